This design comes from an exercise in tuning for small area and a short achievable clock period on the open sky130 flow, not from production work.
The RTL was checked by simulation tests, not by an equivalence proof against the original design.
Runs are listed by start time; runs that overlapped did not see each other's results, and the first one shown may already differ from the original design.
Some runs may be left out. An edit can pass the tests and still lose a function that they never use.

$ cat design/flow/run.sh
#!/bin/bash
# synth_recipe.tcl (not shown) runs the flow's synth.tcl, then flattens the netlist and writes it again
# the make line also repeats each setting of config.mk as NAME=value (left out here)
make -C /OpenROAD-flow-scripts/flow DESIGN_CONFIG=/design/flow/config.mk WORK_HOME=/design/flow/orfs CLKGATE_MAP_FILE= SYNTH_SCRIPT=/design/flow/synth_recipe.tcl finish
$ cat design/flow/config.mk
export PLATFORM = sky130hd
export DESIGN_NAME = kalman_core
export DESIGN_NICKNAME = kalman_core
export VERILOG_FILES = /design/flow/design.v
export SDC_FILE = /design/flow/constraint.sdc
export NUM_CORES = 4
export LEC_CHECK = 0
export CAP_MARGIN = 20
export CORE_MARGIN = 2
export CORE_UTILIZATION = 40
export SLEW_MARGIN = 20
$ cat design/flow/constraint.sdc
create_clock -name core_clock -period 110.0 [get_ports {clk}]
set_input_delay 22.0000 -clock core_clock [delete_from_list [all_inputs] [get_ports {clk}]]
set_output_delay 22.0000 -clock core_clock [all_outputs]
set_load 0.01 [all_outputs]
$ cat design/flow/design.v
module kalman_core (
    input  logic        clk,
    input  logic        rst_n,
    input  logic        valid_in,
    input  logic [15:0] imu_data,
    input  logic [15:0] lidar_data,
    input  logic [15:0] q_noise,
    input  logic [15:0] r_noise,
    output logic [15:0] kalman_out,
    output logic        valid_out
);
    localparam int KA = 10;         
    localparam int KB = 16 - KA;    
    localparam int W  = 20;         
    logic [15:0] r_q, q_q, imu_q, lid_q;
    logic [15:0] zd;
    logic [16:0] yd;
    logic [15:0] pd;
    logic [W-1:0] s_ws, s_wc;       
    logic [15:0]  s_dn;             
    logic [KA-1:0] s_qp, s_qm;      
    logic [16:0] dsum;
    assign dsum = {1'b0, pd} + {1'b0, r_q};
    logic [16:0] d4, d3, d2, d1, d0;
    logic [16:0] n4, n3, n2, n1, n0;
    assign d4 = (dsum[16:1] == 16'd0) ? {dsum[0], 16'd0}  : dsum;
    assign n4 = (dsum[16:1] == 16'd0) ? 17'd0             : {1'b0, pd};
    assign d3 = (d4[16:9] == 8'd0)    ? {d4[8:0], 8'd0}   : d4;
    assign n3 = (d4[16:9] == 8'd0)    ? {n4[8:0], 8'd0}   : n4;
    assign d2 = (d3[16:13] == 4'd0)   ? {d3[12:0], 4'd0}  : d3;
    assign n2 = (d3[16:13] == 4'd0)   ? {n3[12:0], 4'd0}  : n3;
    assign d1 = (d2[16:15] == 2'd0)   ? {d2[14:0], 2'd0}  : d2;
    assign n1 = (d2[16:15] == 2'd0)   ? {n2[14:0], 2'd0}  : n2;
    assign d0 = (d1[16] == 1'b0)      ? {d1[15:0], 1'b0}  : d1;
    assign n0 = (d1[16] == 1'b0)      ? {n1[15:0], 1'b0}  : n1;
    function automatic logic [2*W+1:0] srt_step(input logic [W-1:0] ws,
                                                input logic [W-1:0] wc,
                                                input logic [16:0]  dn);
        logic [W-1:0] a, b, m, s, c;
        logic [3:0]   est;
        logic         qp, qm;
        a   = {ws[W-2:0], 1'b0};
        b   = {wc[W-2:0], 1'b0};
        est = a[W-1:W-4] + b[W-1:W-4];
        qp  = ~est[3];                        
        qm  = est[3] & (est != 4'hF);         
        m   = qp ? ~{{(W-17){1'b0}}, dn} : (qm ? {{(W-17){1'b0}}, dn} : '0);
        s   = a ^ b ^ m;
        c   = {((a & b) | (a & m) | (b & m)), qp};
        srt_step = {qp, qm, s, c};
    endfunction
    logic [W-1:0]  a_ws [0:KA];
    logic [W-1:0]  a_wc [0:KA];
    logic [KA-1:0] a_qp, a_qm;
    assign a_ws[0] = {{(W-17){1'b0}}, n0};
    assign a_wc[0] = '0;
    genvar gi;
    generate
        for (gi = 0; gi < KA; gi++) begin : g_srt_a
            assign {a_qp[KA-1-gi], a_qm[KA-1-gi], a_ws[gi+1], a_wc[gi+1]} =
                srt_step(a_ws[gi], a_wc[gi], d0);
        end
    endgenerate
    logic [W-1:0]  b_ws [0:KB];
    logic [W-1:0]  b_wc [0:KB];
    logic [KB-1:0] b_qp, b_qm;
    assign b_ws[0] = s_ws;
    assign b_wc[0] = s_wc;
    generate
        for (gi = 0; gi < KB; gi++) begin : g_srt_b
            assign {b_qp[KB-1-gi], b_qm[KB-1-gi], b_ws[gi+1], b_wc[gi+1]} =
                srt_step(b_ws[gi], b_wc[gi], {1'b1, s_dn});
        end
    endgenerate
    logic [W-1:0] rem_f;
    logic [15:0]  kb;                  
    assign rem_f = b_ws[KB] + b_wc[KB];
    assign kb    = {s_qp, b_qp} - {s_qm, b_qm} - {15'd0, rem_f[W-1]};
    logic [16:0] pp;
    logic [31:0] pnew;
    assign pp   = {1'b0, pd} + {1'b0, q_q};
    assign pnew = {pp[15:0], 16'd0} - {15'd0, pp} * {16'd0, kb};
    logic [31:0] xnew;
    assign xnew = {kalman_out, 16'd0} + {{15{yd[16]}}, yd} * {16'd0, kb};
    logic [16:0] zsum;
    assign zsum = {1'b0, imu_q} + {1'b0, lid_q};
    always_ff @(posedge clk or negedge rst_n) begin
        if (!rst_n) begin
            r_q        <= 16'd1;
            q_q        <= 16'd1;
            imu_q      <= 16'd0;
            lid_q      <= 16'd0;
            zd         <= 16'd0;
            yd         <= 17'd0;
            pd         <= 16'd0;
            s_ws       <= '0;
            s_wc       <= '0;
            s_dn       <= '0;
            s_qp       <= '0;
            s_qm       <= '0;
            kalman_out <= 16'd0;
            valid_out  <= 1'b0;
        end else if (valid_in) begin
            r_q        <= r_noise;
            q_q        <= q_noise;
            imu_q      <= imu_data;
            lid_q      <= lidar_data;
            zd         <= zsum[16:1];
            yd         <= {1'b0, zd} - {1'b0, kalman_out};
            pd         <= pnew[31:16];
            s_ws       <= a_ws[KA];
            s_wc       <= a_wc[KA];
            s_dn       <= d0[15:0];
            s_qp       <= a_qp;
            s_qm       <= a_qm;
            kalman_out <= xnew[31:16];
            valid_out  <= 1'b1;
        end else begin
            valid_out  <= 1'b0;
        end
    end
endmodule
==> results_dict.tcl, run 1 <==
set metrics [dict create \
    status "complete, no violations" \
    area_growth_pct 7.97 \
    relSlewSlack_pct 23.1 \
    fmax_mhz 30.7 \
    critPathArrivalTime_ps 32980 \
    grt_usage_pct 22.9 \
    routabilityCongestion 0.950 \
    fin_crit_sh_pct 29.6 \
    grtUsageMet1_pct 31.7 \
    yosys-top-cells-area "fa_1 (36%), dfrtp_1 (12%), ha_1 (11%)" \
    setup_viol 0 \
    synthArstFlopShare_pct 100 \
    drc 0 \
    required_ps 110450 \
    clockBufferDepth 3 \
    tightest_slew_ps 1140 \
    avgSynthCellArea_um2 9.06 \
    synth_area_mm2 0.0427 \
    routed_wl_mm 122 \
    synth_cells 4719 \
    cts_buffers 25 \
    setup-tns-final_ps 0 \
    synth_edf_count 0 \
    ys_seq_elements 201 \
    avgRoutedWirePerCell_um 19.9 \
    die_area_mm2 0.110 \
    cpPeakStageDelay_ps 830 \
    synth_cell_types 89 \
    final_common_cell "inv_1" \
    drt-initial-drc-count 1857 \
    vias_per_cell 5.24 \
    drtAntennaViolNets 0 \
    post_cts_buffers 0 \
    initial_core_util_pct 40.4 \
    clk_pin_slew_ps 70 \
    slew_violations 0 \
    cts_max_level 1 \
    n_fill_cell 10474 \
    num_io_pins 84 \
    gr-total-overflow 0 \
    cts_hold_buffers 0 \
    cp-end-kind "register" \
    fp.dieH_um 331 \
    timing.final.crit_period_ps 32520 \
    vias 32079 \
    use_met3_pct 2.77 \
    finalHoldViolCount 0 \
    cts_tree "built" \
    grt_busiest_layer "met2" \
    cp-start-kind "register" \
    final_cell_mix "inv_1 (906), fa_1 (761), ha_1 (374), nand2_1 (372), nor2_1 (348)" \
    ctsRootBufferMaster "clkbuf_16" \
    dpl.hpwl_mm 97.0 \
    rsz0062_at_grt "no" \
    drt_pass1_iterations 5 \
    crit_fanout 36 \
    portBuffers 83 \
    nets 5911 \
    finClkSkew_ps 21.4 \
    yosys.area.top_type_share_pct 35.7 \
    cts_resized 0 \
    critPathBufInv 14 \
    cpLargestDelayFamily "adder cells" \
    ys_warn_count 5 \
    hold_class "reg2reg" \
    drv_cap 0 \
    grt_pass1_wl_mm 195 \
    synthesis.nets 5922 \
    rows 119 \
    grt_max_degree 83 \
    clock-sinks 201 \
    crit_slowest_cell "clkinv_1" \
    yosysSeqAreaShare_pct 11.8 \
    ys.flop_type "dfrtp_1" \
    core_area_mm2 0.106 \
    drive_above_1_share_pct 7.17 \
    yosys.area.top_type "fa_1" \
    antenna_found_initial 6 \
    grt_use_met2_pct 38.8 \
    fp.dieW_um 331 \
    critical_path_class "reg2reg" \
    crit_path_frequent_cell "xnor2_1" \
    insertion_delay_ps 570 \
    grt_pass1_vias 33823 \
]
-- stage by stage --
stage	util, %	cell area (um2)	worst slack [ps]	hold WS (ps)	cells
floorplan	-	42700	82400	456	4719
global placement	42.9	45300	78620	463	6071
detailed placement	42.9	45300	77770	471	6072
CTS	43.7	46200	77700	485	6118
global route	43.7	46200	75030	513	6119
finish	43.7	46200	77480	481	6119
-- sequential cells by signal, indices dropped and copies added (netlist names) --
| name | flops |
|---|---|
| b_ws | 19 |
| b_wc | 17 |
| yd | 17 |
| imu_q | 16 |
| kalman_out | 16 |
| lid_q | 16 |
| pd | 16 |
| q_q | 16 |
| r_q | 16 |
| s_dn | 16 |
| zd | 16 |
| s_qp | 10 |
| s_qm | 9 |
| valid_out | 1 |
-- logic make-up (layout without fill, tap and decap cells) --
family                   after synthesis  in the layout  synth area share [%]
AND/OR/NAND/NOR                     1187           1187                  12.8
AO/OA/AOI/OAI                        672            672                  9.49
multiplexers                         207            207                  5.28
adder cells (fa/ha/maj)             1136           1136                  46.6
buffers and inverters               1128           1136                  9.93
other                                  1              2               0.00877
XOR/XNOR                             187            187                  4.06
flip-flops                           201            201                  11.8
-- per-layer routing --
layer / vias up / share of wire [%] / wire [um]
met5: - / 0.019 / 23
met1: 16294 / 44 / 54000
met3: 156 / 5.8 / 7010
met2: 836 / 48 / 58100
met4: 4 / 2.0 / 2430
li1: 14789 / - / -
-- worst paths after layout --
check	endpoint	slack [ps]	startpoint	cells after the start
max	b_ws[0][10]	77480	pd[0]	110
min	yd[9]	480	yd[9]	2
max reg2reg	b_ws[0][10]	77480	pd[0]	110
min reg2reg	yd[9]	480	yd[9]	2
max in group asynchronous	r_q[6]	87180	rst_n	2
min in group asynchronous	imu_q[3]	21390	rst_n	1
-- cell usage after synthesis, types with 59 or more instances --
library cell	n
ha_1	374
mux2_2	147
nand2_1	372
dfrtp_1	199
xnor2_1	129
clkbuf_1	190
fa_1	762
mux2i_1	59
nor2_1	350
inv_1	906
o21ai_0	163
a21oi_1	280
nor3_1	103
and2_1	145
-- worst min-delay path, delay by kind of cell (launching register included) --
family | cells | cell delay (ps)
flops | 1 | 340
compound gates | 1 | 50
simple gates | 1 | 50
-- final cells by class --
cell class	count	area [um2]	share of cell area, %
Clock buffer	31	648	1.40
Clock inverter	15	159	0.344
Tap cell	1391	1740	3.77
Antenna cell	1	2.50	0.00542
Timing Repair Buffer	170	1500	3.24
Inverter	920	3450	7.48
Sequential cell	201	5030	10.9
Multi-Input combinational cell	3390	33600	72.8
Power of run 1 is not shown: default switching activity piles up to over one toggle a cycle in this logic, so the estimate is an artifact.
==> run 2: too many edits to list; what changed since run 1 <==
design/flow/design.v: 122 -> 1946 lines; modules unchanged: 0
  kalman_core: edited, 122 -> 1946 lines, shown in part
==> module kalman_core, changes in run 2, first 52 of 1911 lines <==
@@ -9,18 +9,130 @@
     output logic [15:0] kalman_out,
     output logic        valid_out
 );
-    localparam int KA = 10;         
-    localparam int KB = 16 - KA;    
-    localparam int W  = 20;         
+    localparam int KA = 10;
+    localparam int KB = 6;
+    localparam int W  = 20;
     logic [15:0] r_q, q_q, imu_q, lid_q;
     logic [15:0] zd;
     logic [16:0] yd;
     logic [15:0] pd;
-    logic [W-1:0] s_ws, s_wc;       
-    logic [15:0]  s_dn;             
-    logic [KA-1:0] s_qp, s_qm;      
+    logic [W-1:0] s_ws, s_wc;
+    logic [15:0]  s_dn;
+    logic [KA-1:0] s_qp, s_qm;
+    wire da_g0_0 = pd[0] & r_q[0];
+    wire da_p0_0 = pd[0] ^ r_q[0];
+    wire da_g0_1 = pd[1] & r_q[1];
+    wire da_p0_1 = pd[1] ^ r_q[1];
+    wire da_g0_2 = pd[2] & r_q[2];
+    wire da_p0_2 = pd[2] ^ r_q[2];
+    wire da_g0_3 = pd[3] & r_q[3];
+    wire da_p0_3 = pd[3] ^ r_q[3];
+    wire da_g0_4 = pd[4] & r_q[4];
+    wire da_p0_4 = pd[4] ^ r_q[4];
+    wire da_g0_5 = pd[5] & r_q[5];
+    wire da_p0_5 = pd[5] ^ r_q[5];
+    wire da_g0_6 = pd[6] & r_q[6];
+    wire da_p0_6 = pd[6] ^ r_q[6];
+    wire da_g0_7 = pd[7] & r_q[7];
+    wire da_p0_7 = pd[7] ^ r_q[7];
+    wire da_g0_8 = pd[8] & r_q[8];
+    wire da_p0_8 = pd[8] ^ r_q[8];
+    wire da_g0_9 = pd[9] & r_q[9];
+    wire da_p0_9 = pd[9] ^ r_q[9];
+    wire da_g0_10 = pd[10] & r_q[10];
+    wire da_p0_10 = pd[10] ^ r_q[10];
+    wire da_g0_11 = pd[11] & r_q[11];
+    wire da_p0_11 = pd[11] ^ r_q[11];
+    wire da_g0_12 = pd[12] & r_q[12];
+    wire da_p0_12 = pd[12] ^ r_q[12];
+    wire da_g0_13 = pd[13] & r_q[13];
+    wire da_p0_13 = pd[13] ^ r_q[13];
+    wire da_g0_14 = pd[14] & r_q[14];
+    wire da_p0_14 = pd[14] ^ r_q[14];
+    wire da_g0_15 = pd[15] & r_q[15];
+    wire da_p0_15 = pd[15] ^ r_q[15];
--- a/design/flow/config.mk
+++ b/design/flow/config.mk
@@ -5,6 +5,7 @@
 export SDC_FILE = /design/flow/constraint.sdc
 export NUM_CORES = 4
 export LEC_CHECK = 0
+export ABC_AREA = 1
 export CAP_MARGIN = 20
 export CORE_MARGIN = 2
 export CORE_UTILIZATION = 40
==> run 2 against run 1 <==
  * Still clean on timing, DRC and antenna
  * Die area shrank 17%
  * Synthesized cell count fell by 7.2%
  * Register-to-register slack better by 3700 ps
  * Fmax rose by 13%
  * Cell count down 10%
  * Core utilization is 0.36 points lower
  * Critical path depth grew 18
  * Design area shrank 17%
  * First-iteration DRC count grew 19%
  * Highest routed layer is now met4
==> results_dict.tcl, run 2 <==
set metrics [dict create \
    dpl.hpwl_mm 74.9 \
    routabilityCongestion 0.906 \
    drtAntennaViolNets 0 \
    finClkSkew_ps 38.6 \
    post_cts_buffers 0 \
    vias_per_cell 5.19 \
    ctsRootBufferMaster "clkbuf_16" \
    drv_cap 0 \
    stdcell_count 5501 \
    cpPeakStageDelay_ps 770 \
    relSlewSlack_pct 25.3 \
    yosys-top-cells-area "fa_1 (30%), dfrtp_1 (14%), nand2_1 (9.5%)" \
    rsz0062_at_grt "no" \
    critical_path_class "reg2reg" \
    cp-end-kind "register" \
    num_io_pins 84 \
    grt_usage_pct 21.9 \
    gr-total-overflow 0 \
    synth_cell_types 59 \
    tightest_slew_ps 1110 \
    ys_warn_count 5 \
    routed-wl-met3_mm 4.71 \
    fmax_mhz 34.6 \
    avgSynthCellArea_um2 8.07 \
    vias 28528 \
    antenna_found_initial 1 \
    crit_path_frequent_cell "inv_1" \
    rows 109 \
    cpLargestDelayFamily "simple AND/OR/NAND/NOR gates" \
    core_area_mm2 0.0880 \
    fin_hold_ws_ps 470 \
    crit_slowest_cell "nor2_1" \
    routed.top_layer "met4" \
    initial_core_util_pct 40.2 \
    yosys.area.top_type "fa_1" \
    cts_tree "built" \
    drt-met1-wl_mm 43.7 \
    synth_edf_count 0 \
    setup-tns-final_ps 0 \
    setup_viol 0 \
    portBuffers 83 \
    setup_ws_ps 81130 \
    critPathArrivalTime_ps 29290 \
    numPlacedInstances 5456 \
    avgRoutedWirePerCell_um 17.7 \
    synthArstFlopShare_pct 100 \
    grt_pass1_vias 29022 \
    finalHoldViolCount 0 \
    hold_class "reg2reg" \
    cts_buffers 25 \
    largest_reg_flops 19 \
    final_common_cell "nand2_1" \
    nets 5150 \
    synth_cells 4381 \
    cp-start-kind "register" \
    crit_fanout 26 \
    fin_crit_sh_pct 26.2 \
    synth_most_common_cell "nand2_1" \
    fp.dieH_um 301 \
    cts_max_level 1 \
    drt-initial-drc-count 2209 \
    routed_wl_mm 97.3 \
    fp.dieW_um 301 \
    cts_resized 0 \
    status "complete, no violations" \
    ys.flop_type "dfrtp_1" \
    yosysSeqAreaShare_pct 14.2 \
    required_ps 110430 \
    slew_violations 0 \
    num_antenna_cells 0 \
    wl_met2_mm 46.5 \
    critPathBufInv 27 \
    drive_above_1_share_pct 4.77 \
    n_fill_cell 8824 \
    insertion_delay_ps 560 \
    clk_pin_slew_ps 60 \
    timing.final.crit_period_ps 28870 \
    final_cell_mix "nand2_1 (894), inv_1 (764), fa_1 (534), o21ai_0 (434), xor2_1 (295)" \
    clock-sinks 201 \
    die_area_mm2 0.0908 \
    drc 0 \
    area_growth_pct 7.77 \
    ys_seq_elements 201 \
    grt_pass1_wl_mm 160 \
    grt_max_degree 123 \
    clockBufferDepth 3 \
    yosys.area.top_type_share_pct 30.2 \
    synth_area_mm2 0.0353 \
    cts_hold_buffers 0 \
    preCtsSetupSlack_ps 81160 \
    drt_pass1_iterations 6 \
    synthesis.nets 5213 \
    synth_commonest_cells "nand2_1 (894), inv_1 (764), fa_1 (534)" \
]
==> run 2: cell types whose count changed after synthesis, sizes merged, moves of 83 or more <==
| cell | previous run | this run |
|---|---|---|
| o21ai | 174 | 487 |
| inv | 914 | 782 |
| fa | 762 | 534 |
| xor2 | 53 | 298 |
| ha | 374 | 231 |
| mux2 | 148 | 0 |
| xnor2 | 132 | 49 |
| nor2 | 353 | 122 |
| a21oi | 281 | 76 |
| and2 | 146 | 0 |
| o22ai | 4 | 257 |
| nand2 | 372 | 926 |
| nor3 | 103 | 8 |
==> run 2: routing by layer <==
metal	up-vias	global-route usage (%)
met4	0	5.54
met1	13946	30.7
met2	812	36.9
li1	13614	-
met3	156	1.61
met5	-	0
==> run 2: final cells by class <==
type / instances / area (um2) / area share, %
inverters: 797 / 3010 / 7.89
flip-flops and latches: 201 / 5030 / 13.2
clock inverters: 9 / 123 / 0.322
well taps: 1165 / 1460 / 3.83
multi-input cells: 3149 / 26500 / 69.5
clock buffers: 36 / 707 / 1.86
repair buffers: 144 / 1290 / 3.40
==> run 2: worst min-delay path, delay by kind of cell (launching register included) <==
family / cells / cell delay [ps]
AND/OR/NAND/NOR: 2 / 100
flip-flops: 1 / 340
==> run 2: per-stage QoR <==
step,area [um2],util [%]
after detailed placement,37300,42.4
final,38100,43.3
after global placement,37300,42.4
after floorplan,35300,-
after CTS,38100,43.3
after global routing,38100,43.3
==> run 2: worst paths after layout <==
check / from / end / slack, ps / cells past startpoint
max: r_q[0] / b_ws[0][13] / 81130 / 128
min: imu_q[0] / imu_q[0] / 470 / 2
max reg2reg: r_q[0] / b_ws[0][13] / 81130 / 128
min reg2reg: imu_q[0] / imu_q[0] / 470 / 2
max in group asynchronous: rst_n / b_wc[0][3] / 86420 / 3
min in group asynchronous: rst_n / lid_q[2] / 21470 / 1
==> run 2: cell families after synthesis <==
group,after synthesis,share of synthesized area (%)
compound gates,874,13.8
xor+xnor,347,8.64
flops,201,14.2
fa+ha+maj,765,38.4
simple gates,1157,13.7
mux,5,0.142
buf+inv,1031,11.1
other cells,1,0.0106
Power of run 2 is left out for the same reason.
==> inputs of run 3 (changes only) <==
--- a/design/flow/design.v
+++ b/design/flow/design.v
@@ -9,16 +9,16 @@
     output logic [15:0] kalman_out,
     output logic        valid_out
 );
-    localparam int KA = 10;
-    localparam int KB = 6;
-    localparam int W  = 20;
+    localparam int KA = 5;
+    localparam int KB = 4;
+    localparam int W  = 18;
     logic [15:0] r_q, q_q, imu_q, lid_q;
     logic [15:0] zd;
     logic [16:0] yd;
     logic [15:0] pd;
-    logic [W-1:0] s_ws, s_wc;
-    logic [15:0]  s_dn;
-    logic [KA-1:0] s_qp, s_qm;
+    logic [17:0] s_ws, s_wc;
+    logic [15:0] s_dn;
+    logic [11:0] s_dg;
     wire da_g0_0 = pd[0] & r_q[0];
     wire da_p0_0 = pd[0] ^ r_q[0];
     wire da_g0_1 = pd[1] & r_q[1];
@@ -145,51 +145,554 @@
     assign n1 = (d2[16:15] == 2'd0)   ? {n2[14:0], 2'd0}  : n2;
     assign d0 = (d1[16] == 1'b0)      ? {d1[15:0], 1'b0}  : d1;
     assign n0 = (d1[16] == 1'b0)      ? {n1[15:0], 1'b0}  : n1;
-    function automatic logic [2*W+1:0] srt_step(input logic [W-1:0] ws,
-                                                input logic [W-1:0] wc,
-                                                input logic [16:0]  dn);
-        logic [W-1:0] a, b, m, s, c;
-        logic [3:0]   est;
-        logic         qp, qm;
-        a   = {ws[W-2:0], 1'b0};
-        b   = {wc[W-2:0], 1'b0};
-        est = a[W-1:W-4] + b[W-1:W-4];
-        qp  = ~est[3];
-        qm  = est[3] & (est != 4'hF);
-        m   = qp ? ~{{(W-17){1'b0}}, dn} : (qm ? {{(W-17){1'b0}}, dn} : '0);
-        s   = a ^ b ^ m;
-        c   = {((a & b) | (a & m) | (b & m)), qp};
-        srt_step = {qp, qm, s, c};
+    function automatic logic [2:0] sel4(input logic [6:0] yh, input logic [2:0] k);
+        logic signed [7:0] y;
+        logic signed [7:0] t2, t1, t0, tm;
+        y = {yh[6], yh};
+        case (k)
+            3'd0: begin t2 = 12; t1 = 4; t0 = -4; tm = -13; end
+            3'd1: begin t2 = 14; t1 = 4; t0 = -6; tm = -15; end
+            3'd2: begin t2 = 15; t1 = 4; t0 = -6; tm = -16; end
+            3'd3: begin t2 = 16; t1 = 4; t0 = -6; tm = -18; end
+            3'd4: begin t2 = 18; t1 = 6; t0 = -8; tm = -20; end
+            3'd5: begin t2 = 20; t1 = 6; t0 = -8; tm = -20; end
+            3'd6: begin t2 = 20; t1 = 8; t0 = -8; tm = -22; end
+            default: begin t2 = 24; t1 = 8; t0 = -8; tm = -24; end
+        endcase
+        if (y >= t2)      sel4 = 3'b101;
+        else if (y >= t1) sel4 = 3'b011;
+        else if (y >= t0) sel4 = 3'b000;
+        else if (y >= tm) sel4 = 3'b010;
+        else              sel4 = 3'b100;
     endfunction
-    logic [W-1:0]  a_ws [0:KA];
-    logic [W-1:0]  a_wc [0:KA];
-    logic [KA-1:0] a_qp, a_qm;
-    assign a_ws[0] = {{(W-17){1'b0}}, n0};
-    assign a_wc[0] = '0;
-    genvar gi;
-    generate
-        for (gi = 0; gi < KA; gi++) begin : g_srt_a
-            assign {a_qp[KA-1-gi], a_qm[KA-1-gi], a_ws[gi+1], a_wc[gi+1]} =
-                srt_step(a_ws[gi], a_wc[gi], d0);
-        end
-    endgenerate
-    logic [W-1:0]  b_ws [0:KB];
-    logic [W-1:0]  b_wc [0:KB];
-    logic [KB-1:0] b_qp, b_qm;
-    assign b_ws[0] = s_ws;
-    assign b_wc[0] = s_wc;
-    generate
-        for (gi = 0; gi < KB; gi++) begin : g_srt_b
-            assign {b_qp[KB-1-gi], b_qm[KB-1-gi], b_ws[gi+1], b_wc[gi+1]} =
-                srt_step(b_ws[gi], b_wc[gi], {1'b1, s_dn});
-        end
-    endgenerate
-    logic [15:0] qpos, qneg;
-    logic [W-1:0] rs, rc;
-    assign qpos = {s_qp, b_qp};
-    assign qneg = {s_qm, b_qm};
-    assign rs = b_ws[KB];
-    assign rc = b_wc[KB];
+    wire [2:0] ra0_q = sel4({3'b000, n0[16], n0[15], n0[14], n0[13]}, {d0[15], d0[14], d0[13]});
+    wire ra0_two = ra0_q[2];
+    wire ra0_one = ra0_q[1];
+    wire ra0_sub = ra0_q[0];
+    wire ra0_m0 = ((ra0_one & d0[0]) | (ra0_two & 1'b0)) ^ ra0_sub;
+    wire ra0_m1 = ((ra0_one & d0[1]) | (ra0_two & d0[0])) ^ ra0_sub;
+    wire ra0_m2 = ((ra0_one & d0[2]) | (ra0_two & d0[1])) ^ ra0_sub;
+    wire ra0_m3 = ((ra0_one & d0[3]) | (ra0_two & d0[2])) ^ ra0_sub;
+    wire ra0_m4 = ((ra0_one & d0[4]) | (ra0_two & d0[3])) ^ ra0_sub;
+    wire ra0_m5 = ((ra0_one & d0[5]) | (ra0_two & d0[4])) ^ ra0_sub;
+    wire ra0_m6 = ((ra0_one & d0[6]) | (ra0_two & d0[5])) ^ ra0_sub;
+    wire ra0_m7 = ((ra0_one & d0[7]) | (ra0_two & d0[6])) ^ ra0_sub;
+    wire ra0_m8 = ((ra0_one & d0[8]) | (ra0_two & d0[7])) ^ ra0_sub;
+    wire ra0_m9 = ((ra0_one & d0[9]) | (ra0_two & d0[8])) ^ ra0_sub;
+    wire ra0_m10 = ((ra0_one & d0[10]) | (ra0_two & d0[9])) ^ ra0_sub;
+    wire ra0_m11 = ((ra0_one & d0[11]) | (ra0_two & d0[10])) ^ ra0_sub;
+    wire ra0_m12 = ((ra0_one & d0[12]) | (ra0_two & d0[11])) ^ ra0_sub;
+    wire ra0_m13 = ((ra0_one & d0[13]) | (ra0_two & d0[12])) ^ ra0_sub;
+    wire ra0_m14 = ((ra0_one & d0[14]) | (ra0_two & d0[13])) ^ ra0_sub;
+    wire ra0_m15 = ((ra0_one & d0[15]) | (ra0_two & d0[14])) ^ ra0_sub;
+    wire ra0_m16 = ((ra0_one & d0[16]) | (ra0_two & d0[15])) ^ ra0_sub;
+    wire ra0_m17 = ((ra0_one & 1'b0) | (ra0_two & d0[16])) ^ ra0_sub;
+    wire ra0_s0 = n0[0] ^ ra0_m0;
+    wire ra0_s1 = n0[1] ^ ra0_m1;
+    wire ra0_s2 = n0[2] ^ ra0_m2;
+    wire ra0_s3 = n0[3] ^ ra0_m3;
+    wire ra0_s4 = n0[4] ^ ra0_m4;
+    wire ra0_s5 = n0[5] ^ ra0_m5;
+    wire ra0_s6 = n0[6] ^ ra0_m6;
+    wire ra0_s7 = n0[7] ^ ra0_m7;
+    wire ra0_s8 = n0[8] ^ ra0_m8;
+    wire ra0_s9 = n0[9] ^ ra0_m9;
+    wire ra0_s10 = n0[10] ^ ra0_m10;
+    wire ra0_s11 = n0[11] ^ ra0_m11;
+    wire ra0_s12 = n0[12] ^ ra0_m12;
+    wire ra0_s13 = n0[13] ^ ra0_m13;
+    wire ra0_s14 = n0[14] ^ ra0_m14;
+    wire ra0_s15 = n0[15] ^ ra0_m15;
+    wire ra0_s16 = n0[16] ^ ra0_m16;
+    wire ra0_s17 = 1'b0 ^ ra0_m17;
+    wire ra0_c1 = n0[0] & ra0_m0;
+    wire ra0_c2 = n0[1] & ra0_m1;
+    wire ra0_c3 = n0[2] & ra0_m2;
+    wire ra0_c4 = n0[3] & ra0_m3;
+    wire ra0_c5 = n0[4] & ra0_m4;
+    wire ra0_c6 = n0[5] & ra0_m5;
+    wire ra0_c7 = n0[6] & ra0_m6;
+    wire ra0_c8 = n0[7] & ra0_m7;
+    wire ra0_c9 = n0[8] & ra0_m8;
+    wire ra0_c10 = n0[9] & ra0_m9;
+    wire ra0_c11 = n0[10] & ra0_m10;
+    wire ra0_c12 = n0[11] & ra0_m11;
+    wire ra0_c13 = n0[12] & ra0_m12;
+    wire ra0_c14 = n0[13] & ra0_m13;
+    wire ra0_c15 = n0[14] & ra0_m14;
+    wire ra0_c16 = n0[15] & ra0_m15;
+    wire ra0_c17 = n0[16] & ra0_m16;
+    wire [6:0] ra1_yh = {ra0_s17, ra0_s16, ra0_s15, ra0_s14, ra0_s13, ra0_s12, ra0_s11} + {ra0_c17, ra0_c16, ra0_c15, ra0_c14, ra0_c13, ra0_c12, ra0_c11};
+    wire [2:0] ra1_q = sel4(ra1_yh, {d0[15], d0[14], d0[13]});
+    wire ra1_two = ra1_q[2];
+    wire ra1_one = ra1_q[1];
+    wire ra1_sub = ra1_q[0];
+    wire ra1_m0 = ((ra1_one & d0[0]) | (ra1_two & 1'b0)) ^ ra1_sub;
+    wire ra1_m1 = ((ra1_one & d0[1]) | (ra1_two & d0[0])) ^ ra1_sub;
+    wire ra1_m2 = ((ra1_one & d0[2]) | (ra1_two & d0[1])) ^ ra1_sub;
+    wire ra1_m3 = ((ra1_one & d0[3]) | (ra1_two & d0[2])) ^ ra1_sub;
+    wire ra1_m4 = ((ra1_one & d0[4]) | (ra1_two & d0[3])) ^ ra1_sub;
+    wire ra1_m5 = ((ra1_one & d0[5]) | (ra1_two & d0[4])) ^ ra1_sub;
+    wire ra1_m6 = ((ra1_one & d0[6]) | (ra1_two & d0[5])) ^ ra1_sub;
+    wire ra1_m7 = ((ra1_one & d0[7]) | (ra1_two & d0[6])) ^ ra1_sub;
+    wire ra1_m8 = ((ra1_one & d0[8]) | (ra1_two & d0[7])) ^ ra1_sub;
+    wire ra1_m9 = ((ra1_one & d0[9]) | (ra1_two & d0[8])) ^ ra1_sub;
+    wire ra1_m10 = ((ra1_one & d0[10]) | (ra1_two & d0[9])) ^ ra1_sub;
+    wire ra1_m11 = ((ra1_one & d0[11]) | (ra1_two & d0[10])) ^ ra1_sub;
+    wire ra1_m12 = ((ra1_one & d0[12]) | (ra1_two & d0[11])) ^ ra1_sub;
+    wire ra1_m13 = ((ra1_one & d0[13]) | (ra1_two & d0[12])) ^ ra1_sub;
+    wire ra1_m14 = ((ra1_one & d0[14]) | (ra1_two & d0[13])) ^ ra1_sub;
+    wire ra1_m15 = ((ra1_one & d0[15]) | (ra1_two & d0[14])) ^ ra1_sub;
+    wire ra1_m16 = ((ra1_one & d0[16]) | (ra1_two & d0[15])) ^ ra1_sub;
+    wire ra1_m17 = ((ra1_one & 1'b0) | (ra1_two & d0[16])) ^ ra1_sub;
+    wire ra1_s0 = 1'b0 ^ 1'b0 ^ ra1_m0;
+    wire ra1_s1 = 1'b0 ^ 1'b0 ^ ra1_m1;
+    wire ra1_s2 = ra0_s0 ^ ra0_sub ^ ra1_m2;
+    wire ra1_s3 = ra0_s1 ^ ra0_c1 ^ ra1_m3;
+    wire ra1_s4 = ra0_s2 ^ ra0_c2 ^ ra1_m4;
+    wire ra1_s5 = ra0_s3 ^ ra0_c3 ^ ra1_m5;
+    wire ra1_s6 = ra0_s4 ^ ra0_c4 ^ ra1_m6;
+    wire ra1_s7 = ra0_s5 ^ ra0_c5 ^ ra1_m7;
+    wire ra1_s8 = ra0_s6 ^ ra0_c6 ^ ra1_m8;
+    wire ra1_s9 = ra0_s7 ^ ra0_c7 ^ ra1_m9;
+    wire ra1_s10 = ra0_s8 ^ ra0_c8 ^ ra1_m10;
+    wire ra1_s11 = ra0_s9 ^ ra0_c9 ^ ra1_m11;
+    wire ra1_s12 = ra0_s10 ^ ra0_c10 ^ ra1_m12;
+    wire ra1_s13 = ra0_s11 ^ ra0_c11 ^ ra1_m13;
+    wire ra1_s14 = ra0_s12 ^ ra0_c12 ^ ra1_m14;
+    wire ra1_s15 = ra0_s13 ^ ra0_c13 ^ ra1_m15;
+    wire ra1_s16 = ra0_s14 ^ ra0_c14 ^ ra1_m16;
+    wire ra1_s17 = ra0_s15 ^ ra0_c15 ^ ra1_m17;
+    wire ra1_c1 = (1'b0 & 1'b0) | (1'b0 & ra1_m0) | (1'b0 & ra1_m0);
+    wire ra1_c2 = (1'b0 & 1'b0) | (1'b0 & ra1_m1) | (1'b0 & ra1_m1);
+    wire ra1_c3 = (ra0_s0 & ra0_sub) | (ra0_s0 & ra1_m2) | (ra0_sub & ra1_m2);
+    wire ra1_c4 = (ra0_s1 & ra0_c1) | (ra0_s1 & ra1_m3) | (ra0_c1 & ra1_m3);
+    wire ra1_c5 = (ra0_s2 & ra0_c2) | (ra0_s2 & ra1_m4) | (ra0_c2 & ra1_m4);
+    wire ra1_c6 = (ra0_s3 & ra0_c3) | (ra0_s3 & ra1_m5) | (ra0_c3 & ra1_m5);
+    wire ra1_c7 = (ra0_s4 & ra0_c4) | (ra0_s4 & ra1_m6) | (ra0_c4 & ra1_m6);
+    wire ra1_c8 = (ra0_s5 & ra0_c5) | (ra0_s5 & ra1_m7) | (ra0_c5 & ra1_m7);
+    wire ra1_c9 = (ra0_s6 & ra0_c6) | (ra0_s6 & ra1_m8) | (ra0_c6 & ra1_m8);
+    wire ra1_c10 = (ra0_s7 & ra0_c7) | (ra0_s7 & ra1_m9) | (ra0_c7 & ra1_m9);
+    wire ra1_c11 = (ra0_s8 & ra0_c8) | (ra0_s8 & ra1_m10) | (ra0_c8 & ra1_m10);
+    wire ra1_c12 = (ra0_s9 & ra0_c9) | (ra0_s9 & ra1_m11) | (ra0_c9 & ra1_m11);
+    wire ra1_c13 = (ra0_s10 & ra0_c10) | (ra0_s10 & ra1_m12) | (ra0_c10 & ra1_m12);
+    wire ra1_c14 = (ra0_s11 & ra0_c11) | (ra0_s11 & ra1_m13) | (ra0_c11 & ra1_m13);
+    wire ra1_c15 = (ra0_s12 & ra0_c12) | (ra0_s12 & ra1_m14) | (ra0_c12 & ra1_m14);
+    wire ra1_c16 = (ra0_s13 & ra0_c13) | (ra0_s13 & ra1_m15) | (ra0_c13 & ra1_m15);
+    wire ra1_c17 = (ra0_s14 & ra0_c14) | (ra0_s14 & ra1_m16) | (ra0_c14 & ra1_m16);
+    wire [6:0] ra2_yh = {ra1_s17, ra1_s16, ra1_s15, ra1_s14, ra1_s13, ra1_s12, ra1_s11} + {ra1_c17, ra1_c16, ra1_c15, ra1_c14, ra1_c13, ra1_c12, ra1_c11};
+    wire [2:0] ra2_q = sel4(ra2_yh, {d0[15], d0[14], d0[13]});
+    wire ra2_two = ra2_q[2];
+    wire ra2_one = ra2_q[1];
+    wire ra2_sub = ra2_q[0];
+    wire ra2_m0 = ((ra2_one & d0[0]) | (ra2_two & 1'b0)) ^ ra2_sub;
+    wire ra2_m1 = ((ra2_one & d0[1]) | (ra2_two & d0[0])) ^ ra2_sub;
+    wire ra2_m2 = ((ra2_one & d0[2]) | (ra2_two & d0[1])) ^ ra2_sub;
+    wire ra2_m3 = ((ra2_one & d0[3]) | (ra2_two & d0[2])) ^ ra2_sub;
+    wire ra2_m4 = ((ra2_one & d0[4]) | (ra2_two & d0[3])) ^ ra2_sub;
+    wire ra2_m5 = ((ra2_one & d0[5]) | (ra2_two & d0[4])) ^ ra2_sub;
+    wire ra2_m6 = ((ra2_one & d0[6]) | (ra2_two & d0[5])) ^ ra2_sub;
+    wire ra2_m7 = ((ra2_one & d0[7]) | (ra2_two & d0[6])) ^ ra2_sub;
+    wire ra2_m8 = ((ra2_one & d0[8]) | (ra2_two & d0[7])) ^ ra2_sub;
+    wire ra2_m9 = ((ra2_one & d0[9]) | (ra2_two & d0[8])) ^ ra2_sub;
+    wire ra2_m10 = ((ra2_one & d0[10]) | (ra2_two & d0[9])) ^ ra2_sub;
+    wire ra2_m11 = ((ra2_one & d0[11]) | (ra2_two & d0[10])) ^ ra2_sub;
+    wire ra2_m12 = ((ra2_one & d0[12]) | (ra2_two & d0[11])) ^ ra2_sub;
+    wire ra2_m13 = ((ra2_one & d0[13]) | (ra2_two & d0[12])) ^ ra2_sub;
+    wire ra2_m14 = ((ra2_one & d0[14]) | (ra2_two & d0[13])) ^ ra2_sub;
+    wire ra2_m15 = ((ra2_one & d0[15]) | (ra2_two & d0[14])) ^ ra2_sub;
+    wire ra2_m16 = ((ra2_one & d0[16]) | (ra2_two & d0[15])) ^ ra2_sub;
+    wire ra2_m17 = ((ra2_one & 1'b0) | (ra2_two & d0[16])) ^ ra2_sub;
+    wire ra2_s0 = 1'b0 ^ 1'b0 ^ ra2_m0;
+    wire ra2_s1 = 1'b0 ^ 1'b0 ^ ra2_m1;
+    wire ra2_s2 = ra1_s0 ^ ra1_sub ^ ra2_m2;
+    wire ra2_s3 = ra1_s1 ^ ra1_c1 ^ ra2_m3;
+    wire ra2_s4 = ra1_s2 ^ ra1_c2 ^ ra2_m4;
+    wire ra2_s5 = ra1_s3 ^ ra1_c3 ^ ra2_m5;
+    wire ra2_s6 = ra1_s4 ^ ra1_c4 ^ ra2_m6;
+    wire ra2_s7 = ra1_s5 ^ ra1_c5 ^ ra2_m7;
+    wire ra2_s8 = ra1_s6 ^ ra1_c6 ^ ra2_m8;
+    wire ra2_s9 = ra1_s7 ^ ra1_c7 ^ ra2_m9;
+    wire ra2_s10 = ra1_s8 ^ ra1_c8 ^ ra2_m10;
+    wire ra2_s11 = ra1_s9 ^ ra1_c9 ^ ra2_m11;
+    wire ra2_s12 = ra1_s10 ^ ra1_c10 ^ ra2_m12;
+    wire ra2_s13 = ra1_s11 ^ ra1_c11 ^ ra2_m13;
+    wire ra2_s14 = ra1_s12 ^ ra1_c12 ^ ra2_m14;
+    wire ra2_s15 = ra1_s13 ^ ra1_c13 ^ ra2_m15;
+    wire ra2_s16 = ra1_s14 ^ ra1_c14 ^ ra2_m16;
+    wire ra2_s17 = ra1_s15 ^ ra1_c15 ^ ra2_m17;
+    wire ra2_c1 = (1'b0 & 1'b0) | (1'b0 & ra2_m0) | (1'b0 & ra2_m0);
+    wire ra2_c2 = (1'b0 & 1'b0) | (1'b0 & ra2_m1) | (1'b0 & ra2_m1);
+    wire ra2_c3 = (ra1_s0 & ra1_sub) | (ra1_s0 & ra2_m2) | (ra1_sub & ra2_m2);
+    wire ra2_c4 = (ra1_s1 & ra1_c1) | (ra1_s1 & ra2_m3) | (ra1_c1 & ra2_m3);
+    wire ra2_c5 = (ra1_s2 & ra1_c2) | (ra1_s2 & ra2_m4) | (ra1_c2 & ra2_m4);
+    wire ra2_c6 = (ra1_s3 & ra1_c3) | (ra1_s3 & ra2_m5) | (ra1_c3 & ra2_m5);
+    wire ra2_c7 = (ra1_s4 & ra1_c4) | (ra1_s4 & ra2_m6) | (ra1_c4 & ra2_m6);
+    wire ra2_c8 = (ra1_s5 & ra1_c5) | (ra1_s5 & ra2_m7) | (ra1_c5 & ra2_m7);
+    wire ra2_c9 = (ra1_s6 & ra1_c6) | (ra1_s6 & ra2_m8) | (ra1_c6 & ra2_m8);
+    wire ra2_c10 = (ra1_s7 & ra1_c7) | (ra1_s7 & ra2_m9) | (ra1_c7 & ra2_m9);
+    wire ra2_c11 = (ra1_s8 & ra1_c8) | (ra1_s8 & ra2_m10) | (ra1_c8 & ra2_m10);
+    wire ra2_c12 = (ra1_s9 & ra1_c9) | (ra1_s9 & ra2_m11) | (ra1_c9 & ra2_m11);
+    wire ra2_c13 = (ra1_s10 & ra1_c10) | (ra1_s10 & ra2_m12) | (ra1_c10 & ra2_m12);
+    wire ra2_c14 = (ra1_s11 & ra1_c11) | (ra1_s11 & ra2_m13) | (ra1_c11 & ra2_m13);
+    wire ra2_c15 = (ra1_s12 & ra1_c12) | (ra1_s12 & ra2_m14) | (ra1_c12 & ra2_m14);
+    wire ra2_c16 = (ra1_s13 & ra1_c13) | (ra1_s13 & ra2_m15) | (ra1_c13 & ra2_m15);
+    wire ra2_c17 = (ra1_s14 & ra1_c14) | (ra1_s14 & ra2_m16) | (ra1_c14 & ra2_m16);
+    wire [6:0] ra3_yh = {ra2_s17, ra2_s16, ra2_s15, ra2_s14, ra2_s13, ra2_s12, ra2_s11} + {ra2_c17, ra2_c16, ra2_c15, ra2_c14, ra2_c13, ra2_c12, ra2_c11};
+    wire [2:0] ra3_q = sel4(ra3_yh, {d0[15], d0[14], d0[13]});
+    wire ra3_two = ra3_q[2];
+    wire ra3_one = ra3_q[1];
+    wire ra3_sub = ra3_q[0];
+    wire ra3_m0 = ((ra3_one & d0[0]) | (ra3_two & 1'b0)) ^ ra3_sub;
+    wire ra3_m1 = ((ra3_one & d0[1]) | (ra3_two & d0[0])) ^ ra3_sub;
+    wire ra3_m2 = ((ra3_one & d0[2]) | (ra3_two & d0[1])) ^ ra3_sub;
+    wire ra3_m3 = ((ra3_one & d0[3]) | (ra3_two & d0[2])) ^ ra3_sub;
+    wire ra3_m4 = ((ra3_one & d0[4]) | (ra3_two & d0[3])) ^ ra3_sub;
+    wire ra3_m5 = ((ra3_one & d0[5]) | (ra3_two & d0[4])) ^ ra3_sub;
+    wire ra3_m6 = ((ra3_one & d0[6]) | (ra3_two & d0[5])) ^ ra3_sub;
+    wire ra3_m7 = ((ra3_one & d0[7]) | (ra3_two & d0[6])) ^ ra3_sub;
+    wire ra3_m8 = ((ra3_one & d0[8]) | (ra3_two & d0[7])) ^ ra3_sub;
+    wire ra3_m9 = ((ra3_one & d0[9]) | (ra3_two & d0[8])) ^ ra3_sub;
+    wire ra3_m10 = ((ra3_one & d0[10]) | (ra3_two & d0[9])) ^ ra3_sub;
+    wire ra3_m11 = ((ra3_one & d0[11]) | (ra3_two & d0[10])) ^ ra3_sub;
+    wire ra3_m12 = ((ra3_one & d0[12]) | (ra3_two & d0[11])) ^ ra3_sub;
+    wire ra3_m13 = ((ra3_one & d0[13]) | (ra3_two & d0[12])) ^ ra3_sub;
+    wire ra3_m14 = ((ra3_one & d0[14]) | (ra3_two & d0[13])) ^ ra3_sub;
+    wire ra3_m15 = ((ra3_one & d0[15]) | (ra3_two & d0[14])) ^ ra3_sub;
+    wire ra3_m16 = ((ra3_one & d0[16]) | (ra3_two & d0[15])) ^ ra3_sub;
+    wire ra3_m17 = ((ra3_one & 1'b0) | (ra3_two & d0[16])) ^ ra3_sub;
+    wire ra3_s0 = 1'b0 ^ 1'b0 ^ ra3_m0;
+    wire ra3_s1 = 1'b0 ^ 1'b0 ^ ra3_m1;
+    wire ra3_s2 = ra2_s0 ^ ra2_sub ^ ra3_m2;
+    wire ra3_s3 = ra2_s1 ^ ra2_c1 ^ ra3_m3;
+    wire ra3_s4 = ra2_s2 ^ ra2_c2 ^ ra3_m4;
+    wire ra3_s5 = ra2_s3 ^ ra2_c3 ^ ra3_m5;
+    wire ra3_s6 = ra2_s4 ^ ra2_c4 ^ ra3_m6;
+    wire ra3_s7 = ra2_s5 ^ ra2_c5 ^ ra3_m7;
+    wire ra3_s8 = ra2_s6 ^ ra2_c6 ^ ra3_m8;
+    wire ra3_s9 = ra2_s7 ^ ra2_c7 ^ ra3_m9;
+    wire ra3_s10 = ra2_s8 ^ ra2_c8 ^ ra3_m10;
+    wire ra3_s11 = ra2_s9 ^ ra2_c9 ^ ra3_m11;
+    wire ra3_s12 = ra2_s10 ^ ra2_c10 ^ ra3_m12;
+    wire ra3_s13 = ra2_s11 ^ ra2_c11 ^ ra3_m13;
+    wire ra3_s14 = ra2_s12 ^ ra2_c12 ^ ra3_m14;
+    wire ra3_s15 = ra2_s13 ^ ra2_c13 ^ ra3_m15;
+    wire ra3_s16 = ra2_s14 ^ ra2_c14 ^ ra3_m16;
+    wire ra3_s17 = ra2_s15 ^ ra2_c15 ^ ra3_m17;
+    wire ra3_c1 = (1'b0 & 1'b0) | (1'b0 & ra3_m0) | (1'b0 & ra3_m0);
+    wire ra3_c2 = (1'b0 & 1'b0) | (1'b0 & ra3_m1) | (1'b0 & ra3_m1);
+    wire ra3_c3 = (ra2_s0 & ra2_sub) | (ra2_s0 & ra3_m2) | (ra2_sub & ra3_m2);
+    wire ra3_c4 = (ra2_s1 & ra2_c1) | (ra2_s1 & ra3_m3) | (ra2_c1 & ra3_m3);
+    wire ra3_c5 = (ra2_s2 & ra2_c2) | (ra2_s2 & ra3_m4) | (ra2_c2 & ra3_m4);
+    wire ra3_c6 = (ra2_s3 & ra2_c3) | (ra2_s3 & ra3_m5) | (ra2_c3 & ra3_m5);
+    wire ra3_c7 = (ra2_s4 & ra2_c4) | (ra2_s4 & ra3_m6) | (ra2_c4 & ra3_m6);
+    wire ra3_c8 = (ra2_s5 & ra2_c5) | (ra2_s5 & ra3_m7) | (ra2_c5 & ra3_m7);
+    wire ra3_c9 = (ra2_s6 & ra2_c6) | (ra2_s6 & ra3_m8) | (ra2_c6 & ra3_m8);
+    wire ra3_c10 = (ra2_s7 & ra2_c7) | (ra2_s7 & ra3_m9) | (ra2_c7 & ra3_m9);
+    wire ra3_c11 = (ra2_s8 & ra2_c8) | (ra2_s8 & ra3_m10) | (ra2_c8 & ra3_m10);
+    wire ra3_c12 = (ra2_s9 & ra2_c9) | (ra2_s9 & ra3_m11) | (ra2_c9 & ra3_m11);
+    wire ra3_c13 = (ra2_s10 & ra2_c10) | (ra2_s10 & ra3_m12) | (ra2_c10 & ra3_m12);
+    wire ra3_c14 = (ra2_s11 & ra2_c11) | (ra2_s11 & ra3_m13) | (ra2_c11 & ra3_m13);
+    wire ra3_c15 = (ra2_s12 & ra2_c12) | (ra2_s12 & ra3_m14) | (ra2_c12 & ra3_m14);
+    wire ra3_c16 = (ra2_s13 & ra2_c13) | (ra2_s13 & ra3_m15) | (ra2_c13 & ra3_m15);
+    wire ra3_c17 = (ra2_s14 & ra2_c14) | (ra2_s14 & ra3_m16) | (ra2_c14 & ra3_m16);
+    wire [6:0] ra4_yh = {ra3_s17, ra3_s16, ra3_s15, ra3_s14, ra3_s13, ra3_s12, ra3_s11} + {ra3_c17, ra3_c16, ra3_c15, ra3_c14, ra3_c13, ra3_c12, ra3_c11};
+    wire [2:0] ra4_q = sel4(ra4_yh, {d0[15], d0[14], d0[13]});
+    wire ra4_two = ra4_q[2];
+    wire ra4_one = ra4_q[1];
+    wire ra4_sub = ra4_q[0];
+    wire ra4_m0 = ((ra4_one & d0[0]) | (ra4_two & 1'b0)) ^ ra4_sub;
+    wire ra4_m1 = ((ra4_one & d0[1]) | (ra4_two & d0[0])) ^ ra4_sub;
+    wire ra4_m2 = ((ra4_one & d0[2]) | (ra4_two & d0[1])) ^ ra4_sub;
+    wire ra4_m3 = ((ra4_one & d0[3]) | (ra4_two & d0[2])) ^ ra4_sub;
+    wire ra4_m4 = ((ra4_one & d0[4]) | (ra4_two & d0[3])) ^ ra4_sub;
+    wire ra4_m5 = ((ra4_one & d0[5]) | (ra4_two & d0[4])) ^ ra4_sub;
+    wire ra4_m6 = ((ra4_one & d0[6]) | (ra4_two & d0[5])) ^ ra4_sub;
+    wire ra4_m7 = ((ra4_one & d0[7]) | (ra4_two & d0[6])) ^ ra4_sub;
+    wire ra4_m8 = ((ra4_one & d0[8]) | (ra4_two & d0[7])) ^ ra4_sub;
+    wire ra4_m9 = ((ra4_one & d0[9]) | (ra4_two & d0[8])) ^ ra4_sub;
+    wire ra4_m10 = ((ra4_one & d0[10]) | (ra4_two & d0[9])) ^ ra4_sub;
+    wire ra4_m11 = ((ra4_one & d0[11]) | (ra4_two & d0[10])) ^ ra4_sub;
+    wire ra4_m12 = ((ra4_one & d0[12]) | (ra4_two & d0[11])) ^ ra4_sub;
+    wire ra4_m13 = ((ra4_one & d0[13]) | (ra4_two & d0[12])) ^ ra4_sub;
+    wire ra4_m14 = ((ra4_one & d0[14]) | (ra4_two & d0[13])) ^ ra4_sub;
+    wire ra4_m15 = ((ra4_one & d0[15]) | (ra4_two & d0[14])) ^ ra4_sub;
+    wire ra4_m16 = ((ra4_one & d0[16]) | (ra4_two & d0[15])) ^ ra4_sub;
+    wire ra4_m17 = ((ra4_one & 1'b0) | (ra4_two & d0[16])) ^ ra4_sub;
+    wire ra4_s0 = 1'b0 ^ 1'b0 ^ ra4_m0;
+    wire ra4_s1 = 1'b0 ^ 1'b0 ^ ra4_m1;
+    wire ra4_s2 = ra3_s0 ^ ra3_sub ^ ra4_m2;
+    wire ra4_s3 = ra3_s1 ^ ra3_c1 ^ ra4_m3;
+    wire ra4_s4 = ra3_s2 ^ ra3_c2 ^ ra4_m4;
+    wire ra4_s5 = ra3_s3 ^ ra3_c3 ^ ra4_m5;
+    wire ra4_s6 = ra3_s4 ^ ra3_c4 ^ ra4_m6;
+    wire ra4_s7 = ra3_s5 ^ ra3_c5 ^ ra4_m7;
+    wire ra4_s8 = ra3_s6 ^ ra3_c6 ^ ra4_m8;
+    wire ra4_s9 = ra3_s7 ^ ra3_c7 ^ ra4_m9;
+    wire ra4_s10 = ra3_s8 ^ ra3_c8 ^ ra4_m10;
+    wire ra4_s11 = ra3_s9 ^ ra3_c9 ^ ra4_m11;
+    wire ra4_s12 = ra3_s10 ^ ra3_c10 ^ ra4_m12;
+    wire ra4_s13 = ra3_s11 ^ ra3_c11 ^ ra4_m13;
+    wire ra4_s14 = ra3_s12 ^ ra3_c12 ^ ra4_m14;
+    wire ra4_s15 = ra3_s13 ^ ra3_c13 ^ ra4_m15;
+    wire ra4_s16 = ra3_s14 ^ ra3_c14 ^ ra4_m16;
+    wire ra4_s17 = ra3_s15 ^ ra3_c15 ^ ra4_m17;
+    wire ra4_c1 = (1'b0 & 1'b0) | (1'b0 & ra4_m0) | (1'b0 & ra4_m0);
+    wire ra4_c2 = (1'b0 & 1'b0) | (1'b0 & ra4_m1) | (1'b0 & ra4_m1);
+    wire ra4_c3 = (ra3_s0 & ra3_sub) | (ra3_s0 & ra4_m2) | (ra3_sub & ra4_m2);
+    wire ra4_c4 = (ra3_s1 & ra3_c1) | (ra3_s1 & ra4_m3) | (ra3_c1 & ra4_m3);
+    wire ra4_c5 = (ra3_s2 & ra3_c2) | (ra3_s2 & ra4_m4) | (ra3_c2 & ra4_m4);
+    wire ra4_c6 = (ra3_s3 & ra3_c3) | (ra3_s3 & ra4_m5) | (ra3_c3 & ra4_m5);
+    wire ra4_c7 = (ra3_s4 & ra3_c4) | (ra3_s4 & ra4_m6) | (ra3_c4 & ra4_m6);
+    wire ra4_c8 = (ra3_s5 & ra3_c5) | (ra3_s5 & ra4_m7) | (ra3_c5 & ra4_m7);
+    wire ra4_c9 = (ra3_s6 & ra3_c6) | (ra3_s6 & ra4_m8) | (ra3_c6 & ra4_m8);
+    wire ra4_c10 = (ra3_s7 & ra3_c7) | (ra3_s7 & ra4_m9) | (ra3_c7 & ra4_m9);
+    wire ra4_c11 = (ra3_s8 & ra3_c8) | (ra3_s8 & ra4_m10) | (ra3_c8 & ra4_m10);
+    wire ra4_c12 = (ra3_s9 & ra3_c9) | (ra3_s9 & ra4_m11) | (ra3_c9 & ra4_m11);
+    wire ra4_c13 = (ra3_s10 & ra3_c10) | (ra3_s10 & ra4_m12) | (ra3_c10 & ra4_m12);
+    wire ra4_c14 = (ra3_s11 & ra3_c11) | (ra3_s11 & ra4_m13) | (ra3_c11 & ra4_m13);
+    wire ra4_c15 = (ra3_s12 & ra3_c12) | (ra3_s12 & ra4_m14) | (ra3_c12 & ra4_m14);
+    wire ra4_c16 = (ra3_s13 & ra3_c13) | (ra3_s13 & ra4_m15) | (ra3_c13 & ra4_m15);
+    wire ra4_c17 = (ra3_s14 & ra3_c14) | (ra3_s14 & ra4_m16) | (ra3_c14 & ra4_m16);
+    wire [17:0] a_ws = {ra4_s17, ra4_s16, ra4_s15, ra4_s14, ra4_s13, ra4_s12, ra4_s11, ra4_s10, ra4_s9, ra4_s8, ra4_s7, ra4_s6, ra4_s5, ra4_s4, ra4_s3, ra4_s2, ra4_s1, ra4_s0};
+    wire [17:0] a_wc = {ra4_c17, ra4_c16, ra4_c15, ra4_c14, ra4_c13, ra4_c12, ra4_c11, ra4_c10, ra4_c9, ra4_c8, ra4_c7, ra4_c6, ra4_c5, ra4_c4, ra4_c3, ra4_c2, ra4_c1, ra4_sub};
+    wire [11:0] a_dg = {ra1_two, ra1_one, ra1_sub, ra2_two, ra2_one, ra2_sub, ra3_two, ra3_one, ra3_sub, ra4_two, ra4_one, ra4_sub};
+    wire [6:0] rb5_yh = {s_ws[17], s_ws[16], s_ws[15], s_ws[14], s_ws[13], s_ws[12], s_ws[11]} + {s_wc[17], s_wc[16], s_wc[15], s_wc[14], s_wc[13], s_wc[12], s_wc[11]};
+    wire [2:0] rb5_q = sel4(rb5_yh, {s_dn[15], s_dn[14], s_dn[13]});
+    wire rb5_two = rb5_q[2];
+    wire rb5_one = rb5_q[1];
+    wire rb5_sub = rb5_q[0];
+    wire rb5_m0 = ((rb5_one & s_dn[0]) | (rb5_two & 1'b0)) ^ rb5_sub;
+    wire rb5_m1 = ((rb5_one & s_dn[1]) | (rb5_two & s_dn[0])) ^ rb5_sub;
+    wire rb5_m2 = ((rb5_one & s_dn[2]) | (rb5_two & s_dn[1])) ^ rb5_sub;
+    wire rb5_m3 = ((rb5_one & s_dn[3]) | (rb5_two & s_dn[2])) ^ rb5_sub;
+    wire rb5_m4 = ((rb5_one & s_dn[4]) | (rb5_two & s_dn[3])) ^ rb5_sub;
+    wire rb5_m5 = ((rb5_one & s_dn[5]) | (rb5_two & s_dn[4])) ^ rb5_sub;
+    wire rb5_m6 = ((rb5_one & s_dn[6]) | (rb5_two & s_dn[5])) ^ rb5_sub;
+    wire rb5_m7 = ((rb5_one & s_dn[7]) | (rb5_two & s_dn[6])) ^ rb5_sub;
+    wire rb5_m8 = ((rb5_one & s_dn[8]) | (rb5_two & s_dn[7])) ^ rb5_sub;
+    wire rb5_m9 = ((rb5_one & s_dn[9]) | (rb5_two & s_dn[8])) ^ rb5_sub;
+    wire rb5_m10 = ((rb5_one & s_dn[10]) | (rb5_two & s_dn[9])) ^ rb5_sub;
+    wire rb5_m11 = ((rb5_one & s_dn[11]) | (rb5_two & s_dn[10])) ^ rb5_sub;
+    wire rb5_m12 = ((rb5_one & s_dn[12]) | (rb5_two & s_dn[11])) ^ rb5_sub;
+    wire rb5_m13 = ((rb5_one & s_dn[13]) | (rb5_two & s_dn[12])) ^ rb5_sub;
+    wire rb5_m14 = ((rb5_one & s_dn[14]) | (rb5_two & s_dn[13])) ^ rb5_sub;
+    wire rb5_m15 = ((rb5_one & s_dn[15]) | (rb5_two & s_dn[14])) ^ rb5_sub;
+    wire rb5_m16 = ((rb5_one & 1'b1) | (rb5_two & s_dn[15])) ^ rb5_sub;
+    wire rb5_m17 = ((rb5_one & 1'b0) | (rb5_two & 1'b1)) ^ rb5_sub;
+    wire rb5_s0 = 1'b0 ^ 1'b0 ^ rb5_m0;
+    wire rb5_s1 = 1'b0 ^ 1'b0 ^ rb5_m1;
+    wire rb5_s2 = s_ws[0] ^ s_wc[0] ^ rb5_m2;
+    wire rb5_s3 = s_ws[1] ^ s_wc[1] ^ rb5_m3;
+    wire rb5_s4 = s_ws[2] ^ s_wc[2] ^ rb5_m4;
+    wire rb5_s5 = s_ws[3] ^ s_wc[3] ^ rb5_m5;
+    wire rb5_s6 = s_ws[4] ^ s_wc[4] ^ rb5_m6;
+    wire rb5_s7 = s_ws[5] ^ s_wc[5] ^ rb5_m7;
+    wire rb5_s8 = s_ws[6] ^ s_wc[6] ^ rb5_m8;
+    wire rb5_s9 = s_ws[7] ^ s_wc[7] ^ rb5_m9;
+    wire rb5_s10 = s_ws[8] ^ s_wc[8] ^ rb5_m10;
+    wire rb5_s11 = s_ws[9] ^ s_wc[9] ^ rb5_m11;
+    wire rb5_s12 = s_ws[10] ^ s_wc[10] ^ rb5_m12;
+    wire rb5_s13 = s_ws[11] ^ s_wc[11] ^ rb5_m13;
+    wire rb5_s14 = s_ws[12] ^ s_wc[12] ^ rb5_m14;
+    wire rb5_s15 = s_ws[13] ^ s_wc[13] ^ rb5_m15;
+    wire rb5_s16 = s_ws[14] ^ s_wc[14] ^ rb5_m16;
+    wire rb5_s17 = s_ws[15] ^ s_wc[15] ^ rb5_m17;
+    wire rb5_c1 = (1'b0 & 1'b0) | (1'b0 & rb5_m0) | (1'b0 & rb5_m0);
+    wire rb5_c2 = (1'b0 & 1'b0) | (1'b0 & rb5_m1) | (1'b0 & rb5_m1);
+    wire rb5_c3 = (s_ws[0] & s_wc[0]) | (s_ws[0] & rb5_m2) | (s_wc[0] & rb5_m2);
+    wire rb5_c4 = (s_ws[1] & s_wc[1]) | (s_ws[1] & rb5_m3) | (s_wc[1] & rb5_m3);
+    wire rb5_c5 = (s_ws[2] & s_wc[2]) | (s_ws[2] & rb5_m4) | (s_wc[2] & rb5_m4);
+    wire rb5_c6 = (s_ws[3] & s_wc[3]) | (s_ws[3] & rb5_m5) | (s_wc[3] & rb5_m5);
+    wire rb5_c7 = (s_ws[4] & s_wc[4]) | (s_ws[4] & rb5_m6) | (s_wc[4] & rb5_m6);
+    wire rb5_c8 = (s_ws[5] & s_wc[5]) | (s_ws[5] & rb5_m7) | (s_wc[5] & rb5_m7);
+    wire rb5_c9 = (s_ws[6] & s_wc[6]) | (s_ws[6] & rb5_m8) | (s_wc[6] & rb5_m8);
+    wire rb5_c10 = (s_ws[7] & s_wc[7]) | (s_ws[7] & rb5_m9) | (s_wc[7] & rb5_m9);
+    wire rb5_c11 = (s_ws[8] & s_wc[8]) | (s_ws[8] & rb5_m10) | (s_wc[8] & rb5_m10);
+    wire rb5_c12 = (s_ws[9] & s_wc[9]) | (s_ws[9] & rb5_m11) | (s_wc[9] & rb5_m11);
+    wire rb5_c13 = (s_ws[10] & s_wc[10]) | (s_ws[10] & rb5_m12) | (s_wc[10] & rb5_m12);
+    wire rb5_c14 = (s_ws[11] & s_wc[11]) | (s_ws[11] & rb5_m13) | (s_wc[11] & rb5_m13);
+    wire rb5_c15 = (s_ws[12] & s_wc[12]) | (s_ws[12] & rb5_m14) | (s_wc[12] & rb5_m14);
+    wire rb5_c16 = (s_ws[13] & s_wc[13]) | (s_ws[13] & rb5_m15) | (s_wc[13] & rb5_m15);
+    wire rb5_c17 = (s_ws[14] & s_wc[14]) | (s_ws[14] & rb5_m16) | (s_wc[14] & rb5_m16);
+    wire [6:0] rb6_yh = {rb5_s17, rb5_s16, rb5_s15, rb5_s14, rb5_s13, rb5_s12, rb5_s11} + {rb5_c17, rb5_c16, rb5_c15, rb5_c14, rb5_c13, rb5_c12, rb5_c11};
+    wire [2:0] rb6_q = sel4(rb6_yh, {s_dn[15], s_dn[14], s_dn[13]});
+    wire rb6_two = rb6_q[2];
+    wire rb6_one = rb6_q[1];
+    wire rb6_sub = rb6_q[0];
+    wire rb6_m0 = ((rb6_one & s_dn[0]) | (rb6_two & 1'b0)) ^ rb6_sub;
+    wire rb6_m1 = ((rb6_one & s_dn[1]) | (rb6_two & s_dn[0])) ^ rb6_sub;
+    wire rb6_m2 = ((rb6_one & s_dn[2]) | (rb6_two & s_dn[1])) ^ rb6_sub;
+    wire rb6_m3 = ((rb6_one & s_dn[3]) | (rb6_two & s_dn[2])) ^ rb6_sub;
+    wire rb6_m4 = ((rb6_one & s_dn[4]) | (rb6_two & s_dn[3])) ^ rb6_sub;
+    wire rb6_m5 = ((rb6_one & s_dn[5]) | (rb6_two & s_dn[4])) ^ rb6_sub;
+    wire rb6_m6 = ((rb6_one & s_dn[6]) | (rb6_two & s_dn[5])) ^ rb6_sub;
+    wire rb6_m7 = ((rb6_one & s_dn[7]) | (rb6_two & s_dn[6])) ^ rb6_sub;
+    wire rb6_m8 = ((rb6_one & s_dn[8]) | (rb6_two & s_dn[7])) ^ rb6_sub;
+    wire rb6_m9 = ((rb6_one & s_dn[9]) | (rb6_two & s_dn[8])) ^ rb6_sub;
+    wire rb6_m10 = ((rb6_one & s_dn[10]) | (rb6_two & s_dn[9])) ^ rb6_sub;
+    wire rb6_m11 = ((rb6_one & s_dn[11]) | (rb6_two & s_dn[10])) ^ rb6_sub;
+    wire rb6_m12 = ((rb6_one & s_dn[12]) | (rb6_two & s_dn[11])) ^ rb6_sub;
+    wire rb6_m13 = ((rb6_one & s_dn[13]) | (rb6_two & s_dn[12])) ^ rb6_sub;
+    wire rb6_m14 = ((rb6_one & s_dn[14]) | (rb6_two & s_dn[13])) ^ rb6_sub;
+    wire rb6_m15 = ((rb6_one & s_dn[15]) | (rb6_two & s_dn[14])) ^ rb6_sub;
+    wire rb6_m16 = ((rb6_one & 1'b1) | (rb6_two & s_dn[15])) ^ rb6_sub;
+    wire rb6_m17 = ((rb6_one & 1'b0) | (rb6_two & 1'b1)) ^ rb6_sub;
+    wire rb6_s0 = 1'b0 ^ 1'b0 ^ rb6_m0;
+    wire rb6_s1 = 1'b0 ^ 1'b0 ^ rb6_m1;
+    wire rb6_s2 = rb5_s0 ^ rb5_sub ^ rb6_m2;
+    wire rb6_s3 = rb5_s1 ^ rb5_c1 ^ rb6_m3;
+    wire rb6_s4 = rb5_s2 ^ rb5_c2 ^ rb6_m4;
+    wire rb6_s5 = rb5_s3 ^ rb5_c3 ^ rb6_m5;
+    wire rb6_s6 = rb5_s4 ^ rb5_c4 ^ rb6_m6;
+    wire rb6_s7 = rb5_s5 ^ rb5_c5 ^ rb6_m7;
+    wire rb6_s8 = rb5_s6 ^ rb5_c6 ^ rb6_m8;
+    wire rb6_s9 = rb5_s7 ^ rb5_c7 ^ rb6_m9;
+    wire rb6_s10 = rb5_s8 ^ rb5_c8 ^ rb6_m10;
+    wire rb6_s11 = rb5_s9 ^ rb5_c9 ^ rb6_m11;
+    wire rb6_s12 = rb5_s10 ^ rb5_c10 ^ rb6_m12;
+    wire rb6_s13 = rb5_s11 ^ rb5_c11 ^ rb6_m13;
+    wire rb6_s14 = rb5_s12 ^ rb5_c12 ^ rb6_m14;
+    wire rb6_s15 = rb5_s13 ^ rb5_c13 ^ rb6_m15;
+    wire rb6_s16 = rb5_s14 ^ rb5_c14 ^ rb6_m16;
+    wire rb6_s17 = rb5_s15 ^ rb5_c15 ^ rb6_m17;
+    wire rb6_c1 = (1'b0 & 1'b0) | (1'b0 & rb6_m0) | (1'b0 & rb6_m0);
+    wire rb6_c2 = (1'b0 & 1'b0) | (1'b0 & rb6_m1) | (1'b0 & rb6_m1);
+    wire rb6_c3 = (rb5_s0 & rb5_sub) | (rb5_s0 & rb6_m2) | (rb5_sub & rb6_m2);
+    wire rb6_c4 = (rb5_s1 & rb5_c1) | (rb5_s1 & rb6_m3) | (rb5_c1 & rb6_m3);
+    wire rb6_c5 = (rb5_s2 & rb5_c2) | (rb5_s2 & rb6_m4) | (rb5_c2 & rb6_m4);
+    wire rb6_c6 = (rb5_s3 & rb5_c3) | (rb5_s3 & rb6_m5) | (rb5_c3 & rb6_m5);
+    wire rb6_c7 = (rb5_s4 & rb5_c4) | (rb5_s4 & rb6_m6) | (rb5_c4 & rb6_m6);
+    wire rb6_c8 = (rb5_s5 & rb5_c5) | (rb5_s5 & rb6_m7) | (rb5_c5 & rb6_m7);
+    wire rb6_c9 = (rb5_s6 & rb5_c6) | (rb5_s6 & rb6_m8) | (rb5_c6 & rb6_m8);
+    wire rb6_c10 = (rb5_s7 & rb5_c7) | (rb5_s7 & rb6_m9) | (rb5_c7 & rb6_m9);
+    wire rb6_c11 = (rb5_s8 & rb5_c8) | (rb5_s8 & rb6_m10) | (rb5_c8 & rb6_m10);
+    wire rb6_c12 = (rb5_s9 & rb5_c9) | (rb5_s9 & rb6_m11) | (rb5_c9 & rb6_m11);
+    wire rb6_c13 = (rb5_s10 & rb5_c10) | (rb5_s10 & rb6_m12) | (rb5_c10 & rb6_m12);
+    wire rb6_c14 = (rb5_s11 & rb5_c11) | (rb5_s11 & rb6_m13) | (rb5_c11 & rb6_m13);
+    wire rb6_c15 = (rb5_s12 & rb5_c12) | (rb5_s12 & rb6_m14) | (rb5_c12 & rb6_m14);
+    wire rb6_c16 = (rb5_s13 & rb5_c13) | (rb5_s13 & rb6_m15) | (rb5_c13 & rb6_m15);
+    wire rb6_c17 = (rb5_s14 & rb5_c14) | (rb5_s14 & rb6_m16) | (rb5_c14 & rb6_m16);
+    wire [6:0] rb7_yh = {rb6_s17, rb6_s16, rb6_s15, rb6_s14, rb6_s13, rb6_s12, rb6_s11} + {rb6_c17, rb6_c16, rb6_c15, rb6_c14, rb6_c13, rb6_c12, rb6_c11};
+    wire [2:0] rb7_q = sel4(rb7_yh, {s_dn[15], s_dn[14], s_dn[13]});
+    wire rb7_two = rb7_q[2];
+    wire rb7_one = rb7_q[1];
+    wire rb7_sub = rb7_q[0];
+    wire rb7_m0 = ((rb7_one & s_dn[0]) | (rb7_two & 1'b0)) ^ rb7_sub;
+    wire rb7_m1 = ((rb7_one & s_dn[1]) | (rb7_two & s_dn[0])) ^ rb7_sub;
+    wire rb7_m2 = ((rb7_one & s_dn[2]) | (rb7_two & s_dn[1])) ^ rb7_sub;
+    wire rb7_m3 = ((rb7_one & s_dn[3]) | (rb7_two & s_dn[2])) ^ rb7_sub;
+    wire rb7_m4 = ((rb7_one & s_dn[4]) | (rb7_two & s_dn[3])) ^ rb7_sub;
+    wire rb7_m5 = ((rb7_one & s_dn[5]) | (rb7_two & s_dn[4])) ^ rb7_sub;
+    wire rb7_m6 = ((rb7_one & s_dn[6]) | (rb7_two & s_dn[5])) ^ rb7_sub;
+    wire rb7_m7 = ((rb7_one & s_dn[7]) | (rb7_two & s_dn[6])) ^ rb7_sub;
+    wire rb7_m8 = ((rb7_one & s_dn[8]) | (rb7_two & s_dn[7])) ^ rb7_sub;
+    wire rb7_m9 = ((rb7_one & s_dn[9]) | (rb7_two & s_dn[8])) ^ rb7_sub;
+    wire rb7_m10 = ((rb7_one & s_dn[10]) | (rb7_two & s_dn[9])) ^ rb7_sub;
+    wire rb7_m11 = ((rb7_one & s_dn[11]) | (rb7_two & s_dn[10])) ^ rb7_sub;
+    wire rb7_m12 = ((rb7_one & s_dn[12]) | (rb7_two & s_dn[11])) ^ rb7_sub;
+    wire rb7_m13 = ((rb7_one & s_dn[13]) | (rb7_two & s_dn[12])) ^ rb7_sub;
+    wire rb7_m14 = ((rb7_one & s_dn[14]) | (rb7_two & s_dn[13])) ^ rb7_sub;
+    wire rb7_m15 = ((rb7_one & s_dn[15]) | (rb7_two & s_dn[14])) ^ rb7_sub;
+    wire rb7_m16 = ((rb7_one & 1'b1) | (rb7_two & s_dn[15])) ^ rb7_sub;
+    wire rb7_m17 = ((rb7_one & 1'b0) | (rb7_two & 1'b1)) ^ rb7_sub;
+    wire rb7_s0 = 1'b0 ^ 1'b0 ^ rb7_m0;
+    wire rb7_s1 = 1'b0 ^ 1'b0 ^ rb7_m1;
+    wire rb7_s2 = rb6_s0 ^ rb6_sub ^ rb7_m2;
+    wire rb7_s3 = rb6_s1 ^ rb6_c1 ^ rb7_m3;
+    wire rb7_s4 = rb6_s2 ^ rb6_c2 ^ rb7_m4;
+    wire rb7_s5 = rb6_s3 ^ rb6_c3 ^ rb7_m5;
+    wire rb7_s6 = rb6_s4 ^ rb6_c4 ^ rb7_m6;
+    wire rb7_s7 = rb6_s5 ^ rb6_c5 ^ rb7_m7;
+    wire rb7_s8 = rb6_s6 ^ rb6_c6 ^ rb7_m8;
+    wire rb7_s9 = rb6_s7 ^ rb6_c7 ^ rb7_m9;
+    wire rb7_s10 = rb6_s8 ^ rb6_c8 ^ rb7_m10;
+    wire rb7_s11 = rb6_s9 ^ rb6_c9 ^ rb7_m11;
+    wire rb7_s12 = rb6_s10 ^ rb6_c10 ^ rb7_m12;
+    wire rb7_s13 = rb6_s11 ^ rb6_c11 ^ rb7_m13;
+    wire rb7_s14 = rb6_s12 ^ rb6_c12 ^ rb7_m14;
+    wire rb7_s15 = rb6_s13 ^ rb6_c13 ^ rb7_m15;
+    wire rb7_s16 = rb6_s14 ^ rb6_c14 ^ rb7_m16;
+    wire rb7_s17 = rb6_s15 ^ rb6_c15 ^ rb7_m17;
+    wire rb7_c1 = (1'b0 & 1'b0) | (1'b0 & rb7_m0) | (1'b0 & rb7_m0);
+    wire rb7_c2 = (1'b0 & 1'b0) | (1'b0 & rb7_m1) | (1'b0 & rb7_m1);
+    wire rb7_c3 = (rb6_s0 & rb6_sub) | (rb6_s0 & rb7_m2) | (rb6_sub & rb7_m2);
+    wire rb7_c4 = (rb6_s1 & rb6_c1) | (rb6_s1 & rb7_m3) | (rb6_c1 & rb7_m3);
+    wire rb7_c5 = (rb6_s2 & rb6_c2) | (rb6_s2 & rb7_m4) | (rb6_c2 & rb7_m4);
+    wire rb7_c6 = (rb6_s3 & rb6_c3) | (rb6_s3 & rb7_m5) | (rb6_c3 & rb7_m5);
+    wire rb7_c7 = (rb6_s4 & rb6_c4) | (rb6_s4 & rb7_m6) | (rb6_c4 & rb7_m6);
+    wire rb7_c8 = (rb6_s5 & rb6_c5) | (rb6_s5 & rb7_m7) | (rb6_c5 & rb7_m7);
+    wire rb7_c9 = (rb6_s6 & rb6_c6) | (rb6_s6 & rb7_m8) | (rb6_c6 & rb7_m8);
+    wire rb7_c10 = (rb6_s7 & rb6_c7) | (rb6_s7 & rb7_m9) | (rb6_c7 & rb7_m9);
+    wire rb7_c11 = (rb6_s8 & rb6_c8) | (rb6_s8 & rb7_m10) | (rb6_c8 & rb7_m10);
+    wire rb7_c12 = (rb6_s9 & rb6_c9) | (rb6_s9 & rb7_m11) | (rb6_c9 & rb7_m11);
+    wire rb7_c13 = (rb6_s10 & rb6_c10) | (rb6_s10 & rb7_m12) | (rb6_c10 & rb7_m12);
+    wire rb7_c14 = (rb6_s11 & rb6_c11) | (rb6_s11 & rb7_m13) | (rb6_c11 & rb7_m13);
+    wire rb7_c15 = (rb6_s12 & rb6_c12) | (rb6_s12 & rb7_m14) | (rb6_c12 & rb7_m14);
+    wire rb7_c16 = (rb6_s13 & rb6_c13) | (rb6_s13 & rb7_m15) | (rb6_c13 & rb7_m15);
+    wire rb7_c17 = (rb6_s14 & rb6_c14) | (rb6_s14 & rb7_m16) | (rb6_c14 & rb7_m16);
+    wire [6:0] rb8_yh = {rb7_s17, rb7_s16, rb7_s15, rb7_s14, rb7_s13, rb7_s12, rb7_s11} + {rb7_c17, rb7_c16, rb7_c15, rb7_c14, rb7_c13, rb7_c12, rb7_c11};
+    wire [2:0] rb8_q = sel4(rb8_yh, {s_dn[15], s_dn[14], s_dn[13]});
+    wire rb8_two = rb8_q[2];
+    wire rb8_one = rb8_q[1];
+    wire rb8_sub = rb8_q[0];
+    wire rb8_m0 = ((rb8_one & s_dn[0]) | (rb8_two & 1'b0)) ^ rb8_sub;
+    wire rb8_m1 = ((rb8_one & s_dn[1]) | (rb8_two & s_dn[0])) ^ rb8_sub;
+    wire rb8_m2 = ((rb8_one & s_dn[2]) | (rb8_two & s_dn[1])) ^ rb8_sub;
+    wire rb8_m3 = ((rb8_one & s_dn[3]) | (rb8_two & s_dn[2])) ^ rb8_sub;
+    wire rb8_m4 = ((rb8_one & s_dn[4]) | (rb8_two & s_dn[3])) ^ rb8_sub;
+    wire rb8_m5 = ((rb8_one & s_dn[5]) | (rb8_two & s_dn[4])) ^ rb8_sub;
+    wire rb8_m6 = ((rb8_one & s_dn[6]) | (rb8_two & s_dn[5])) ^ rb8_sub;
+    wire rb8_m7 = ((rb8_one & s_dn[7]) | (rb8_two & s_dn[6])) ^ rb8_sub;
+    wire rb8_m8 = ((rb8_one & s_dn[8]) | (rb8_two & s_dn[7])) ^ rb8_sub;
+    wire rb8_m9 = ((rb8_one & s_dn[9]) | (rb8_two & s_dn[8])) ^ rb8_sub;
+    wire rb8_m10 = ((rb8_one & s_dn[10]) | (rb8_two & s_dn[9])) ^ rb8_sub;
+    wire rb8_m11 = ((rb8_one & s_dn[11]) | (rb8_two & s_dn[10])) ^ rb8_sub;
+    wire rb8_m12 = ((rb8_one & s_dn[12]) | (rb8_two & s_dn[11])) ^ rb8_sub;
+    wire rb8_m13 = ((rb8_one & s_dn[13]) | (rb8_two & s_dn[12])) ^ rb8_sub;
+    wire rb8_m14 = ((rb8_one & s_dn[14]) | (rb8_two & s_dn[13])) ^ rb8_sub;
+    wire rb8_m15 = ((rb8_one & s_dn[15]) | (rb8_two & s_dn[14])) ^ rb8_sub;
+    wire rb8_m16 = ((rb8_one & 1'b1) | (rb8_two & s_dn[15])) ^ rb8_sub;
+    wire rb8_m17 = ((rb8_one & 1'b0) | (rb8_two & 1'b1)) ^ rb8_sub;
+    wire rb8_s0 = 1'b0 ^ 1'b0 ^ rb8_m0;
+    wire rb8_s1 = 1'b0 ^ 1'b0 ^ rb8_m1;
+    wire rb8_s2 = rb7_s0 ^ rb7_sub ^ rb8_m2;
+    wire rb8_s3 = rb7_s1 ^ rb7_c1 ^ rb8_m3;
+    wire rb8_s4 = rb7_s2 ^ rb7_c2 ^ rb8_m4;
+    wire rb8_s5 = rb7_s3 ^ rb7_c3 ^ rb8_m5;
+    wire rb8_s6 = rb7_s4 ^ rb7_c4 ^ rb8_m6;
+    wire rb8_s7 = rb7_s5 ^ rb7_c5 ^ rb8_m7;
+    wire rb8_s8 = rb7_s6 ^ rb7_c6 ^ rb8_m8;
+    wire rb8_s9 = rb7_s7 ^ rb7_c7 ^ rb8_m9;
+    wire rb8_s10 = rb7_s8 ^ rb7_c8 ^ rb8_m10;
+    wire rb8_s11 = rb7_s9 ^ rb7_c9 ^ rb8_m11;
+    wire rb8_s12 = rb7_s10 ^ rb7_c10 ^ rb8_m12;
+    wire rb8_s13 = rb7_s11 ^ rb7_c11 ^ rb8_m13;
+    wire rb8_s14 = rb7_s12 ^ rb7_c12 ^ rb8_m14;
+    wire rb8_s15 = rb7_s13 ^ rb7_c13 ^ rb8_m15;
+    wire rb8_s16 = rb7_s14 ^ rb7_c14 ^ rb8_m16;
+    wire rb8_s17 = rb7_s15 ^ rb7_c15 ^ rb8_m17;
+    wire rb8_c1 = (1'b0 & 1'b0) | (1'b0 & rb8_m0) | (1'b0 & rb8_m0);
+    wire rb8_c2 = (1'b0 & 1'b0) | (1'b0 & rb8_m1) | (1'b0 & rb8_m1);
+    wire rb8_c3 = (rb7_s0 & rb7_sub) | (rb7_s0 & rb8_m2) | (rb7_sub & rb8_m2);
+    wire rb8_c4 = (rb7_s1 & rb7_c1) | (rb7_s1 & rb8_m3) | (rb7_c1 & rb8_m3);
+    wire rb8_c5 = (rb7_s2 & rb7_c2) | (rb7_s2 & rb8_m4) | (rb7_c2 & rb8_m4);
+    wire rb8_c6 = (rb7_s3 & rb7_c3) | (rb7_s3 & rb8_m5) | (rb7_c3 & rb8_m5);
+    wire rb8_c7 = (rb7_s4 & rb7_c4) | (rb7_s4 & rb8_m6) | (rb7_c4 & rb8_m6);
+    wire rb8_c8 = (rb7_s5 & rb7_c5) | (rb7_s5 & rb8_m7) | (rb7_c5 & rb8_m7);
+    wire rb8_c9 = (rb7_s6 & rb7_c6) | (rb7_s6 & rb8_m8) | (rb7_c6 & rb8_m8);
+    wire rb8_c10 = (rb7_s7 & rb7_c7) | (rb7_s7 & rb8_m9) | (rb7_c7 & rb8_m9);
+    wire rb8_c11 = (rb7_s8 & rb7_c8) | (rb7_s8 & rb8_m10) | (rb7_c8 & rb8_m10);
+    wire rb8_c12 = (rb7_s9 & rb7_c9) | (rb7_s9 & rb8_m11) | (rb7_c9 & rb8_m11);
+    wire rb8_c13 = (rb7_s10 & rb7_c10) | (rb7_s10 & rb8_m12) | (rb7_c10 & rb8_m12);
+    wire rb8_c14 = (rb7_s11 & rb7_c11) | (rb7_s11 & rb8_m13) | (rb7_c11 & rb8_m13);
+    wire rb8_c15 = (rb7_s12 & rb7_c12) | (rb7_s12 & rb8_m14) | (rb7_c12 & rb8_m14);
+    wire rb8_c16 = (rb7_s13 & rb7_c13) | (rb7_s13 & rb8_m15) | (rb7_c13 & rb8_m15);
+    wire rb8_c17 = (rb7_s14 & rb7_c14) | (rb7_s14 & rb8_m16) | (rb7_c14 & rb8_m16);
+    wire [17:0] rs = {rb8_s17, rb8_s16, rb8_s15, rb8_s14, rb8_s13, rb8_s12, rb8_s11, rb8_s10, rb8_s9, rb8_s8, rb8_s7, rb8_s6, rb8_s5, rb8_s4, rb8_s3, rb8_s2, rb8_s1, rb8_s0};
+    wire [17:0] rc = {rb8_c17, rb8_c16, rb8_c15, rb8_c14, rb8_c13, rb8_c12, rb8_c11, rb8_c10, rb8_c9, rb8_c8, rb8_c7, rb8_c6, rb8_c5, rb8_c4, rb8_c3, rb8_c2, rb8_c1, rb8_sub};
+    wire [15:0] qpos = {(s_dg[11] & s_dg[9]), (s_dg[10] & s_dg[9]), (s_dg[8] & s_dg[6]), (s_dg[7] & s_dg[6]), (s_dg[5] & s_dg[3]), (s_dg[4] & s_dg[3]), (s_dg[2] & s_dg[0]), (s_dg[1] & s_dg[0]), (rb5_two & rb5_sub), (rb5_one & rb5_sub), (rb6_two & rb6_sub), (rb6_one & rb6_sub), (rb7_two & rb7_sub), (rb7_one & rb7_sub), (rb8_two & rb8_sub), (rb8_one & rb8_sub)};
+    wire [15:0] nqneg = {~(s_dg[11] & ~s_dg[9]), ~(s_dg[10] & ~s_dg[9]), ~(s_dg[8] & ~s_dg[6]), ~(s_dg[7] & ~s_dg[6]), ~(s_dg[5] & ~s_dg[3]), ~(s_dg[4] & ~s_dg[3]), ~(s_dg[2] & ~s_dg[0]), ~(s_dg[1] & ~s_dg[0]), ~(rb5_two & ~rb5_sub), ~(rb5_one & ~rb5_sub), ~(rb6_two & ~rb6_sub), ~(rb6_one & ~rb6_sub), ~(rb7_two & ~rb7_sub), ~(rb7_one & ~rb7_sub), ~(rb8_two & ~rb8_sub), ~(rb8_one & ~rb8_sub)};
     wire rm_g0_0 = rs[0] & rc[0];
     wire rm_p0_0 = rs[0] ^ rc[0];
     wire rm_g0_1 = rs[1] & rc[1];
@@ -224,10 +727,6 @@
     wire rm_p0_15 = rs[15] ^ rc[15];
     wire rm_g0_16 = rs[16] & rc[16];
     wire rm_p0_16 = rs[16] ^ rc[16];
-    wire rm_g0_17 = rs[17] & rc[17];
-    wire rm_p0_17 = rs[17] ^ rc[17];
-    wire rm_g0_18 = rs[18] & rc[18];
-    wire rm_p0_18 = rs[18] ^ rc[18];
     wire rm_g1_1 = rm_g0_1 | (rm_p0_1 & rm_g0_0);
     wire rm_p1_1 = rm_p0_1 & rm_p0_0;
     wire rm_g1_3 = rm_g0_3 | (rm_p0_3 & rm_g0_2);
@@ -244,8 +743,6 @@
     wire rm_p1_13 = rm_p0_13 & rm_p0_12;
     wire rm_g1_15 = rm_g0_15 | (rm_p0_15 & rm_g0_14);
     wire rm_p1_15 = rm_p0_15 & rm_p0_14;
-    wire rm_g1_17 = rm_g0_17 | (rm_p0_17 & rm_g0_16);
-    wire rm_p1_17 = rm_p0_17 & rm_p0_16;
     wire rm_g2_2 = rm_g0_2 | (rm_p0_2 & rm_g1_1);
     wire rm_p2_2 = rm_p0_2 & rm_p1_1;
     wire rm_g2_3 = rm_g1_3 | (rm_p1_3 & rm_g1_1);
@@ -262,8 +759,6 @@
     wire rm_p2_14 = rm_p0_14 & rm_p1_13;
     wire rm_g2_15 = rm_g1_15 | (rm_p1_15 & rm_g1_13);
     wire rm_p2_15 = rm_p1_15 & rm_p1_13;
-    wire rm_g2_18 = rm_g0_18 | (rm_p0_18 & rm_g1_17);
-    wire rm_p2_18 = rm_p0_18 & rm_p1_17;
     wire rm_g3_4 = rm_g0_4 | (rm_p0_4 & rm_g2_3);
     wire rm_p3_4 = rm_p0_4 & rm_p2_3;
     wire rm_g3_5 = rm_g1_5 | (rm_p1_5 & rm_g2_3);
@@ -298,12 +793,7 @@
     wire rm_p4_15 = rm_p3_15 & rm_p3_7;
     wire rm_g5_16 = rm_g0_16 | (rm_p0_16 & rm_g4_15);
     wire rm_p5_16 = rm_p0_16 & rm_p4_15;
-    wire rm_g5_17 = rm_g1_17 | (rm_p1_17 & rm_g4_15);
-    wire rm_p5_17 = rm_p1_17 & rm_p4_15;
-    wire rm_g5_18 = rm_g2_18 | (rm_p2_18 & rm_g4_15);
-    wire rm_p5_18 = rm_p2_18 & rm_p4_15;
-    wire rem_neg = rs[W-1] ^ rc[W-1] ^ rm_g5_18;
-    wire [15:0] nqneg = ~qneg;
+    wire rem_neg = rs[17] ^ rc[17] ^ rm_g5_16;
     wire kc_g0_0 = qpos[0] & nqneg[0];
     wire kc_p0_0 = qpos[0] ^ nqneg[0];
     wire kc_g0_1 = qpos[1] & nqneg[1];
@@ -1920,8 +2410,7 @@
             s_ws       <= '0;
             s_wc       <= '0;
             s_dn       <= '0;
-            s_qp       <= '0;
-            s_qm       <= '0;
+            s_dg       <= '0;
             kalman_out <= 16'd0;
             valid_out  <= 1'b0;
         end else if (valid_in) begin
@@ -1932,11 +2421,10 @@
             zd         <= znew;
             yd         <= ynew;
             pd         <= pnew;
-            s_ws       <= a_ws[KA];
-            s_wc       <= a_wc[KA];
+            s_ws       <= a_ws;
+            s_wc       <= a_wc;
             s_dn       <= d0[15:0];
-            s_qp       <= a_qp;
-            s_qm       <= a_qm;
+            s_dg       <= a_dg;
             kalman_out <= xnew;
             valid_out  <= 1'b1;
         end else begin
==> run 3 against run 2 <==
  * Area after synthesis up 3.0%
  * Design area up 2.4%
  * Core utilization about the same
  * Still clean
  * Register-to-register slack better by 1800 ps
  * Non-clock buffer count unchanged
  * Fmax up 6.7%
  * Critical path type unchanged
  * First-iteration DRC count up 14%
  * Clock-buffer cell count down 19
==> results_dict.tcl, run 3 <==
set metrics [dict create \
    status "complete, no violations" \
    grt_pass1_vias 31548 \
    synth_area_mm2 0.0364 \
    synth_most_common_cell "nand2_1" \
    synth_commonest_cells "nand2_1 (1263), inv_1 (855), fa_1 (399)" \
    crit_slowest_cell "o21ai_0" \
    area_growth_pct 7.12 \
    finalHoldViolCount 0 \
    antenna_found_initial 0 \
    critical_path_class "reg2reg" \
    vias_per_cell 5.25 \
    drt_pass1_iterations 9 \
    drt-initial-drc-count 2529 \
    finClkSkew_ps 32.3 \
    yosys.area.top_type_share_pct 21.9 \
    cts_buffers 17 \
    critPathBufInv 13 \
    fp.dieH_um 306 \
    avgRoutedWirePerCell_um 17.7 \
    synth_edf_count 0 \
    required_ps 110440 \
    fin_area_mm2 0.0390 \
    largest_reg_flops 18 \
    num_antenna_cells 0 \
    dpl.hpwl_mm 84.5 \
    critPathArrivalTime_ps 27490 \
    cts_resized 0 \
    yosysSeqAreaShare_pct 13.1 \
    placed_cell_area_mm2 0.0383 \
    drv_cap 0 \
    initial_core_util_pct 40.4 \
    cp-start-kind "register" \
    portBuffers 83 \
    slew_violations 0 \
    fp.dieW_um 306 \
    clock-sinks 191 \
    ys.flop_type "dfrtp_1" \
    drtAntennaViolNets 0 \
    yosys.area.top_type "fa_1" \
    crit_fanout 28 \
    final_cell_mix "nand2_1 (1263), inv_1 (854), fa_1 (399), o21ai_0 (362), ha_1 (345)" \
    core_area_mm2 0.0901 \
    synth_cell_types 64 \
    crit_path_frequent_cell "nand2_1" \
    fmax_mhz 37.0 \
    final_common_cell "nand2_1" \
    setup_viol 0 \
    routed_wl_mm 108 \
    avgSynthCellArea_um2 7.35 \
    num_io_pins 84 \
    clockBufferDepth 2 \
    post_cts_buffers 0 \
    gr-total-overflow 0 \
    cp_num_cells 110 \
    ctsRootBufferMaster "clkbuf_16" \
    timing.final.crit_period_ps 27060 \
    tightest_slew_ps 1090 \
    grt_pass1_wl_mm 174 \
    n_fill_cell 9238 \
    fin_crit_sh_pct 24.6 \
    rows 110 \
    cp-end-kind "register" \
    die_area_mm2 0.0934 \
    insertion_delay_ps 520 \
    relSlewSlack_pct 26.9 \
    rr_worst_depth 110 \
    yosys-top-cells-area "fa_1 (22%), nand2_1 (13%), dfrtp_1 (13%)" \
    synthArstFlopShare_pct 100 \
    holdPathStages 2 \
    cpLargestDelayFamily "adder cells" \
    grt_max_degree 94 \
    hold_class "reg2reg" \
    grt_usage_pct 23.3 \
    cts_max_level 4 \
    synth_cells 4953 \
    cts_hold_buffers 0 \
    clk_pin_slew_ps 110 \
    ys_warn_count 1 \
    cpPeakStageDelay_ps 690 \
    nets 5718 \
    routabilityCongestion 0.922 \
    rsz0062_at_grt "no" \
    ys_seq_elements 191 \
    drive_above_1_share_pct 4.02 \
    synthesis.nets 5764 \
    cts_tree "built" \
    drc 0 \
    vias 32005 \
    setup-tns-final_ps 0 \
]
run 3: cell type report:
type                            instances  area, um2  share of cell area, %
Clock inverter                         15        224                  0.574
Timing Repair Buffer                  144       1320                   3.37
Multi-Input combinational cell       3643      27400                   70.1
Clock buffer                           17        425                   1.09
Sequential cell                       191       4780                   12.3
Inverter                              910       3420                   8.78
Tap cell                             1176       1470                   3.77
run 3: worst reg2reg max path, delay by kind of cell, from the launching register on:
family | cells | cell delay, ps
adder cells (fa/ha/maj) | 22 | 8940
AO/OA/AOI/OAI | 35 | 7970
AND/OR/NAND/NOR | 32 | 4050
flip-flops | 1 | 520
XOR/XNOR | 8 | 2370
buffers and inverters | 13 | 3130
run 3: kinds of logic after synthesis:
kind of cell	after synthesis	synth area share (%)
compound gates	870	13.8
xor+xnor	345	8.30
fa+ha+maj	744	33.8
buf+inv	1119	11.8
flops	191	13.1
mux	4	0.110
simple gates	1680	19.1
run 3: worst paths after layout:
check                      startpoint  slack (ps)        to
min                          imu_q[0]         480  imu_q[0]
max in group asynchronous       rst_n       86750  imu_q[3]
min in group asynchronous       rst_n       21420    q_q[3]
max reg2reg                  s_dn[15]       82940    pd[15]
max                          s_dn[15]       82940    pd[15]
min reg2reg                  imu_q[0]         480  imu_q[0]
run 3: metal layers:
metal	wire length, um	track usage (%)	part of all wire [%]
met5	0	0	0
met3	5290	2.50	4.9
met1	48200	31.5	45
met2	51500	39.5	48
met4	2790	6.82	2.6
run 3: through the flow:
step                hold slack [ps]  setup WS (ps)  instances  utilization, %
floorplan                       442          87000       4953               -
global placement                458          83850       6063            42.5
detailed placement              459          83150       6063            42.5
CTS                             484          83070       6095            43.2
global route                    510          80610       6096            43.3
finish                          479          82940       6096            43.3
Power of run 3 is left out for the same reason.
## Run 4: large edit since run 3, in outline
design/flow/design.v: 2434 -> 2661 lines; modules unchanged: 0
  kalman_core: edited, 2434 -> 2661 lines, shown in part
==> module kalman_core as of run 4, first 54 of 2661 lines <==
module kalman_core (
    input  logic        clk,
    input  logic        rst_n,
    input  logic        valid_in,
    input  logic [15:0] imu_data,
    input  logic [15:0] lidar_data,
    input  logic [15:0] q_noise,
    input  logic [15:0] r_noise,
    output logic [15:0] kalman_out,
    output logic        valid_out
);
    localparam int KA = 5;
    localparam int KB = 4;
    localparam int W  = 18;
    logic [15:0] r_q, q_q, imu_q, lid_q;
    logic [15:0] zd;
    logic [16:0] yd;
    logic [15:0] pd;
    logic [17:0] s_ws, s_wc;
    logic [15:0] s_dn;
    logic [11:0] s_dg;
    logic s_q1;
    wire da_g0_0 = pd[0] & r_q[0];
    wire da_p0_0 = pd[0] ^ r_q[0];
    wire da_g0_1 = pd[1] & r_q[1];
    wire da_p0_1 = pd[1] ^ r_q[1];
    wire da_g0_2 = pd[2] & r_q[2];
    wire da_p0_2 = pd[2] ^ r_q[2];
    wire da_g0_3 = pd[3] & r_q[3];
    wire da_p0_3 = pd[3] ^ r_q[3];
    wire da_g0_4 = pd[4] & r_q[4];
    wire da_p0_4 = pd[4] ^ r_q[4];
    wire da_g0_5 = pd[5] & r_q[5];
    wire da_p0_5 = pd[5] ^ r_q[5];
    wire da_g0_6 = pd[6] & r_q[6];
    wire da_p0_6 = pd[6] ^ r_q[6];
    wire da_g0_7 = pd[7] & r_q[7];
    wire da_p0_7 = pd[7] ^ r_q[7];
    wire da_g0_8 = pd[8] & r_q[8];
    wire da_p0_8 = pd[8] ^ r_q[8];
    wire da_g0_9 = pd[9] & r_q[9];
    wire da_p0_9 = pd[9] ^ r_q[9];
    wire da_g0_10 = pd[10] & r_q[10];
    wire da_p0_10 = pd[10] ^ r_q[10];
    wire da_g0_11 = pd[11] & r_q[11];
    wire da_p0_11 = pd[11] ^ r_q[11];
    wire da_g0_12 = pd[12] & r_q[12];
    wire da_p0_12 = pd[12] ^ r_q[12];
    wire da_g0_13 = pd[13] & r_q[13];
    wire da_p0_13 = pd[13] ^ r_q[13];
    wire da_g0_14 = pd[14] & r_q[14];
    wire da_p0_14 = pd[14] ^ r_q[14];
    wire da_g0_15 = pd[15] & r_q[15];
    wire da_p0_15 = pd[15] ^ r_q[15];
==> run 4 against run 3 <==
  * Global-route usage down 0.88 points
  * Worst hold slack lost 2.7 ps
  * Design area increased by 1.6%
  * Non-clock buffer count fell by 11
  * Critical path depth is 10 lower
  * Highest routed layer is now met5
  * First-iteration DRC count decreased by 16%
  * Core utilization decreased by 0.11 points
  * Synthesized cell count decreased by 8.0%
  * Area after synthesis increased by 2.0%
  * Clock skew shrank 4.3 ps
  * Routed wire length down 3.4%
==> results_dict.tcl, run 4 <==
set metrics [dict create \
    crit_slowest_cell "nand2_1" \
    synthArstFlopShare_pct 100 \
    drc 0 \
    rsz0062_at_grt "no" \
    slew_violations 0 \
    final_common_cell "inv_1" \
    min-delay-start "lid_q[0]" \
    crit_path_frequent_cell "nand2_1" \
    tightest_slew_ps 1070 \
    nets 5424 \
    yosys.area.top_type_share_pct 23.4 \
    n_fill_cell 9265 \
    dpl.hpwl_mm 83.2 \
    ys.flop_type "dfrtp_1" \
    setup_viol 0 \
    antenna_found_initial 1 \
    required_ps 110360 \
    largest_reg_flops 18 \
    numPlacedInstances 5703 \
    drt_pass1_iterations 8 \
    num_antenna_cells 0 \
    multiInputGateArea_mm2 0.0284 \
    grt_pass1_wl_mm 169 \
    routabilityCongestion 0.894 \
    ctsRootBufferMaster "clkbuf_16" \
    rows 111 \
    hold_class "reg2reg" \
    clk_pin_slew_ps 80 \
    num_io_pins 84 \
    fin_util_pct 43.1 \
    synth_most_common_cell "inv_1" \
    cp-end-kind "register" \
    initial_core_util_pct 40.5 \
    fin_crit_sh_pct 23.2 \
    synth_area_mm2 0.0371 \
    fp.dieW_um 309 \
    grt_pass1_vias 30372 \
    finalHoldViolCount 0 \
    die_area_mm2 0.0953 \
    core_area_mm2 0.0918 \
    drive_above_1_share_pct 4.19 \
    synth_cells 4555 \
    yosys.area.top_type "fa_1" \
    insertion_delay_ps 520 \
    finClkSkew_ps 28.0 \
    cp-start-kind "register" \
    vias_per_cell 5.29 \
    relSlewSlack_pct 28.6 \
    yosysSeqAreaShare_pct 12.9 \
    cts_max_level 4 \
    avgRoutedWirePerCell_um 18.2 \
    post_cts_buffers 0 \
    timing.final.crit_period_ps 25500 \
    fp.dieH_um 309 \
    layout.area.seq_mm2 0.00481 \
    r2r-start "s_ws[11]" \
    vias 30337 \
    regToRegEndpoint "pd[15]" \
    critical_path_class "reg2reg" \
    whs_endpoint "lid_q[0]" \
    synth_commonest_cells "inv_1 (772), nand2_1 (754), ha_1 (444)" \
    synth_edf_count 0 \
    final_cell_mix "inv_1 (771), nand2_1 (752), ha_1 (444), fa_1 (434), o22ai_1 (393)" \
    grt_max_degree 88 \
    cts_hold_buffers 0 \
    cts_resized 0 \
    cts_tree "built" \
    avgSynthCellArea_um2 8.15 \
    grt_usage_pct 22.5 \
    crit_fanout 51 \
    ys_seq_elements 192 \
    routed_wl_mm 104 \
    cpPeakStageDelay_ps 790 \
    rr_worst_depth 100 \
    cts_buffers 17 \
    clockBufferDepth 2 \
    critPathArrivalTime_ps 25860 \
    status "complete, no violations" \
    drt-initial-drc-count 2123 \
    synth_cell_types 66 \
    area_growth_pct 6.67 \
    stdcell_count 5735 \
    clock-sinks 192 \
    reg2reg_slack_ps 84500 \
    ys_warn_count 1 \
    synthesis.nets 5500 \
    setup-tns-final_ps 0 \
    portBuffers 83 \
    drtAntennaViolNets 0 \
    yosys-top-cells-area "fa_1 (23%), ha_1 (15%), dfrtp_1 (13%)" \
    drv_cap 0 \
    gr-total-overflow 0 \
    holdPathStages 2 \
    fmax_mhz 39.2 \
]
[run 4: area by class of cell]
class	count	share of cell area [%]
inverter	810	7.70
tap	1243	3.93
multi-input combinational	3325	71.6
clock buffer	17	1.07
timing repair buffer	133	3.06
clock inverter	15	0.483
sequential	192	12.1
[run 4: worst max path at each step]
stage             start             end  slack (ps)  depth (start not counted)
2_1_floorplan  valid_in         s_ws[1]       86970                          4
3_3_place_gp   s_ws[11]          pd[15]       85270                        102
3_5_place_dp   s_ws[11]          pd[15]       84740                         97
4_1_cts        s_ws[11]          pd[15]       84690                         97
5_1_grt        s_ws[13]  kalman_out[15]       82360                        105
6_report       s_ws[11]          pd[15]       84500                        100
[run 4: kinds of logic after synthesis]
| family | count (synthesis) | synth area share, % |
|---|---|---|
| mux | 7 | 0.195 |
| flops | 192 | 12.9 |
| fa+ha+maj | 878 | 38.4 |
| buf+inv | 1038 | 10.7 |
| xor+xnor | 494 | 11.7 |
| compound gates | 851 | 13.7 |
| simple gates | 1095 | 12.4 |
[run 4: worst max-delay path, delay by kind of cell, from the launching register on]
kind	cells	cell delay, ps
compound gates	29	6280
xor+xnor	9	2340
fa+ha+maj	19	6930
buf+inv	15	3390
flops	1	430
simple gates	28	5930
[run 4: metal layers]
metal  up-vias  track usage (%)  wire (um)
met5         -                0          8
met4         2             8.09       3690
met2       853             35.0      46300
li1      14538                -          -
met1     14768             31.4      48100
met3       176             3.75       6060
[run 4: per-stage QoR]
step | hold WS (ps) | instance area, um2 | setup slack (ps)
finish | 477 | 39600 | 84500
global route | 498 | 39600 | 82360
global placement | 455 | 39000 | 85270
floorplan | 442 | 37100 | 86970
detailed placement | 463 | 39000 | 84740
CTS | 481 | 39600 | 84690
Power of run 4 is left out for the same reason.
==> inputs of run 5 (changes only) <==
--- a/design/flow/config.mk
+++ b/design/flow/config.mk
@@ -6,7 +6,8 @@
 export NUM_CORES = 4
 export LEC_CHECK = 0
 export ABC_AREA = 1
-export CAP_MARGIN = 20
+export CAP_MARGIN = 50
 export CORE_MARGIN = 2
-export CORE_UTILIZATION = 40
-export SLEW_MARGIN = 20
+export CORE_UTILIZATION = 60
+export PLACE_DENSITY = 0.75
+export SLEW_MARGIN = 70
==> run 5 against run 4 <==
  * Still clean on timing, DRC and antenna
  * Cell count decreased by 7.9%
  * Core utilization increased by 21 points
  * Design area increased by 0.16%
  * Synthesized cell count unchanged
  * Routed wire length decreased by 2.6%
  * Sequential cell count unchanged
  * Global-route usage increased by 10 points
  * Register-to-register slack improved by 2600 ps
  * Area after synthesis unchanged
  * Highest routed layer is now met4
==> results_dict.tcl, run 5 <==
set metrics [dict create \
    cts_max_level 4 \
    synth_cells 4555 \
    final_cell_mix "nand2_1 (744), inv_1 (744), ha_1 (444), fa_1 (426), o22ai_1 (392)" \
    grt_pass1_vias 30480 \
    r2r-start "s_dn[14]" \
    gr-total-overflow 0 \
    num_io_pins 84 \
    synth_edf_count 0 \
    yosys.area.top_type "fa_1" \
    finClkSkew_ps 27.3 \
    synth-simple-area-share_pct 12.4 \
    drt_pass1_iterations 6 \
    ys_seq_elements 192 \
    drtAntennaViolNets 0 \
    critical_path_class "reg2out" \
    fmax_mhz 42.3 \
    fp.dieW_um 253 \
    hold_class "reg2reg" \
    yosysSeqAreaShare_pct 12.9 \
    synth_cell_types 66 \
    synth_area_mm2 0.0371 \
    synthesis.nets 5500 \
    vias 31005 \
    clockBufferDepth 2 \
    ctsRootBufferMaster "clkbuf_16" \
    clk_pin_slew_ps 90 \
    setup_viol 0 \
    cp_cell_sequence "clkdlybuf4s50_1" \
    routabilityCongestion 0.977 \
    avgSynthCellArea_um2 8.15 \
    ys.flop_type "dfrtp_1" \
    drv_cap 0 \
    avgRoutedWirePerCell_um 19.2 \
    cpPeakStageDelay_ps 620 \
    nets 5425 \
    cp-end-kind "primary output" \
    critPathArrivalTime_ps 1630 \
    area_growth_pct 6.84 \
    synth_most_common_cell "inv_1" \
    status "complete, no violations" \
    yosys.area_share.xor_xnor_pct 11.7 \
    antenna_found_initial 0 \
    initial_core_util_pct 60.4 \
    yosys-top-cells-area "fa_1 (23%), ha_1 (15%), dfrtp_1 (13%)" \
    rsz0062_at_grt "no" \
    portBuffers 83 \
    grt_max_degree 84 \
    slew_violations 0 \
    synth_top_family_by_area "adder cells" \
    drt-initial-drc-count 2859 \
    largest_reg_flops 18 \
    critPathBufInv 1 \
    min-delay-start "lid_q[0]" \
    whs_endpoint "lid_q[0]" \
    synthArstFlopShare_pct 100 \
    drive_above_1_share_pct 6.39 \
    routed_wl_mm 101 \
    cts_hold_buffers 0 \
    rr_worst_depth 110 \
    grt_usage_pct 32.6 \
    yosys.area.top_type_share_pct 23.4 \
    cts_tree "built" \
    synth_compound_area_share_pct 13.7 \
    fin_crit_sh_pct 21.5 \
    crit_slowest_cell "clkdlybuf4s50_1" \
    cp-start-kind "register" \
    timing.final.crit_period_ps 23630 \
    tightest_slew_ps 453 \
    cpLargestDelayFamily "buffers and inverters" \
    synth-adder-area-share_pct 38.4 \
    synth_commonest_cells "inv_1 (772), nand2_1 (754), ha_1 (444)" \
    post_cts_buffers 0 \
    relSlewSlack_pct 69.8 \
    insertion_delay_ps 500 \
    finalHoldViolCount 0 \
    drc 0 \
    fp.dieH_um 253 \
    crit_fanout 4 \
    regToRegEndpoint "pd[15]" \
    cts_resized 0 \
    num_antenna_cells 0 \
    die_area_mm2 0.0639 \
    required_ps 88000 \
    grt_pass1_wl_mm 165 \
    core_area_mm2 0.0615 \
    rows 91 \
    setup-tns-final_ps 0 \
    cts_buffers 17 \
    vias_per_cell 5.87 \
    holdPathStages 2 \
    dpl.hpwl_mm 80.1 \
    synth.area.mux_share_pct 0.195 \
    ys_warn_count 1 \
    clock-sinks 192 \
    reg2reg_slack_ps 87130 \
]
run 5: cell counts after synthesis:
No cell type changed its count.
run 5: worst max path at each step:
stage	from	to	slack, ps	cells past startpoint
2_1_floorplan	valid_in	s_ws[1]	86970	4
3_3_place_gp	s_ws[11]	pd[15]	84970	104
3_5_place_dp	valid_in	kalman_out[10]	86560	5
4_1_cts	kalman_out[8]	kalman_out[8]	86330	1
5_1_grt	s_dn[14]	pd[15]	85290	112
6_report	kalman_out[8]	kalman_out[8]	86370	1
run 5: kinds of logic (layout without fill, tap and decap cells):
logic type               after synthesis  after routing
multiplexers                           7              7
AO/OA/AOI/OAI                        851            851
AND/OR/NAND/NOR                     1095           1095
XOR/XNOR                             494            494
adder cells (fa/ha/maj)              878            878
flip-flops                           192            192
buffers and inverters               1038            976
run 5: metrics by stage:
| stage | cells | hold slack [ps] | utilization (%) | cell area (um2) | worst slack [ps] |
|---|---|---|---|---|---|
| after detailed placement | 5249 | 458 | 63.3 | 38900 | 86560 |
| after global routing | 5283 | 500 | 64.5 | 39700 | 85290 |
| after floorplan | 4555 | 442 | - | 37100 | 86970 |
| after CTS | 5281 | 477 | 64.3 | 39600 | 86330 |
| final | 5283 | 473 | 64.5 | 39700 | 86370 |
| after global placement | 5241 | 454 | 62.4 | 38400 | 84970 |
run 5: area by class of cell:
class,count,area (um2)
Clock buffer,17,425
Clock inverter,15,223
Fill cell,5248,21800
Inverter,810,3080
Multi-Input combinational cell,3325,28800
Sequential cell,192,4810
Tap cell,790,988
Timing Repair Buffer,134,1390
run 5: routing by layer:
metal  vias to the layer above  wire length [um]  track usage, %
li1                      14541                 -               -
met1                     14954             44000            45.5
met2                      1289             45200            50.5
met3                       221              8350            6.18
met4                         0              3940            12.2
met5                         -                 0               0
Power of run 5 is left out for the same reason.
==> inputs of run 6 (changes only) <==
--- a/design/flow/design.v
+++ b/design/flow/design.v
@@ -2623,39 +2623,37 @@
     wire ya_c15 = (zd[15] & nko[15]) | (zd[15] & ya_c14) | (nko[15] & ya_c14);
     logic [16:0] ynew;
     assign ynew = {~ya_c15, ya_s15, ya_s14, ya_s13, ya_s12, ya_s11, ya_s10, ya_s9, ya_s8, ya_s7, ya_s6, ya_s5, ya_s4, ya_s3, ya_s2, ya_s1, ya_s0};
+    logic started;
     always_ff @(posedge clk or negedge rst_n) begin
         if (!rst_n) begin
-            r_q        <= 16'd1;
-            q_q        <= 16'd1;
-            imu_q      <= 16'd0;
-            lid_q      <= 16'd0;
+            started    <= 1'b0;
             zd         <= 16'd0;
             yd         <= 17'd0;
             pd         <= 16'd0;
-            s_ws       <= '0;
-            s_wc       <= '0;
-            s_dn       <= '0;
-            s_dg       <= '0;
-            s_q1       <= 1'b0;
             kalman_out <= 16'd0;
             valid_out  <= 1'b0;
         end else if (valid_in) begin
+            started    <= 1'b1;
+            zd         <= started ? znew : 16'd0;
+            yd         <= ynew;
+            pd         <= started ? pnew : 16'd1;
+            kalman_out <= xnew;
+            valid_out  <= 1'b1;
+        end else begin
+            valid_out  <= 1'b0;
+        end
+    end
+    always_ff @(posedge clk) begin
+        if (valid_in) begin
             r_q        <= r_noise;
             q_q        <= q_noise;
             imu_q      <= imu_data;
             lid_q      <= lidar_data;
-            zd         <= znew;
-            yd         <= ynew;
-            pd         <= pnew;
             s_ws       <= a_ws;
             s_wc       <= a_wc;
             s_dn       <= d0[15:0];
             s_dg       <= a_dg;
             s_q1       <= a_q1;
-            kalman_out <= xnew;
-            valid_out  <= 1'b1;
-        end else begin
-            valid_out  <= 1'b0;
         end
     end
 endmodule
==> run 6 against run 5 <==
  * Still clean on timing, DRC and antenna
  * Sequential share of layout area increased by 1.8 points
  * Clock skew is 0.69 ps lower
  * First-iteration DRC count down 8.8%
  * Sequential cell count rose by 1
  * Routed wire length shrank 7.1%
  * Register-to-register slack worse by 280 ps
  * Via count down 5.2%
  * Critical path type unchanged
  * Highest routed layer unchanged
==> results_dict.tcl, run 6 <==
set metrics [dict create \
    status "complete, no violations" \
    slew_violations 0 \
    cpLargestDelayFamily "buffers and inverters" \
    dpl.hpwl_mm 73.8 \
    routed_wl_mm 94.3 \
    fp.dieH_um 251 \
    fp.dieW_um 251 \
    ys_warn_count 1 \
    vias 29397 \
    gr-total-overflow 0 \
    initial_core_util_pct 60.6 \
    rsz0062_at_grt "no" \
    rows 90 \
    final_common_cell "inv_1" \
    num_io_pins 84 \
    crit_slowest_cell "clkdlybuf4s50_1" \
    yosys.area.top_type "fa_1" \
    synth_cells 4258 \
    largest_reg_flops 18 \
    area_growth_pct 7.31 \
    grt_pass1_vias 29083 \
    cp_cell_sequence "clkdlybuf4s50_1" \
    yosys-top-cells-area "fa_1 (24%), ha_1 (15%), edfxtp_1 (10%)" \
    die_area_mm2 0.0628 \
    clock-sinks 193 \
    post_cts_buffers 0 \
    cts_tree "built" \
    drtAntennaViolNets 0 \
    critPathBufInv 1 \
    timing.final.crit_period_ps 23590 \
    critPathArrivalTime_ps 1590 \
    clk_pin_slew_ps 90 \
    setup-tns-final_ps 0 \
    synthesis.nets 5203 \
    portBuffers 83 \
    grt_usage_pct 30.6 \
    clockBufferDepth 2 \
    grt_pass1_wl_mm 153 \
    core_area_mm2 0.0602 \
    critical_path_class "reg2out" \
    synth_cell_types 58 \
    required_ps 88000 \
    cts_buffers 17 \
    n_fill_cell 4893 \
    yosysSeqAreaShare_pct 15.0 \
    cp-start-kind "register" \
    fmax_mhz 42.4 \
    synthArstFlopShare_pct 34.7 \
    fin_crit_sh_pct 21.4 \
    tightest_slew_ps 477 \
    synth_most_common_cell "inv_1" \
    routabilityCongestion 0.944 \
    finalHoldViolCount 0 \
    cts_hold_buffers 0 \
    cpPeakStageDelay_ps 590 \
    finClkSkew_ps 26.6 \
    avgSynthCellArea_um2 8.57 \
    drt_pass1_iterations 6 \
    vias_per_cell 5.86 \
    cp-end-kind "primary output" \
    setup_viol 0 \
    insertion_delay_ps 500 \
    synth_commonest_cells "inv_1 (845), nand2_1 (503), ha_1 (444)" \
    hold_class "reg2reg" \
    grt_max_degree 59 \
    ys.flop_type "edfxtp_1" \
    ys_seq_elements 193 \
    drc 0 \
    yosys.area.top_type_share_pct 23.8 \
    avgRoutedWirePerCell_um 18.8 \
    drive_above_1_share_pct 6.92 \
    drt-initial-drc-count 2606 \
    cts_resized 0 \
    synth_edf_count 126 \
    drv_cap 0 \
    synth_area_mm2 0.0365 \
    final_cell_mix "inv_1 (817), nand2_1 (496), ha_1 (444), fa_1 (430), xor2_1 (410)" \
    relSlewSlack_pct 68.2 \
    antenna_found_initial 0 \
    crit_fanout 4 \
    nets 5165 \
    ctsRootBufferMaster "clkbuf_16" \
    cts_max_level 4 \
]
[run 6: cell count changes after synthesis, sizes merged, moves of 11 or more]
cell / previous run / this run
nand3: 86 / 75
buf: 69 / 52
inv: 791 / 866
dfrtp: 190 / 67
nand2: 783 / 534
xor2: 388 / 415
clkbuf: 159 / 144
xnor2: 106 / 73
o21ai: 252 / 190
o22ai: 395 / 406
edfxtp: 0 / 126
[run 6: routing by layer]
layer	global-route usage (%)	wire length [um]	vias to the layer above
met5	0	0	-
met4	8.57	2540	0
met1	42.9	40400	14305
met3	5.02	7740	172
met2	49.1	43600	1188
li1	-	-	13732
[run 6: layout make-up]
type	count	area, um2	area share [%]
diodes	2	5.00	0.0128
clock buffers	17	425	1.09
clock inverters	15	244	0.623
inverters	877	3320	8.48
multi-input cells	2992	27400	69.9
flip-flops and latches	193	5460	13.9
well taps	782	978	2.50
repair buffers	139	1340	3.43
[run 6: final timing paths]
path / start / endpoint / slack [ps] / depth (start not counted)
setup / recovery: kalman_out[4] / kalman_out[4] / 86410 / 1
setup reg to reg: pd[0] / s_ws[15] / 86850 / 115
hold reg to reg: yd[6] / yd[6] / 570 / 2
hold / removal: yd[6] / yd[6] / 570 / 2
max in group asynchronous: rst_n / pd[1] / 88110 / 2
min in group asynchronous: rst_n / kalman_out[3] / 21340 / 1
[run 6: kinds of logic after synthesis]
family | Yosys count | synth area share [%]
buffers and inverters | 1073 | 11.2
adders and majority gates | 878 | 39.0
and+or+nand+nor | 830 | 9.91
AOI/OAI and AO/OA | 794 | 13.1
xor gates and xnor gates | 488 | 11.7
DFF | 193 | 15.0
muxes | 2 | 0.0617
[run 6: stage by stage]
stage | setup slack (ps) | area [um2] | std cells | util (%) | hold WS (ps)
CTS | 86380 | 39000 | 5014 | 64.8 | 573
global route | 85320 | 39200 | 5015 | 65.0 | 582
floorplan | 87040 | 36500 | 4258 | - | 463
detailed placement | 86320 | 38300 | 4982 | 63.6 | 555
finish | 86410 | 39200 | 5017 | 65.0 | 566
global placement | 85420 | 37900 | 4972 | 62.8 | 480
Power of run 6 is left out for the same reason.
==> inputs of run 7 (changes only) <==
--- a/design/flow/config.mk
+++ b/design/flow/config.mk
@@ -8,6 +8,6 @@
 export ABC_AREA = 1
 export CAP_MARGIN = 50
 export CORE_MARGIN = 2
-export CORE_UTILIZATION = 60
-export PLACE_DENSITY = 0.75
+export CORE_UTILIZATION = 70
+export PLACE_DENSITY = 0.88
 export SLEW_MARGIN = 70
==> run 7 against run 6 <==
  * Still clean
  * Critical path depth stayed put
  * Sequential share of layout area increased by 0.089 points
  * Sequential cell count did not move
  * Cell count shrank 2.3%
  * Die area decreased by 14%
  * Fmax is essentially flat
  * Clock skew is 1.5 ps higher
==> results_dict.tcl, run 7 <==
set metrics [dict create \
    reg2reg_slack_ps 87220 \
    grt_usage_pct 37.4 \
    setup_viol 0 \
    clock-sinks 193 \
    fin_util_pct 75.7 \
    rsz0062_at_grt "no" \
    fmax_mhz 42.4 \
    avgRoutedWirePerCell_um 20.3 \
    ctsRootBufferMaster "clkbuf_16" \
    setup-tns-final_ps 0 \
    critPathArrivalTime_ps 1610 \
    timing.final.crit_period_ps 23610 \
    synth_cell_types 58 \
    n_fill_cell 3319 \
    cts_resized 0 \
    cpLargestDelayFamily "buffers and inverters" \
    cts_buffers 17 \
    final_common_cell "inv_1" \
    routed_wl_mm 99.5 \
    fin_crit_sh_pct 21.5 \
    drtAntennaViolNets 0 \
    synthesis.nets 5203 \
    regToRegEndpoint "s_ws[15]" \
    synth_edf_count 126 \
    synth_commonest_cells "inv_1 (845), nand2_1 (503), ha_1 (444)" \
    area_growth_pct 6.63 \
    drive_above_1_share_pct 6.91 \
    synth_area_mm2 0.0365 \
    final_cell_mix "inv_1 (816), nand2_1 (495), ha_1 (443), fa_1 (423), xor2_1 (410)" \
    crit_fanout 4 \
    yosys-top-cells-area "fa_1 (24%), ha_1 (15%), edfxtp_1 (10%)" \
    insertion_delay_ps 500 \
    cp-end-kind "primary output" \
    critical_path_class "reg2out" \
    relSlewSlack_pct 68.6 \
    drv_cap 0 \
    yosys.area.top_type_share_pct 23.8 \
    drc 0 \
    vias_per_cell 6.34 \
    r2r-start "pd[0]" \
    cp-start-kind "register" \
    finalHoldViolCount 0 \
    core_area_mm2 0.0514 \
    cts_max_level 4 \
    portBuffers 83 \
    avgSynthCellArea_um2 8.57 \
    dpl.hpwl_mm 75.7 \
    yosys.area.top_type "fa_1" \
    synthArstFlopShare_pct 34.7 \
    drt_pass1_iterations 9 \
    fp.dieH_um 232 \
    routabilityCongestion 0.967 \
    cts_hold_buffers 0 \
    post_cts_buffers 0 \
    clk_pin_slew_ps 90 \
    required_ps 88000 \
    num_antenna_cells 0 \
    rr_worst_depth 115 \
    rows 83 \
    ys_seq_elements 193 \
    crit_slowest_cell "clkdlybuf4s50_1" \
    initial_core_util_pct 71.0 \
    gr-total-overflow 0 \
    tightest_slew_ps 472 \
    grt_pass1_vias 31567 \
    yosysSeqAreaShare_pct 15.0 \
    nets 5156 \
    largest_reg_flops 18 \
    holdPathStages 2 \
    slew_violations 0 \
    vias 31081 \
    grt_max_degree 54 \
    ys_warn_count 1 \
    synth_most_common_cell "inv_1" \
    whs_endpoint "zd[15]" \
    die_area_mm2 0.0540 \
    finClkSkew_ps 28.2 \
    cpPeakStageDelay_ps 600 \
    min-delay-start "zd[15]" \
    drt-initial-drc-count 3996 \
    fp.dieW_um 232 \
    critPathBufInv 1 \
    grt_pass1_wl_mm 160 \
    cts_tree "built" \
    clockBufferDepth 2 \
    synth_cells 4258 \
    hold_class "reg2reg" \
    num_io_pins 84 \
    status "complete, no violations" \
    ys.flop_type "edfxtp_1" \
    antenna_found_initial 2 \
    cp_cell_sequence "clkdlybuf4s50_1" \
]
-- run 7: cell families (layout without fill, tap and decap cells) --
logic type	after synthesis	count (layout)	synth area share, %
flip-flops	193	193	15.0
XOR/XNOR	488	488	11.7
adder cells (fa/ha/maj)	878	878	39.0
AND/OR/NAND/NOR	830	830	9.91
AO/OA/AOI/OAI	794	794	13.1
multiplexers	2	2	0.0617
buffers and inverters	1073	1039	11.2
-- run 7: through the flow --
step           cells  instance area (um2)  hold WS [ps]  worst slack, ps
2_1_floorplan   4258                36500           463            87040
3_3_place_gp    4861                37700           509            86060
3_5_place_dp    4870                38100           557            86320
4_1_cts         4902                38700           579            86380
5_1_grt         4904                38900           611            85790
6_report        4904                38900           586            86390
-- run 7: final cells by class --
cell class	instances	area [um2]	share of cell area, %
inverters	877	3320	8.52
clock buffers	17	425	1.09
flip-flops and latches	193	5460	14.0
well taps	680	851	2.19
multi-input cells	2992	27400	70.4
clock inverters	15	188	0.482
repair buffers	130	1270	3.27
-- run 7: worst max-delay path by stage --
| stage | start | to | slack (ps) | cells past startpoint |
|---|---|---|---|---|
| finish | kalman_out[12] | kalman_out[12] | 86390 | 1 |
| CTS | kalman_out[12] | kalman_out[12] | 86380 | 1 |
| detailed placement | valid_in | yd[0] | 86320 | 6 |
| global route | pd[0] | s_ws[15] | 85790 | 114 |
| global placement | valid_in | yd[0] | 86060 | 6 |
| floorplan | valid_in | kalman_out[13] | 87040 | 6 |
-- run 7: metal layers --
layer / GRT usage [%] / vias up / share of wire, %
li1: - / 13690 / -
met1: 48.1 / 14800 / 37
met2: 59.9 / 2086 / 46
met3: 7.98 / 501 / 11
met4: 18.5 / 4 / 5.5
met5: 0 / - / 0.027
-- run 7: worst register-to-register path, delay by kind of cell, from the launching register on --
| kind | cells | cell delay [ps] |
|---|---|---|
| and+or+nand+nor | 44 | 6310 |
| adders and majority gates | 19 | 6990 |
| AOI/OAI and AO/OA | 25 | 4180 |
| DFF | 1 | 470 |
| buffers and inverters | 20 | 3060 |
| xor gates and xnor gates | 7 | 1580 |
Power of run 7 is left out for the same reason.

what the ideal ports hide:
How much do the figures lean on ideal ports? The routed layouts below were timed once more, with nothing changed but the port constraints. Step 1 sets driving cells, clkbuf_16 on the clock port and buf_2 on the other inputs (assumed; they add their load-dependent delay and slew). Step 2 adds t to the input delays and takes it off the output delays; t is the mean of the earliest and latest rising clock arrival at the registers after step 1. Input paths then give back, and output paths get back, about the clock's delay inside the block. Slacks: no drivers / after step 1 / after step 2; pairs: no drivers / after step 1.
run | shift t [ns] | slack for setup (ns) | worst setup path at the end | slew at the worst register clock pin (ns)
run 1 | 0.617 | 77.477 / 77.477 / 77.477 | register to register | 0.07 / 0.07
run 2 | 0.605 | 81.134 / 81.134 / 81.134 | register to register | 0.07 / 0.07
run 3 | 0.573 | 82.943 / 82.943 / 82.943 | register to register | 0.11 / 0.11
run 4 | 0.552 | 84.498 / 84.498 / 84.498 | register to register | 0.10 / 0.10
run 5 | 0.541 | 86.370 / 86.314 / 86.608 | input to register | 0.10 / 0.10
run 6 | 0.548 | 86.410 / 86.350 / 86.516 | input to register | 0.09 / 0.09
run 7 | 0.543 | 86.389 / 86.332 / 86.185 | input to register | 0.09 / 0.09
After both steps setup and hold are still met in every run listed. The setup slack of run 7, which loses most, moves by -0.057 ns with the drivers and by -0.204 ns with both steps.
